Source: an optimization exercise on an open RTL-to-GDS flow (aim: small area). Production flows keep margins and buffers that such runs may drop. At most, simulation tests tie the RTL to the original design; equivalence was not proved. Order is by start time. A run may have started before the one above it ended, and the first run may already hold edits. Not every run is shown, and edits may drop behaviour that the tests do not exercise. Only the layout flow was run in run 3; the RTL was not checked for function there. The clock cells of runs 6 to 8 come from the design's own scripts or RTL, not from TritonCTS. The clock input has no modelled driver; a real chip could not lean on it and would need a root buffer or a full tree.

## flow/config.mk

```make
export PLATFORM = sky130hd
export DESIGN_NAME = TOP_PWM_RAINBOW
export DESIGN_NICKNAME = TOP_PWM_RAINBOW
export VERILOG_FILES = /design/flow/design.v
export SDC_FILE = /design/flow/constraint.sdc
export NUM_CORES = 4
export LEC_CHECK = 0
export CAP_MARGIN = 20
export CORE_MARGIN = 2
export CORE_UTILIZATION = 40
export SLEW_MARGIN = 20
```

## flow/constraint.sdc

```tcl
create_clock -name core_clock -period 8.0 [get_ports {clk}]
set_input_delay 1.6000 -clock core_clock [delete_from_list [all_inputs] [get_ports {clk}]]
set_output_delay 1.6000 -clock core_clock [all_outputs]
set_load 0.01 [all_outputs]
```

## flow/design.v

```verilog
`timescale 1ns / 1ps
module PWM_ENHANCED #(parameter R = 10)
(
input wire clk, 
input wire rst,
input wire[31:0] dvsr,
input wire[R:0] duty,
output wire pwm_out
);
reg[31:0] q_reg;
wire[31:0] q_next;
reg[R-1:0] d_reg;
wire[R-1:0] d_next;
wire[R:0] d_ext;
reg pwm_reg;
wire pwm_next;
wire tick;
always@(posedge clk or posedge rst) 
begin
    if(rst)
    begin
        q_reg <= 0;
        d_reg <= 0;
        pwm_reg <= 0;
    end
    else
    begin
        q_reg <= q_next;
        d_reg <= d_next;
        pwm_reg <= pwm_next;
    end
end
assign q_next = (q_reg == dvsr) ? 0 : (q_reg + 1'b1);
assign tick = (!q_reg) ? 1 : 0;
assign d_next = (tick) ? (d_reg + 1) : d_reg;
assign d_ext = {1'b0, d_reg};
assign pwm_next = (d_ext < duty) ? 1'b1 : 1'b0;
assign pwm_out = pwm_reg;
endmodule
`timescale 1ns / 1ps
module TOP_PWM_RAINBOW
(
input wire clk,
input wire rst,
output wire[2:0] rgb,
input wire [3:0] sw
);
localparam resolution = 8;
wire[31:0] dvsr = 4;  
wire pwm_out1, pwm_out2, pwm_out3;
reg clk_50hz;
integer counter;
reg[resolution : 0] duty_reg;
reg[resolution : 0] duty_reg2, duty_reg3;
wire[resolution: 0] duty, duty2, duty3;
integer main_count;
wire tick_50hz = !rst && !(counter < 1279) && !clk_50hz;
always@(posedge clk)
begin
    if(rst)
    begin
        counter <= 0;
        clk_50hz <= 0;
    end
    else
    begin
        if(counter < 1279)
        begin
            counter <= counter + 1;                       
        end       
        else
        begin
            counter <= 0;
            clk_50hz <= ~ clk_50hz;
        end
    end
end
always@(posedge clk)
begin
    if(rst)
        main_count <= 0;
    else if(tick_50hz)
    begin
        if(main_count <= 256)
            main_count<=main_count + 1;
        else
            main_count <= 0;
    end
end
always@(posedge clk)
begin
    if(rst)
    begin
        duty_reg <= 2**resolution;
        duty_reg2 <= 0;
        duty_reg3 <= 0;
    end
    else if(tick_50hz)
    begin
        if(main_count >= 0 && main_count <= 45)
        begin
            duty_reg2 <= duty_reg2 + 1;  
        end
        else if(main_count >45 && main_count <= 90)
        begin
            duty_reg <= duty_reg - 1;    
        end
        else if(main_count > 90 && main_count <= 135)
        begin
            duty_reg3 <= duty_reg3 + 1;
        end
        else if(main_count > 135 && main_count <= 180)
        begin
            duty_reg2 <= duty_reg2 -1;
        end
        else if(main_count > 180 && main_count <= 225)
        begin
            duty_reg <= duty_reg + 1;
        end
        else if(main_count > 225 && main_count <= 255)
        begin
            duty_reg3 <= duty_reg3 - 1;
        end
        else
        begin
            duty_reg <= 2**resolution;
            duty_reg2 <= 0;
            duty_reg3 <= 0;
        end
    end
end
PWM_ENHANCED #(.R(resolution)) R1(.clk(clk), .rst(rst), .dvsr(dvsr), .duty(duty), .pwm_out(pwm_out1));
PWM_ENHANCED #(.R(resolution)) R2(.clk(clk), .rst(rst), .dvsr(dvsr), .duty(duty2), .pwm_out(pwm_out2));
PWM_ENHANCED #(.R(resolution)) R3(.clk(clk), .rst(rst), .dvsr(dvsr), .duty(duty3), .pwm_out(pwm_out3));
assign rgb[0] = pwm_out1;
assign rgb[1] = pwm_out2;
assign rgb[2] = pwm_out3;
assign duty = duty_reg;
assign duty2 = duty_reg2;
assign duty3 = duty_reg3;
endmodule
```

## flow/run.sh

```bash
#!/bin/bash
# synth_recipe.tcl (not shown) runs the flow's synth.tcl, then flattens the netlist and writes it again
# the make line also repeats each setting of config.mk as NAME=value (left out here)
make -C /OpenROAD-flow-scripts/flow DESIGN_CONFIG=/design/flow/config.mk WORK_HOME=/design/flow/orfs CLKGATE_MAP_FILE= SYNTH_SCRIPT=/design/flow/synth_recipe.tcl finish
```

==> results of run 1 <==
## per-stage QoR
step	worst slack [ns]	hold slack [ns]	instances	area, um^2	util, %
floorplan	2.092	0.4302	1211	11040	-
global placement	3.826	0.4465	1525	11400	42.19
detailed placement	3.779	0.4676	1525	11400	42.19
CTS	4.331	0.4753	1571	12210	45.19
global route	4.075	0.4916	1571	12210	45.19
finish	4.321	0.4677	1571	12210	45.19
## cell type report
cell class | count | share of cell area [%]
Inverter | 49 | 1.547
Multi-Input combinational cell | 907 | 47.15
Clock buffer | 39 | 6.126
Sequential cell | 215 | 40.28
Timing Repair Buffer | 13 | 0.8810
Tap cell | 341 | 3.493
Clock inverter | 7 | 0.5224
## per-layer routing
metal,share of wire (%),routed length (um)
met4,2.3,488
met5,0,0
met1,49,10450
met2,46,9629
met3,2.8,583
## logic make-up after synthesis
kind of cell / count (synthesis) / synth area share [%]
muxes: 6 / 0.6117
xor gates and xnor gates: 158 / 12.53
adders and majority gates: 41 / 4.645
DFF: 215 / 44.55
AOI/OAI and AO/OA: 162 / 9.516
and+or+nand+nor: 540 / 24.75
buffers and inverters: 89 / 3.399
## synthesized netlist by cell type (5+ instances only)
cell type / n / area, um^2
sky130_fd_sc_hd__or3_1: 21 / 131.4
sky130_fd_sc_hd__or2_2: 7 / 43.79
sky130_fd_sc_hd__ha_1: 41 / 513.0
sky130_fd_sc_hd__o22ai_1: 14 / 87.58
sky130_fd_sc_hd__a21oi_1: 50 / 250.2
sky130_fd_sc_hd__nor2b_1: 8 / 50.05
sky130_fd_sc_hd__dfrtp_1: 123 / 3078
sky130_fd_sc_hd__nand2b_1: 7 / 43.79
sky130_fd_sc_hd__buf_2: 6 / 30.03
sky130_fd_sc_hd__nor3_1: 26 / 130.1
sky130_fd_sc_hd__and4_1: 9 / 78.83
sky130_fd_sc_hd__clkbuf_1: 28 / 105.1
sky130_fd_sc_hd__o31ai_1: 6 / 45.04
sky130_fd_sc_hd__nor4_1: 37 / 231.5
sky130_fd_sc_hd__nand3_1: 77 / 385.4
sky130_fd_sc_hd__o21ai_0: 31 / 155.2
sky130_fd_sc_hd__xnor2_1: 89 / 779.5
sky130_fd_sc_hd__dfxtp_1: 92 / 1842
sky130_fd_sc_hd__and2_1: 5 / 31.28
sky130_fd_sc_hd__xor2_1: 69 / 604.3
sky130_fd_sc_hd__mux2_2: 6 / 67.56
sky130_fd_sc_hd__inv_1: 48 / 180.2
sky130_fd_sc_hd__nand2_1: 96 / 360.4
sky130_fd_sc_hd__a211oi_1: 15 / 112.6
sky130_fd_sc_hd__nand4_1: 45 / 281.5
sky130_fd_sc_hd__nor2_1: 140 / 525.5
sky130_fd_sc_hd__and3_1: 40 / 250.2
sky130_fd_sc_hd__a221oi_1: 10 / 87.58
## critical path, stage by stage
cell and delay, ns:
sky130_fd_sc_hd__clkdlybuf4s50_1 0.39, sky130_fd_sc_hd__buf_4 0.26, sky130_fd_sc_hd__or3_1 0.44, sky130_fd_sc_hd__nor2_1 0.32, sky130_fd_sc_hd__nand3_1 0.43, sky130_fd_sc_hd__or4_1 0.59, sky130_fd_sc_hd__o21ai_0 0.08
## worst min path at each step
stage                  from           end  depth (start not counted)
5_1_grt         R1.d_reg[7]   R1.d_reg[7]                          1
4_1_cts        R1.q_reg[31]  R1.q_reg[31]                          1
3_5_place_dp   R1.q_reg[31]  R1.q_reg[31]                          1
3_3_place_gp     counter[0]    counter[0]                          1
6_report       R1.q_reg[31]  R1.q_reg[31]                          1
2_1_floorplan    counter[0]    counter[0]                          1
==> impl_metrics.yaml, run 1 <==
outcome:
  run_status: "complete, no violations"
final_layout:
  num-nets-final: 1258
  layout-drive-gt1-share_pct: 6.098
  layout.cells.most_common: "sky130_fd_sc_hd__nor2_1"
  area_growth_pct: 10.59
  mostFrequentLayoutCells: "sky130_fd_sc_hd__nor2_1, sky130_fd_sc_hd__dfrtp_1, sky130_fd_sc_hd__nand2_1"
  insertedDiodeCount: 0
  seq_area_mm2: 0.004920
  multi_input_area_mm2: 0.005759
  n_fill_cell: 2590
global_route:
  globalRouteMet1Util_pct: 20.43
  global_route_track_usage_on_met3_pct: 2.163
  global_route_wire_length_before_repair_mm: 37.85
  number_of_global_route_vias_before_repair: 8199
  number_of_antenna_violations_at_the_first_check_in_global_routing: 0
  grtUsageMet2_pct: 25.38
  grt_usage_pct: 15.15
  grt_max_degree: 71
  gr-max-usage-layer: "met2"
  grt_remaining_overflow: 0
timing:
  rsz0062_at_grt: "no"
  slew_headroom_pct: 32.51
  timing.final.hold_violations: 0
  final_max_slew_viol_count: 0
  fin_setup_tns_ns: 0
  fin_worst_skew_ns: 0.01124
  finalCriticalPeriod_ns: 3.679
  clock.fmax_mhz: 271.8
  timing_worst_slew_pin_value_ns: 1.010
  setup-violations-final: 0
  final.period_utilization_pct: 45.98
yosys:
  synth_nets: 1258
  ys_async_sr_fraction_pct: 57.21
  synth-edff-count: 0
  ys_types: 65
  syn_area_mm2: 0.01104
  ys.warnings.count: 2
  sequential_cell_area_fraction_in_the_yosys_report_pct: 44.55
  postSynthCellCount: 1211
  synth-main-ff-cell: "sky130_fd_sc_hd__dfrtp_1"
  average_instance_area_after_synthesis_um2: 9.120
  yosys_register_bits: 215
clock_tree:
  cts.repair.resized: 0
  tritoncts: "done"
  cts-root-buf: "sky130_fd_sc_hd__clkbuf_16"
  htreeDepth: 1
  cts_buffers: 25
  cts-root-to-sink-buffers: 3
  cts.repair_timing.setup_buffer_count: 0
  path_clk_slew_ns: 0.06
  clkLatencyLatePin_ns: 0.52
  cts_hold_buf: 0
  cts.sink_count: 215
routing:
  post-route-drc-count: 0
  vias: 8388
  drtIter0Drc: 468
  antenna_violating_nets_left: 0
  detail_route.wirelength_mm: 21.16
  firstDrtPassIters: 5
  route.detailed.vias_per_inst: 5.339
  drt-wirelength-per-cell_um: 13.47
critical_path:
  worst_ep_required_time_ns: 8.45
  worstSetupPathType: "input pin to register"
  timing.critical_path.fanout_max: 30
  r2r_cells: 9
  timing.rr.end: "main_count[26]"
  setup.worst_path.end_class: "register"
  worstSetupEndpoint: "duty_reg3[8]"
  regToRegSetupSlack_ns: 5.04
  critical_path_launch_point: "rst"
  critPathArrivalTime_ns: 4.12
  rr_startpoint: "counter[0]"
  start_kind: "input pin"
die:
  die-height_um: 170.2
  die_ar_mm2: 0.02896
  initial_utilization_pct: 40.87
  row_count: 60
  die_width_um: 170.2
  i_o_pin_cnt: 9
  core_area_mm2: 0.02703
placement:
  dpl.hpwl_mm: 14.08
  io_buffers: 4
  routabilityCongestion: 0.8015
hold_path:
  worstHoldPathType: "register to register"
run:
  max-cap-violations: 0
Power of run 1 is not shown: the default activity estimate is doubtful for this run.
==> inputs of run 2 (changes only) <==
==> flow/design.v (replaced) <==
`timescale 1ns / 1ps
module PWM_ENHANCED #(parameter R = 10)
(
input wire clk,
input wire rst,
input wire[31:0] dvsr,
input wire[R:0] duty,
output wire pwm_out
);
reg[31:0] q_reg;
reg[R-1:0] d_reg;
reg pwm_reg;
wire tick = (q_reg == 0);
always@(posedge clk or posedge rst)
begin
    if(rst)
    begin
        q_reg <= 0;
        d_reg <= 0;
        pwm_reg <= 0;
    end
    else
    begin
        q_reg <= (q_reg == dvsr) ? 0 : (q_reg + 1'b1);
        d_reg <= tick ? (d_reg + 1) : d_reg;
        pwm_reg <= ({1'b0, d_reg} < duty);
    end
end
assign pwm_out = pwm_reg;
endmodule
`timescale 1ns / 1ps
module TOP_PWM_RAINBOW
(
input wire clk,
input wire rst,
output wire[2:0] rgb,
input wire [3:0] sw
);
reg [2:0] q;
reg [8:0] d;       
reg [2:0] seg;
reg [5:0] off;
reg       armed;
wire q_zero = !q[2] && !q[0];
wire q_four = q[2] && !q[1];
wire step   = q_four && (d[7:0] == 8'd0) && d[8];
reg       seg_end;
reg [5:0] off_start;
always @(*)
begin
    case (seg)
    3'd0:    seg_end = (off == 6'd45);
    3'd1:    seg_end = (off == 6'd44);
    3'd2:    seg_end = (off == 6'd44);
    3'd3:    seg_end = (off == 6'd61);
    3'd4:    seg_end = (off == 6'd62);
    3'd5:    seg_end = (off == 6'd48);
    default: seg_end = 1'b1;
    endcase
    case (seg)
    3'd2:    off_start = 6'd17;
    3'd3:    off_start = 6'd18;
    3'd4:    off_start = 6'd18;
    default: off_start = 6'd0;
    endcase
end
always @(posedge clk)
begin
    if (rst)
    begin
        q   <= 3'b100;
        d   <= 9'd0;
        seg <= 3'd0;
        off <= 6'd0;
    end
    else
    begin
        q <= {q[1:0], !q[2] && !q[1]};
        if (q_zero)
            d <= d + 9'd1;
        if (step)
        begin
            if (seg_end)
            begin
                seg <= (seg == 3'd6) ? 3'd0 : seg + 3'd1;
                off <= off_start;
            end
            else
                off <= off + 6'd1;
        end
    end
end
always @(posedge clk or posedge rst)
begin
    if (rst)
        armed <= 1'b0;
    else
        armed <= 1'b1;
end
wire       dn   = (seg == 3'd3) || (seg == 3'd4) || (seg == 3'd5);
wire       rr   = (seg == 3'd1) || (seg == 3'd4);
wire [5:0] ramp = dn ? ~off : off;
wire [7:0] x    = rr ? ~d[7:0] : d[7:0];
wire       ro   = (x < {2'b00, ramp}) ^ rr;
reg r, g, b;
always @(*)
begin
    case (seg)
    3'd0:    begin r = 1'b1;           g = ro;              b = 1'b0;          end
    3'd1:    begin r = ro;             g = (d[7:0] < 8'd46); b = 1'b0;          end
    3'd2:    begin r = (d[7:0] < 8'd211); g = (d[7:0] < 8'd46); b = ro;          end
    3'd3:    begin r = (d[7:0] < 8'd211); g = ro;              b = (d[7:0] < 8'd45); end
    3'd4:    begin r = ro;             g = (d[7:0] == 8'd0); b = (d[7:0] < 8'd45); end
    3'd5:    begin r = 1'b1;           g = (d[7:0] == 8'd0); b = ro;            end
    default: begin r = 1'b1;           g = 1'b0;            b = 1'b0;          end
    endcase
end
assign rgb = armed ? {b, g, r} : 3'b000;
endmodule
==> impl_metrics.yaml, run 2 <==
global_route:
  grt_remaining_overflow: 0
  number_of_global_route_vias_before_repair: 1412
  number_of_antenna_violations_at_the_first_check_in_global_routing: 0
  global_route_wire_length_before_repair_mm: 6.686
  grt_max_degree: 22
  grt_usage_pct: 16.34
yosys:
  average_instance_area_after_synthesis_um2: 7.962
  ys_types: 51
  synth_area_leaders: "sky130_fd_sc_hd__dfxtp_1, sky130_fd_sc_hd__ha_1, sky130_fd_sc_hd__xnor2_1, sky130_fd_sc_hd__xor2_1, sky130_fd_sc_hd__nor2_1"
  yosys_register_bits: 22
  sequential_cell_area_fraction_in_the_yosys_report_pct: 25.09
  synth-edff-count: 0
  synth-main-ff-cell: "sky130_fd_sc_hd__dfxtp_1"
  ys_async_sr_fraction_pct: 4.545
  syn_area_mm2: 0.001775
  netlist.top_cell.by_area: "sky130_fd_sc_hd__dfxtp_1"
  ys.warnings.count: 1
  synthMostInstantiatedCell: "sky130_fd_sc_hd__nor2_1"
  yosysTopAreaCellShare_pct: 23.68
  ys_top_cells_by_count: "sky130_fd_sc_hd__nor2_1, sky130_fd_sc_hd__dfxtp_1, sky130_fd_sc_hd__nand2_1"
  postSynthCellCount: 223
  synth_nets: 239
die:
  initial_utilization_pct: 41.06
  die_ar_mm2: 0.004988
  core_area_mm2: 0.004324
  die-height_um: 70.63
  i_o_pin_cnt: 9
  row_count: 24
  die_width_um: 70.63
clock_tree:
  path_clk_slew_ns: 0.09
  cts.repair_timing.setup_buffer_count: 0
  htreeDepth: 1
  tritoncts: "done"
  cts_hold_buf: 0
  cts-root-to-sink-buffers: 2
  cts.repair.resized: 0
  cts.sink_count: 22
  cts_buffers: 3
  clkLatencyLatePin_ns: 0.28
  cts-root-buf: "sky130_fd_sc_hd__clkbuf_8"
routing:
  detail_route.wirelength_mm: 3.849
  post-route-drc-count: 0
  route.detailed.vias_per_inst: 5.642
  drt-wirelength-per-cell_um: 14.52
  route.met3.wl_um: 86
  wirelength_met1_mm: 2.049
  drtIter0Drc: 54
  vias: 1495
  antenna_violating_nets_left: 0
  met2RoutedLength_mm: 1.647
  firstDrtPassIters: 4
  top_routing_layer_in_use: "met4"
timing:
  fin_worst_skew_ns: 0.005587
  fin_setup_tns_ns: 0
  finalCriticalPeriod_ns: 5.480
  rsz0062_at_grt: "no"
  setup-violations-final: 0
  clock.fmax_mhz: 182.5
  slew_headroom_pct: 45.46
  final.period_utilization_pct: 68.50
  timing.final.hold_violations: 0
  timing_worst_slew_pin_value_ns: 0.8156
  final_max_slew_viol_count: 0
final_layout:
  area_growth_pct: 5.004
  mostFrequentLayoutCells: "sky130_fd_sc_hd__nor2_1, sky130_fd_sc_hd__dfxtp_1, sky130_fd_sc_hd__nand2_1"
  num-nets-final: 230
  insertedDiodeCount: 0
  layout-drive-gt1-share_pct: 7.042
  layout.cells.most_common: "sky130_fd_sc_hd__nor2_1"
  largest_register_ffs: 9
critical_path:
  start_kind: "register"
  setup.worst_path.end_class: "output port"
  timing.critical_path.fanout_max: 21
  worst_ep_required_time_ns: 6.40
  critPathArrivalTime_ns: 3.88
  worstSetupPathType: "register to output port"
placement:
  dpl.hpwl_mm: 2.770
  io_buffers: 4
  routabilityCongestion: 0.7951
hold_path:
  worstHoldPathType: "register to register"
outcome:
  run_status: "complete, no violations"
run:
  max-cap-violations: 0
[run 2: metal layers]
metal | global-route usage [%] | up-vias
met3 | 1.709 | 5
li1 | - | 777
met2 | 25.05 | 16
met5 | 0 | -
met1 | 23.68 | 697
met4 | 6.289 | 0
[run 2: worst paths after layout]
| kind | endpoint | slack, ns | cells past startpoint | startpoint |
|---|---|---|---|---|
| worst max-delay path | rgb[1] | 2.52 | 13 | seg[0] |
| worst min-delay path | q[2] | 0.46 | 1 | q[1] |
| worst max register to register | off[4] | 5.20 | 8 | seg[0] |
| worst min register to register | q[2] | 0.46 | 1 | q[1] |
| max in group asynchronous | armed | 5.65 | 2 | rst |
| min in group asynchronous | armed | 2.14 | 2 | rst |
[run 2: cells by family after synthesis]
group           synth area share [%]
simple gates                   28.33
compound gates                 18.46
xor+xnor                       11.84
buf+inv                        6.201
flops                          25.09
fa+ha+maj                      7.047
mux                            2.819
other cells                   0.2112
[run 2: cell type report]
type | count | area (um^2)
Fill cell | 468 | 2460
Multi-Input combinational cell | 177 | 1220
Sequential cell | 22 | 445.4
Tap cell | 52 | 65.06
Clock buffer | 3 | 41.29
Timing Repair Buffer | 4 | 40.04
Clock inverter | 1 | 30.03
Inverter | 6 | 22.52
[run 2: worst max-delay path: stages (launching register included)]
cell,delay (ns)
sky130_fd_sc_hd__dfxtp_1,0.76
sky130_fd_sc_hd__xnor2_1,0.12
sky130_fd_sc_hd__nor2_1,0.54
sky130_fd_sc_hd__xor2_1,0.15
sky130_fd_sc_hd__ha_1,0.34
sky130_fd_sc_hd__a21oi_1,0.14
sky130_fd_sc_hd__nor2b_1,0.05
sky130_fd_sc_hd__o21ai_0,0.16
sky130_fd_sc_hd__o211ai_1,0.13
sky130_fd_sc_hd__ha_1,0.30
sky130_fd_sc_hd__o21ai_0,0.16
sky130_fd_sc_hd__a41oi_1,0.06
sky130_fd_sc_hd__nor2b_1,0.14
sky130_fd_sc_hd__clkdlybuf4s50_1,0.55
[run 2: stage by stage]
stage	util (%)	cell area (um^2)	hold slack (ns)	setup slack (ns)	instances
finish	43.11	1864	0.4642	2.520	265
global route	43.11	1864	0.4879	2.193	265
detailed placement	41.46	1793	0.4497	2.851	261
CTS	43.11	1864	0.4708	2.527	265
floorplan	-	1775	0.4313	3.626	223
global placement	41.46	1793	0.4503	2.843	261
Power of run 2 is not shown: the default activity estimate is doubtful for this run.
==> inputs of run 3 (changes only) <==
--- a/flow/design.v
+++ b/flow/design.v
@@ -99,7 +99,9 @@
 end
-wire       dn   = (seg == 3'd3) || (seg == 3'd4) || (seg == 3'd5);
-wire       rr   = (seg == 3'd1) || (seg == 3'd4);
-wire [5:0] ramp = dn ? ~off : off;
-wire [7:0] x    = rr ? ~d[7:0] : d[7:0];
-wire       ro   = (x < {2'b00, ramp}) ^ rr;
+wire [5:0] t    = d[5:0] ^ {6{seg[0]}};
+wire       up   = (seg == 3'd0) || (seg == 3'd1) || (seg == 3'd2);
+wire       lo   = (d[7:6] == 2'b00);
+wire       hi   = (d[7:6] != 2'b11);
+wire       cmp  = up ? (t < off) : (off < t);
+wire       ramp_gb = lo && cmp;
+wire       ramp_r  = hi || !cmp;
 reg r, g, b;
@@ -108,9 +110,9 @@
     case (seg)
-    3'd0:    begin r = 1'b1;           g = ro;              b = 1'b0;          end
-    3'd1:    begin r = ro;             g = (d[7:0] < 8'd46); b = 1'b0;          end
-    3'd2:    begin r = (d[7:0] < 8'd211); g = (d[7:0] < 8'd46); b = ro;          end
-    3'd3:    begin r = (d[7:0] < 8'd211); g = ro;              b = (d[7:0] < 8'd45); end
-    3'd4:    begin r = ro;             g = (d[7:0] == 8'd0); b = (d[7:0] < 8'd45); end
-    3'd5:    begin r = 1'b1;           g = (d[7:0] == 8'd0); b = ro;            end
-    default: begin r = 1'b1;           g = 1'b0;            b = 1'b0;          end
+    3'd0:    begin r = 1'b1;              g = ramp_gb;          b = 1'b0;             end
+    3'd1:    begin r = ramp_r;            g = (d[7:0] < 8'd46); b = 1'b0;             end
+    3'd2:    begin r = (d[7:0] < 8'd211); g = (d[7:0] < 8'd46); b = ramp_gb;          end
+    3'd3:    begin r = (d[7:0] < 8'd211); g = ramp_gb;          b = (d[7:0] < 8'd45); end
+    3'd4:    begin r = ramp_r;            g = (d[7:0] == 8'd0); b = (d[7:0] < 8'd45); end
+    3'd5:    begin r = 1'b1;              g = (d[7:0] == 8'd0); b = ramp_gb;          end
+    default: begin r = 1'b1;              g = 1'b0;             b = 1'b0;             end
     endcase
--- a/flow/config.mk
+++ b/flow/config.mk
@@ -7,2 +7,3 @@
 export LEC_CHECK = 0
+export ABC_AREA = 1
 export CAP_MARGIN = 20
==> impl_metrics.yaml, run 3 <==
outcome:
  run_status: "complete, no violations"
yosys:
  yosysTopAreaCellShare_pct: 26.31
  ys_top_cells_by_count: "sky130_fd_sc_hd__nand2_1, sky130_fd_sc_hd__inv_1, sky130_fd_sc_hd__nor2_1"
  synth-main-ff-cell: "sky130_fd_sc_hd__dfxtp_1"
  ys_async_sr_fraction_pct: 4.545
  sequential_cell_area_fraction_in_the_yosys_report_pct: 27.88
  synthMostInstantiatedCell: "sky130_fd_sc_hd__nand2_1"
  syn_area_mm2: 0.001598
  synth-edff-count: 0
  ys.warnings.count: 1
  yosys_register_bits: 22
  synth_nets: 253
  postSynthCellCount: 236
  synth_area_leaders: "sky130_fd_sc_hd__dfxtp_1, sky130_fd_sc_hd__nand2_1, sky130_fd_sc_hd__ha_1, sky130_fd_sc_hd__inv_1, sky130_fd_sc_hd__nor2_1"
  average_instance_area_after_synthesis_um2: 6.770
  ys_types: 33
  netlist.top_cell.by_area: "sky130_fd_sc_hd__dfxtp_1"
routing:
  firstDrtPassIters: 4
  wirelength_met1_mm: 1.666
  detail_route.wirelength_mm: 3.310
  route.met3.wl_um: 113
  route.detailed.vias_per_inst: 4.909
  drtIter0Drc: 49
  top_routing_layer_in_use: "met4"
  vias: 1399
  met2RoutedLength_mm: 1.515
  antenna_violating_nets_left: 0
  post-route-drc-count: 0
  drt-wirelength-per-cell_um: 11.61
timing:
  setup-violations-final: 0
  clock.fmax_mhz: 217.3
  rsz0062_at_grt: "no"
  fin_setup_tns_ns: 0
  fin_worst_skew_ns: 0.001153
  timing_worst_slew_pin_value_ns: 0.6137
  finalWorstSetupSlack_ns: 3.397
  final_max_slew_viol_count: 0
  final.period_utilization_pct: 57.54
  slew_headroom_pct: 59.03
  finalCriticalPeriod_ns: 4.603
  timing.final.hold_violations: 0
critical_path:
  timing.critical_path.fanout_max: 14
  rr_startpoint: "seg[0]"
  critPathArrivalTime_ns: 3.00
  worstSetupPathType: "register to output port"
  r2r_cells: 14
  start_kind: "register"
  regToRegSetupSlack_ns: 5.81
  timing.rr.end: "seg[2]"
  setup.worst_path.end_class: "output port"
  worst_ep_required_time_ns: 6.40
final_layout:
  num-nets-final: 255
  seq_area_um2: 445.4
  largest_register_ffs: 9
  n_fill_cell: 428
  layout-drive-gt1-share_pct: 10.97
  layout.cells.most_common: "sky130_fd_sc_hd__nand2_1"
  multi_input_area_um2: 985.9
  insertedDiodeCount: 0
  mostFrequentLayoutCells: "sky130_fd_sc_hd__nand2_1, sky130_fd_sc_hd__inv_1, sky130_fd_sc_hd__nor2_1"
  finalInstanceArea_mm2: 0.001730
  area_growth_pct: 8.301
hold_path:
  min_from: "q[0]"
  worstHoldPathType: "register to register"
  min_path_cells: 2
  sink_of_the_worst_hold_path: "q[1]"
clock_tree:
  cts-root-buf: "sky130_fd_sc_hd__clkbuf_8"
  cts.repair.resized: 0
  cts_hold_buf: 0
  tritoncts: "done"
  htreeDepth: 1
  clkLatencyLatePin_ns: 0.26
  cts_buffers: 3
  cts.repair_timing.setup_buffer_count: 0
  path_clk_slew_ns: 0.08
  cts-root-to-sink-buffers: 2
  cts.sink_count: 22
global_route:
  number_of_antenna_violations_at_the_first_check_in_global_routing: 0
  number_of_global_route_vias_before_repair: 1269
  grt_remaining_overflow: 0
  global_route_wire_length_before_repair_mm: 5.664
  grt_max_degree: 15
  grt_usage_pct: 16.40
die:
  core_area_mm2: 0.003744
  initial_utilization_pct: 42.68
  die_ar_mm2: 0.004516
  row_count: 22
  die-height_um: 67.20
  i_o_pin_cnt: 9
  die_width_um: 67.20
placement:
  routabilityCongestion: 0.8191
  dpl.hpwl_mm: 2.644
  io_buffers: 4
  post_dp_cell_area_mm2: 0.001659
  dpl_worst_slack_ns: 3.649
run:
  max-cap-violations: 0
-- run 3: cell count changes in the layout (fill, tap and decap cells not counted), sizes merged, moves of 7 or more --
| cell | change |
|---|---|
| inv | +28 |
| xor2 | -7 |
| nand2 | +31 |
| nor2 | +10 |
| a21oi | +12 |
| nor3b | -7 |
| nor2b | -9 |
| nand3 | +10 |
-- run 3: worst max path at each step --
| stage | start | endpoint |
|---|---|---|
| after floorplan | seg[0] | rgb[1] |
| after global placement | seg[0] | rgb[1] |
| after detailed placement | seg[0] | rgb[1] |
| after CTS | seg[0] | rgb[1] |
| after global routing | seg[0] | rgb[2] |
| final | seg[0] | rgb[1] |
-- run 3: metrics by stage --
step                hold WS [ns]  instances  utilization, %
floorplan                 0.4145        236               -
global placement          0.4286        281           44.32
detailed placement        0.4301        281           44.32
CTS                       0.4437        285           46.22
global route              0.4610        285           46.22
finish                    0.4389        285           46.22
-- run 3: area by class of cell --
| cell class | count | area share, % |
|---|---|---|
| multi-input combinational | 173 | 56.98 |
| timing repair buffer | 4 | 2.314 |
| tap | 48 | 3.471 |
| sequential | 22 | 25.74 |
| clock inverter | 1 | 1.735 |
| inverter | 34 | 7.375 |
| clock buffer | 3 | 2.386 |
-- run 3: critical path: stages (launching register included) --
cell and delay (ns):
sky130_fd_sc_hd__dfxtp_1 0.72, sky130_fd_sc_hd__xnor2_1 0.18, sky130_fd_sc_hd__ha_1 0.31, sky130_fd_sc_hd__nand2_1 0.07
sky130_fd_sc_hd__inv_1 0.04, sky130_fd_sc_hd__o21bai_1 0.12, sky130_fd_sc_hd__nand3_1 0.10, sky130_fd_sc_hd__o21ai_0 0.33
sky130_fd_sc_hd__nand3_1 0.12, sky130_fd_sc_hd__a21oi_1 0.19, sky130_fd_sc_hd__clkdlybuf4s50_1 0.56
-- run 3: cell families (layout without fill, tap and decap cells) --
kind of cell | count (synthesis) | in the layout | share of synthesized area, %
and+or+nand+nor | 110 | 110 | 32.18
buffers and inverters | 41 | 42 | 10.41
AOI/OAI and AO/OA | 39 | 39 | 14.10
DFF | 22 | 22 | 27.88
xor gates and xnor gates | 12 | 12 | 6.578
adders and majority gates | 11 | 11 | 8.614
other | 1 | 1 | 0.2347
-- run 3: layer usage --
layer / up-vias / GRT usage (%)
met4: 0 / 2.296
met2: 15 / 28.09
met3: 2 / 4.167
met1: 622 / 21.22
met5: - / 0
li1: 760 / -
Power of run 3 is not shown: the default activity estimate is doubtful for this run.
==> inputs of run 4 (changes only) <==
==> flow/design.v (replaced) <==
`timescale 1ns / 1ps
module PWM_ENHANCED #(parameter R = 10)
(
input wire clk,
input wire rst,
input wire[31:0] dvsr,
input wire[R:0] duty,
output wire pwm_out
);
reg[31:0] q_reg;
reg[R-1:0] d_reg;
reg pwm_reg;
wire tick = (q_reg == 0);
always@(posedge clk or posedge rst)
begin
    if(rst)
    begin
        q_reg <= 0;
        d_reg <= 0;
        pwm_reg <= 0;
    end
    else
    begin
        q_reg <= (q_reg == dvsr) ? 0 : (q_reg + 1'b1);
        d_reg <= tick ? (d_reg + 1) : d_reg;
        pwm_reg <= ({1'b0, d_reg} < duty);
    end
end
assign pwm_out = pwm_reg;
endmodule
`timescale 1ns / 1ps
module TOP_PWM_RAINBOW
(
input wire clk,
input wire rst,
output wire[2:0] rgb,
input wire [3:0] sw
);
reg [2:0] q;
reg [8:0] d;       
reg [2:0] seg;
reg [5:0] off;
wire q_zero = !q[2] && !q[0];
wire q_four = q[2] && !q[1];
wire step   = q_four && (d[7:0] == 8'd0) && d[8];
reg seg_end;
always @(*)
begin
    case (seg)
    3'd0:    seg_end = (off == 6'd45);
    3'd1:    seg_end = (off == 6'd44);
    3'd2:    seg_end = (off == 6'd45);
    3'd3:    seg_end = (off == 6'd62);
    3'd4:    seg_end = (off == 6'd63);
    3'd5:    seg_end = (off == 6'd49);
    default: seg_end = 1'b1;
    endcase
end
wire [5:0] off_start = (seg == 3'd2 || seg == 3'd3 || seg == 3'd4) ? 6'd19 : 6'd0;
always @(posedge clk)
begin
    if (rst)
    begin
        q   <= 3'b100;
        d   <= 9'd0;
        seg <= 3'd7;
        off <= 6'd0;
    end
    else
    begin
        q <= {q[1:0], !q[2] && !q[1]};
        if (q_zero)
            d <= d + 9'd1;
        if (step || seg == 3'd7)
        begin
            if (seg_end)
            begin
                seg <= (seg == 3'd6 || seg == 3'd7) ? 3'd0 : seg + 3'd1;
                off <= off_start;
            end
            else
                off <= off + 6'd1;
        end
    end
end
wire [6:0] sum = {1'b0, d[5:0]} + {1'b0, off};
wire lt  = (d[5:0] < off);    
wire cy  = sum[6];            
wire lo  = (d[7:6] == 2'b00);
wire hi  = (d[7:6] != 2'b11);
reg r, g, b;
always @(*)
begin
    case (seg)
    3'd0:    begin r = 1'b1;              g = lo && lt;         b = 1'b0;             end
    3'd1:    begin r = hi || !cy;         g = (d[7:0] < 8'd46); b = 1'b0;             end
    3'd2:    begin r = (d[7:0] < 8'd211); g = (d[7:0] < 8'd46); b = lo && lt;         end
    3'd3:    begin r = (d[7:0] < 8'd211); g = lo && !cy;        b = (d[7:0] < 8'd45); end
    3'd4:    begin r = hi || lt;          g = (d[7:0] == 8'd0); b = (d[7:0] < 8'd45); end
    3'd5:    begin r = 1'b1;              g = (d[7:0] == 8'd0); b = lo && !cy;        end
    3'd6:    begin r = 1'b1;              g = 1'b0;             b = 1'b0;             end
    default: begin r = 1'b0;              g = 1'b0;             b = 1'b0;             end
    endcase
end
assign rgb = {b, g, r};
endmodule
==> flow/flow/run.sh (new file) <==
#!/bin/bash
# Own layout flow: the standard flow (standard.sh) with three changes.
#  1. Synthesis runs the standard flow's synthesis script (synth_recipe.tcl, so the registers
#     and their names are the standard synthesis's) with the combinational logic
#     mapped by a stronger ABC script (flow/area.abc) and without the adder
#     extraction step.
#  2. Clock tree synthesis without dummy loads.
# Each tool's output goes to a log of its own in this folder.
set -euo pipefail
W=$(pwd)
F=$W/flow

cat > $W/own_synth.tcl <<EOT
proc abc {args} {
  set i [lsearch -exact \$args -script]
  if {\$i >= 0} { set args [lreplace \$args \$i [expr {\$i + 1}] -script $F/area.abc] }
  yosys abc {*}\$args
}
source $W/synth_recipe.tcl
EOT

bash standard.sh SYNTH_SCRIPT=$W/own_synth.tcl ADDER_MAP_FILE= synth > $W/synth.log 2>&1
bash standard.sh "CTS_ARGS=-sink_clustering_enable -sink_clustering_size 30 -sink_clustering_max_diameter 300 -repair_clock_nets -dont_use_dummy_load" "BUFFER_PORTS_ARGS=-buffer_cell sky130_fd_sc_hd__buf_1" finish > $W/layout.log 2>&1
==> flow/flow/area.abc (new file) <==
strash
ifraig
scorr
dc2
strash
&get -n
&deepsyn -T 20 -S 2
&put
dch -f
amap
topo
==> flow/standard.sh (new file) <==
#!/bin/bash
# synth_recipe.tcl (not shown) runs the flow's synth.tcl, then flattens the netlist and writes it again
# the make line also repeats each setting of config.mk as NAME=value (left out here)
make -C /OpenROAD-flow-scripts/flow DESIGN_CONFIG=/design/flow/config.mk WORK_HOME=/design/flow/orfs CLKGATE_MAP_FILE= SYNTH_SCRIPT=/design/flow/synth_recipe.tcl "${@:-finish}"
--- a/flow/config.mk
+++ b/flow/config.mk
@@ -9,4 +9,4 @@
 export CAP_MARGIN = 20
-export CORE_MARGIN = 2
-export CORE_UTILIZATION = 40
+export CORE_AREA = 3 3 67 67
+export DIE_AREA = 0 0 70 70
 export SLEW_MARGIN = 20
removed: flow/run.sh
==> impl_metrics.yaml, run 4 <==
final_layout:
  insertedDiodeCount: 0
  n_fill_cell: 430
  mostFrequentLayoutCells: "sky130_fd_sc_hd__nor2_1, sky130_fd_sc_hd__dfxtp_1, sky130_fd_sc_hd__clkinv_1"
  layout.cells.most_common: "sky130_fd_sc_hd__nor2_1"
  area_growth_pct: 8.700
  layout-drive-gt1-share_pct: 1.987
  num-nets-final: 159
  largest_register_ffs: 9
yosys:
  synth-simple-area-share_pct: 20.53
  syn_area_mm2: 0.001079
  synth-main-ff-cell: "sky130_fd_sc_hd__dfxtp_1"
  synthAdderAreaFrac_pct: 0
  synth-compound-area-share_pct: 31.44
  synth-edff-count: 0
  synth_mux_area_share_pct: 0
  combinational_family_with_the_most_area_after_synthesis: "compound AO/OA/AOI/OAI gates"
  netlist.top_cell.by_area: "sky130_fd_sc_hd__dfxtp_1"
  yosysTopAreaCellShare_pct: 38.98
  sequential_cell_area_fraction_in_the_yosys_report_pct: 38.98
  postSynthCellCount: 147
  ys.warnings.count: 1
  ys_types: 26
  synth_xor_area_share_pct: 0
  average_instance_area_after_synthesis_um2: 7.337
  synth_nets: 153
  ys_top_cells_by_count: "sky130_fd_sc_hd__nor2_1, sky130_fd_sc_hd__dfxtp_1, sky130_fd_sc_hd__clkinv_1"
  ys_async_sr_fraction_pct: 0
  synthMostInstantiatedCell: "sky130_fd_sc_hd__nor2_1"
  synth_area_leaders: "sky130_fd_sc_hd__dfxtp_1, sky130_fd_sc_hd__nor2_1, sky130_fd_sc_hd__o21ai_0, sky130_fd_sc_hd__clkinv_1, sky130_fd_sc_hd__nand2_1"
  yosys_register_bits: 21
die:
  die-height_um: 70
  core_area_mm2: 0.003799
  row_count: 22
  die_width_um: 70
  i_o_pin_cnt: 9
  initial_utilization_pct: 28.39
  die_ar_mm2: 0.004900
critical_path:
  worst_path_most_repeated_cell: "sky130_fd_sc_hd__o221ai_1"
  worstSetupPathType: "register to output port"
  worst_ep_required_time_ns: 6.40
  setup.worst_path.end_class: "output port"
  timing.critical_path.fanout_max: 6
  regToRegSetupSlack_ns: 4.90
  critical_path.cell_chain: "clkinv_1 -> o22ai_1 -> o221ai_1 -> a31oi_1 -> o221ai_1 -> o31ai_1 -> o21ai_0 -> o32ai_1 -> buf_1"
  max_stage_delay_ns: 0.43
  start_kind: "register"
  critPathArrivalTime_ns: 2.46
  critical-path-slowest-cell: "sky130_fd_sc_hd__dfxtp_1"
timing:
  timing_worst_slew_pin_value_ns: 0.5800
  rsz0062_at_grt: "no"
  slew_headroom_pct: 60.34
  finalCriticalPeriod_ns: 4.060
  fin_worst_skew_ns: 0.01312
  fin_setup_tns_ns: 0
  timing.final.hold_violations: 0
  final_max_slew_viol_count: 0
  setup-violations-final: 0
  final.period_utilization_pct: 50.75
  clock.fmax_mhz: 246.3
routing:
  post-route-drc-count: 0
  detail_route.wirelength_mm: 2.402
  route.detailed.vias_per_inst: 5.236
  drtIter0Drc: 44
  drt-wirelength-per-cell_um: 12.07
  firstDrtPassIters: 4
  antenna_violating_nets_left: 0
  vias: 1042
clock_tree:
  cts-root-to-sink-buffers: 2
  cts.sink_count: 21
  path_clk_slew_ns: 0.08
  cts.repair.resized: 0
  tritoncts: "done"
  clkLatencyLatePin_ns: 0.26
  cts_buffers: 3
  cts_hold_buf: 0
  htreeDepth: 1
  cts-root-buf: "sky130_fd_sc_hd__clkbuf_8"
  cts.repair_timing.setup_buffer_count: 0
global_route:
  global_route_wire_length_before_repair_mm: 4.057
  grt_usage_pct: 9.848
  grt_max_degree: 13
  gr-max-usage-layer: "met2"
  globalRouteMet1Util_pct: 13.62
  grt_remaining_overflow: 0
  number_of_antenna_violations_at_the_first_check_in_global_routing: 0
  grtUsageMet2_pct: 14.80
  global_route_track_usage_on_met3_pct: 3.597
  number_of_global_route_vias_before_repair: 918
placement:
  routabilityCongestion: 0.8104
  io_buffers: 4
  dpl.hpwl_mm: 1.880
outcome:
  run_status: "complete, no violations"
run:
  max-cap-violations: 0
hold_path:
  worstHoldPathType: "register to register"
-- run 4: cell type report --
cell class / instances / area, um^2 / share of cell area, %
flip-flops and latches: 21 / 420.4 / 35.86
clock buffers: 3 / 41.29 / 3.522
repair buffers: 4 / 15.01 / 1.281
inverters: 20 / 75.07 / 6.403
well taps: 48 / 60.06 / 5.123
multi-input cells: 103 / 560.5 / 47.81
-- run 4: path summary, 6_finish.rpt --
kind / startpoint / endpoint / cells after the start
worst max register to register: d[4] / off[0] / 11
worst min register to register: q[2] / q[0] / 1
worst max-delay path: off[1] / rgb[1] / 9
worst min-delay path: q[2] / q[0] / 1
-- run 4: logic make-up (layout without fill, tap and decap cells) --
group                  count (synthesis)  count (layout)
flip-flops                            21              21
buffers and inverters                 23              27
AND/OR/NAND/NOR                       52              52
AO/OA/AOI/OAI                         51              51
-- run 4: critical path: cells and delay by family, from the launching register on --
family | cells | cell delay (ns)
compound gates | 7 | 1.43
flops | 1 | 0.43
buf+inv | 2 | 0.35
-- run 4: through the flow --
step	utilization [%]	worst slack [ns]	instance area, um^2	cells	hold slack (ns)
after floorplan	-	4.623	1079	147	0.4141
after global placement	29.78	4.249	1131	196	0.4359
after detailed placement	29.78	4.276	1131	196	0.4450
after CTS	30.86	3.993	1172	199	0.4587
after global routing	30.86	3.696	1172	199	0.4773
final	30.86	3.940	1172	199	0.4526
-- run 4: routing by layer --
metal	wire length (um)	share of wire (%)	up-vias
met5	0	0	-
met4	22	0.92	0
met3	75	3.1	4
met2	992	41	13
met1	1312	55	479
li1	-	-	546
Power of run 4 is not shown: the default activity estimate is doubtful for this run.
==> inputs of run 5 (changes only) <==
==> flow/flow/run.sh (replaced) <==
#!/bin/bash
# Own layout flow: the standard flow (standard.sh) with these changes.
#  1. Synthesis runs the standard flow's synthesis script (synth_recipe.tcl, so the registers
#     and their names are the standard synthesis's) with the combinational logic
#     mapped by a stronger ABC script (flow/area.abc) and without the adder
#     extraction step.
#  2. Instead of a clock tree, one clock buffer drives all registers
#     (flow/cts.tcl).
#  3. The ports are buffered with the smallest buffer.
# Each tool's output goes to a log of its own in this folder.
set -euo pipefail
W=$(pwd)
F=$W/flow

cat > $W/own_synth.tcl <<EOT
proc abc {args} {
  set i [lsearch -exact \$args -script]
  if {\$i >= 0} { set args [lreplace \$args \$i [expr {\$i + 1}] -script $F/area.abc] }
  yosys abc {*}\$args
}
source $W/synth_recipe.tcl
EOT

bash standard.sh SYNTH_SCRIPT=$W/own_synth.tcl ADDER_MAP_FILE= synth > $W/synth.log 2>&1
bash standard.sh "PRE_CTS_TCL=$F/cts.tcl" "ONE_CLOCK_BUFFER=sky130_fd_sc_hd__clkbuf_8" "BUFFER_PORTS_ARGS=-buffer_cell sky130_fd_sc_hd__buf_1" finish > $W/layout.log 2>&1
==> flow/flow/area.abc (replaced) <==
strash
ifraig
scorr
dc2
strash
&get -n
&deepsyn -I 1 -J 300 -S 2
&put
dch -f
amap
topo
==> flow/flow/cts.tcl (new file) <==
# Sourced by ORFS's cts.tcl before clock tree synthesis (PRE_CTS_TCL). The
# design has few registers, so instead of TritonCTS's tree one clock buffer,
# placed at the centre of the registers, drives all of them; the clock port
# then feeds only that buffer.
proc clock_tree_synthesis {args} {
  set block [ord::get_db_block]
  set dbu [$block getDbUnitsPerMicron]
  set net [$block findNet clk]
  set xs 0
  set ys 0
  set n 0
  foreach it [$net getITerms] {
    set bb [[$it getInst] getBBox]
    incr xs [expr {([$bb xMin] + [$bb xMax]) / 2}]
    incr ys [expr {([$bb yMin] + [$bb yMax]) / 2}]
    incr n
  }
  set x [expr {double($xs) / $n / $dbu}]
  set y [expr {double($ys) / $n / $dbu}]
  puts "one clock buffer for $n clock pins at ($x, $y)"
  insert_buffer -buffer_cell $::env(ONE_CLOCK_BUFFER) -net clk -location [list $x $y] \
    -buffer_name clkbuf_0_clk -net_name clknet_0_clk
  [$block findNet clknet_0_clk] setSigType CLOCK
  set_propagated_clock [all_clocks]
}
==> impl_metrics.yaml, run 5 <==
outcome:
  run_status: "aborted with a tool error"
  stop_stage: "clock tree synthesis (4_1_cts)"
  error: "Error: cts.tcl, 36 invalid command name \"NULL\""
yosys:
  average_instance_area_after_synthesis_um2: 7.224
  ys_top_cells_by_count: "sky130_fd_sc_hd__nor2_1, sky130_fd_sc_hd__dfxtp_1, sky130_fd_sc_hd__clkinv_1"
  ys_types: 28
  yosysTopAreaCellShare_pct: 38.80
  yosys_register_bits: 21
  sequential_cell_area_fraction_in_the_yosys_report_pct: 38.80
  netlist.top_cell.by_area: "sky130_fd_sc_hd__dfxtp_1"
  postSynthCellCount: 150
  synth-main-ff-cell: "sky130_fd_sc_hd__dfxtp_1"
  synth_nets: 156
  ys_async_sr_fraction_pct: 0
  synth_area_leaders: "sky130_fd_sc_hd__dfxtp_1, sky130_fd_sc_hd__nor2_1, sky130_fd_sc_hd__o21ai_0, sky130_fd_sc_hd__clkinv_1, sky130_fd_sc_hd__a211oi_1"
  syn_area_mm2: 0.001084
  synth-edff-count: 0
  synthMostInstantiatedCell: "sky130_fd_sc_hd__nor2_1"
  ys.warnings.count: 1
die:
  die_width_um: 70
  die-height_um: 70
  initial_utilization_pct: 28.52
  row_count: 22
  i_o_pin_cnt: 9
placement:
  routabilityCongestion: 0.8197
  dpl.hpwl_mm: 1.827
  io_buffers: 4
-- run 5: worst max path at each step --
stage / to / slack (ns)
after detailed placement: rgb[1] / 4.50
after floorplan: rgb[1] / 4.73
after global placement: rgb[1] / 4.47
-- run 5: cells by family after synthesis --
family	synth area share [%]
and+or+nand+nor	22.17
buffers and inverters	8.661
AOI/OAI and AO/OA	30.37
DFF	38.80
-- run 5: stage by stage --
step | area [um^2] | util (%) | instances | worst slack [ns]
floorplan | 1084 | - | 150 | 4.728
global placement | 1136 | 29.91 | 199 | 4.474
detailed placement | 1136 | 29.91 | 199 | 4.498
==> inputs of run 6 (changes only) <==
--- a/flow/flow/run.sh
+++ b/flow/flow/run.sh
@@ -6,3 +6,3 @@
 #     extraction step.
-#  2. Instead of a clock tree, one clock buffer drives all registers
+#  2. Instead of a clock tree, a few clock buffers drive all registers
 #     (flow/cts.tcl).
@@ -24,2 +24,2 @@
 bash standard.sh SYNTH_SCRIPT=$W/own_synth.tcl ADDER_MAP_FILE= synth > $W/synth.log 2>&1
-bash standard.sh "PRE_CTS_TCL=$F/cts.tcl" "ONE_CLOCK_BUFFER=sky130_fd_sc_hd__clkbuf_8" "BUFFER_PORTS_ARGS=-buffer_cell sky130_fd_sc_hd__buf_1" finish > $W/layout.log 2>&1
+bash standard.sh "PRE_CTS_TCL=$F/cts.tcl" "CLOCK_BUFFER=sky130_fd_sc_hd__clkbuf_4" "CLOCK_BUFFERS=3" "BUFFER_PORTS_ARGS=-buffer_cell sky130_fd_sc_hd__buf_1" finish > $W/layout.log 2>&1
==> flow/flow/cts.tcl (replaced) <==
# Sourced by ORFS's cts.tcl before clock tree synthesis (PRE_CTS_TCL). The
# design has few registers, so instead of TritonCTS's tree, CLOCK_BUFFERS
# buffers of type CLOCK_BUFFER, each at the centre of its share of the
# registers (split along the longer side of their spread), drive them all; the
# clock port feeds only these buffers.
proc clock_tree_synthesis {args} {
  set block [ord::get_db_block]
  set master [[ord::get_db] findMaster $::env(CLOCK_BUFFER)]
  set nbuf $::env(CLOCK_BUFFERS)
  set clk [$block findNet clk]
  set sinks {}
  foreach it [$clk getITerms] {
    set bb [[$it getInst] getBBox]
    lappend sinks [list [expr {([$bb xMin] + [$bb xMax]) / 2}] [expr {([$bb yMin] + [$bb yMax]) / 2}] $it]
  }
  set xs [lsort -integer [lmap s $sinks {lindex $s 0}]]
  set ys [lsort -integer [lmap s $sinks {lindex $s 1}]]
  set axis [expr {([lindex $xs end] - [lindex $xs 0]) >= ([lindex $ys end] - [lindex $ys 0]) ? 0 : 1}]
  set sinks [lsort -integer -index $axis $sinks]
  set n [llength $sinks]
  for {set k 0} {$k < $nbuf} {incr k} {
    set part [lrange $sinks [expr {$k * $n / $nbuf}] [expr {($k + 1) * $n / $nbuf - 1}]]
    set inst [odb::dbInst_create $block $master clkbuf_${k}_clk]
    set net [odb::dbNet_create $block clknet_${k}_clk]
    $net setSigType CLOCK
    set sx 0
    set sy 0
    foreach s $part {
      incr sx [lindex $s 0]
      incr sy [lindex $s 1]
      set it [lindex $s 2]
      $it disconnect
      $it connect $net
    }
    [$inst findITerm A] connect $clk
    [$inst findITerm X] connect $net
    $inst setLocation [expr {$sx / [llength $part]}] [expr {$sy / [llength $part]}]
    $inst setPlacementStatus PLACED
    puts "clock buffer $k: [llength $part] registers"
  }
  global_connect
  set_propagated_clock [all_clocks]
}
--- a/flow/config.mk
+++ b/flow/config.mk
@@ -11,2 +11,3 @@
 export DIE_AREA = 0 0 70 70
+export PLACE_DENSITY = 0.8
 export SLEW_MARGIN = 20
==> impl_metrics.yaml, run 6 <==
clock_tree:
  path_clk_slew_ns: 0.08
  cts_hold_buf: 0
  cts.repair_timing.setup_buffer_count: 0
  cts.repair.resized: 0
  clkLatencyLatePin_ns: 0.15
outcome:
  run_status: "complete, no violations"
die:
  core_area_mm2: 0.003799
  i_o_pin_cnt: 9
  die-height_um: 70
  row_count: 22
  die_width_um: 70
  initial_utilization_pct: 28.52
  die_ar_mm2: 0.004900
critical_path:
  critical-path-slowest-cell: "sky130_fd_sc_hd__dfxtp_1"
  timing.critical_path.fanout_max: 5
  worstSetupPathType: "register to output port"
  start_kind: "register"
  worst_path_most_repeated_cell: "sky130_fd_sc_hd__o221ai_1"
  path_delay_family: "compound AO/OA/AOI/OAI gates"
  critical_path.cell_chain: "clkinv_1 -> o22ai_1 -> o221ai_1 -> o221ai_1 -> o221ai_1 -> a31oi_1 -> nand2_1 -> nand2_1 -> o21ai_0 -> o21ai_0 -> buf_1"
  max_stage_delay_ns: 0.39
  path_buf_inv: 2
  regToRegSetupSlack_ns: 5.33
  critPathArrivalTime_ns: 2.12
  setup.worst_path.end_class: "output port"
  worst_ep_required_time_ns: 6.40
routing:
  vias: 1023
  route.detailed.vias_per_inst: 5.064
  drtIter0Drc: 78
  detail_route.wirelength_mm: 2.207
  post-route-drc-count: 0
  drt-wirelength-per-cell_um: 10.93
  firstDrtPassIters: 4
  antenna_violating_nets_left: 0
yosys:
  yosys_register_bits: 21
  netlist.top_cell.by_area: "sky130_fd_sc_hd__dfxtp_1"
  syn_area_mm2: 0.001084
  ys.warnings.count: 1
  ys_top_cells_by_count: "sky130_fd_sc_hd__nor2_1, sky130_fd_sc_hd__dfxtp_1, sky130_fd_sc_hd__clkinv_1"
  synth-main-ff-cell: "sky130_fd_sc_hd__dfxtp_1"
  average_instance_area_after_synthesis_um2: 7.224
  ys_async_sr_fraction_pct: 0
  postSynthCellCount: 150
  synthMostInstantiatedCell: "sky130_fd_sc_hd__nor2_1"
  yosysTopAreaCellShare_pct: 38.80
  synth-edff-count: 0
  synth_area_leaders: "sky130_fd_sc_hd__dfxtp_1, sky130_fd_sc_hd__nor2_1, sky130_fd_sc_hd__o21ai_0, sky130_fd_sc_hd__clkinv_1, sky130_fd_sc_hd__a211oi_1"
  synth_nets: 156
  ys_types: 28
  sequential_cell_area_fraction_in_the_yosys_report_pct: 38.80
final_layout:
  finalInstanceArea_mm2: 0.001159
  layout-drive-gt1-share_pct: 1.948
  largest_register_ffs: 9
  insertedDiodeCount: 0
  n_fill_cell: 409
  layout.cells.most_common: "sky130_fd_sc_hd__nor2_1"
  num-nets-final: 162
  mostFrequentLayoutCells: "sky130_fd_sc_hd__nor2_1, sky130_fd_sc_hd__dfxtp_1, sky130_fd_sc_hd__clkinv_1"
  area_growth_pct: 6.928
  seq_area_um2: 420.4
  multi_input_area_um2: 569.3
global_route:
  grt_usage_pct: 8.371
  grt_max_degree: 11
  number_of_global_route_vias_before_repair: 801
  number_of_antenna_violations_at_the_first_check_in_global_routing: 0
  grt_remaining_overflow: 0
  global_route_wire_length_before_repair_mm: 3.622
placement:
  io_buffers: 4
  post_dp_cell_area_mm2: 0.001136
  dpl_worst_slack_ns: 4.465
  routabilityCongestion: 0.9326
  dpl.hpwl_mm: 1.733
timing:
  finalWorstSetupSlack_ns: 4.280
  timing.final.hold_violations: 0
  slew_headroom_pct: 66.90
  timing_worst_slew_pin_value_ns: 0.4840
  setup-violations-final: 0
  finalCriticalPeriod_ns: 3.720
  clock.fmax_mhz: 268.8
  fin_setup_tns_ns: 0
  fin_worst_skew_ns: 0.007928
  final.period_utilization_pct: 46.50
  final.hold.worst_slack_ns: 0.4640
  final_max_slew_viol_count: 0
  rsz0062_at_grt: "no"
hold_path:
  worstHoldPathType: "register to register"
run:
  max-cap-violations: 0
[run 6: cell counts after synthesis]
No cell type changed its count.
[run 6: kinds of logic after synthesis]
kind of cell	synth area share (%)
AOI/OAI and AO/OA	30.37
DFF	38.80
buffers and inverters	8.661
and+or+nand+nor	22.17
[run 6: cell type report]
class / instances / share of cell area (%)
repair buffers: 4 / 1.296
multi-input cells: 107 / 49.14
flip-flops and latches: 21 / 36.29
plain buffers: 3 / 1.944
inverters: 19 / 6.156
well taps: 48 / 5.184
[run 6: path summary, 6_finish.rpt]
check,start,to,cells past startpoint
setup / recovery,off[1],rgb[1],11
hold / removal,q[0],q[1],1
setup reg to reg,d[4],off[0],13
hold reg to reg,q[0],q[1],1
[run 6: worst register-to-register path, delay by kind of cell, from the launching register on]
| family | cells | cell delay (ns) |
|---|---|---|
| flops | 1 | 0.38 |
| compound gates | 3 | 0.35 |
| buf+inv | 2 | 0.26 |
| simple gates | 8 | 1.62 |
[run 6: layer usage]
layer,track usage (%),share of wire [%],routed length [um],vias to the layer above
li1,-,-,-,557
met1,13.40,54,1187,442
met2,12.17,40,878,22
met3,0.8633,5.3,117,2
met4,1.064,1.0,23,0
met5,0,0,0,-
[run 6: per-stage QoR]
step / std cells / utilization (%)
2_1_floorplan: 150 / -
3_3_place_gp: 199 / 29.91
3_5_place_dp: 199 / 29.91
4_1_cts: 202 / 30.50
5_1_grt: 202 / 30.50
6_report: 202 / 30.50
Power of run 6 is not shown: the default activity estimate is doubtful for this run.
==> inputs of run 7 (changes only) <==
--- a/flow/flow/run.sh
+++ b/flow/flow/run.sh
@@ -24,2 +24,2 @@
 bash standard.sh SYNTH_SCRIPT=$W/own_synth.tcl ADDER_MAP_FILE= synth > $W/synth.log 2>&1
-bash standard.sh "PRE_CTS_TCL=$F/cts.tcl" "CLOCK_BUFFER=sky130_fd_sc_hd__clkbuf_4" "CLOCK_BUFFERS=3" "BUFFER_PORTS_ARGS=-buffer_cell sky130_fd_sc_hd__buf_1" finish > $W/layout.log 2>&1
+bash standard.sh "PRE_CTS_TCL=$F/cts.tcl" "CLOCK_BUFFER=sky130_fd_sc_hd__clkbuf_4" "CLOCK_BUFFERS=2" "BUFFER_PORTS_ARGS=-buffer_cell sky130_fd_sc_hd__buf_1" finish > $W/layout.log 2>&1
==> impl_metrics.yaml, run 7 <==
yosys:
  synth_xor_area_share_pct: 0
  average_instance_area_after_synthesis_um2: 7.224
  synthAdderAreaFrac_pct: 0
  ys_top_cells_by_count: "sky130_fd_sc_hd__nor2_1, sky130_fd_sc_hd__dfxtp_1, sky130_fd_sc_hd__clkinv_1"
  postSynthCellCount: 150
  synth-main-ff-cell: "sky130_fd_sc_hd__dfxtp_1"
  netlist.top_cell.by_area: "sky130_fd_sc_hd__dfxtp_1"
  ys_types: 28
  combinational_family_with_the_most_area_after_synthesis: "compound AO/OA/AOI/OAI gates"
  yosysTopAreaCellShare_pct: 38.80
  syn_area_mm2: 0.001084
  synth_mux_area_share_pct: 0
  ys.warnings.count: 1
  synthMostInstantiatedCell: "sky130_fd_sc_hd__nor2_1"
  synth-edff-count: 0
  sequential_cell_area_fraction_in_the_yosys_report_pct: 38.80
  synth-compound-area-share_pct: 30.37
  synth_nets: 156
  ys_async_sr_fraction_pct: 0
  yosys_register_bits: 21
  synth_area_leaders: "sky130_fd_sc_hd__dfxtp_1, sky130_fd_sc_hd__nor2_1, sky130_fd_sc_hd__o21ai_0, sky130_fd_sc_hd__clkinv_1, sky130_fd_sc_hd__a211oi_1"
  synth-simple-area-share_pct: 22.17
routing:
  route.detailed.vias_per_inst: 5.060
  wirelength_met1_mm: 1.186
  firstDrtPassIters: 4
  met2RoutedLength_um: 887
  top_routing_layer_in_use: "met4"
  drt-wirelength-per-cell_um: 10.89
  vias: 1017
  route.met3.wl_um: 97
  post-route-drc-count: 0
  drtIter0Drc: 99
  detail_route.wirelength_mm: 2.189
  antenna_violating_nets_left: 0
final_layout:
  num-nets-final: 161
  largest_register_ffs: 9
  n_fill_cell: 408
  insertedDiodeCount: 0
  layout-drive-gt1-share_pct: 1.307
  stdcell_count: 201
  layout.cells.most_common: "sky130_fd_sc_hd__nor2_1"
  final_core_utilization_pct: 30.30
  mostFrequentLayoutCells: "sky130_fd_sc_hd__nor2_1, sky130_fd_sc_hd__dfxtp_1, sky130_fd_sc_hd__clkinv_1"
  area_growth_pct: 6.235
hold_path:
  min_from: "q[0]"
  min_path_cells: 1
  worstHoldPathType: "register to register"
  sink_of_the_worst_hold_path: "q[1]"
clock_tree:
  cts_hold_buf: 0
  cts.repair_timing.setup_buffer_count: 0
  clkLatencyLatePin_ns: 0.17
  path_clk_slew_ns: 0.11
  cts.repair.resized: 0
die:
  core_area_mm2: 0.003799
  die_width_um: 70
  die-height_um: 70
  die_ar_mm2: 0.004900
  initial_utilization_pct: 28.52
  i_o_pin_cnt: 9
  row_count: 22
global_route:
  number_of_global_route_vias_before_repair: 786
  grt_remaining_overflow: 0
  global_route_wire_length_before_repair_mm: 3.560
  number_of_antenna_violations_at_the_first_check_in_global_routing: 0
  grt_max_degree: 12
  grt_usage_pct: 8.222
run:
  max-cap-violations: 0
critical_path:
  start_kind: "register"
  worstSetupPathType: "register to output port"
  r2r_cells: 13
  timing.rr.end: "off[0]"
  critical_path_launch_point: "off[1]"
  critPathArrivalTime_ns: 2.15
  worst_ep_required_time_ns: 6.40
  regToRegSetupSlack_ns: 5.30
  rr_startpoint: "d[4]"
  setup.worst_path.end_class: "output port"
  timing.critical_path.fanout_max: 5
timing:
  finalCriticalPeriod_ns: 3.749
  timing_worst_slew_pin_value_ns: 0.4777
  timing.final.hold_violations: 0
  final.period_utilization_pct: 46.87
  fin_worst_skew_ns: 0.001186
  clock.fmax_mhz: 266.7
  setup-violations-final: 0
  fin_setup_tns_ns: 0
  final_max_slew_viol_count: 0
  final.hold.worst_slack_ns: 0.4700
  rsz0062_at_grt: "no"
  slew_headroom_pct: 67.33
placement:
  io_buffers: 4
  routabilityCongestion: 0.9326
  dpl.hpwl_mm: 1.733
  dp.cells: 199
outcome:
  run_status: "complete, no violations"
## run 7: cell counts after synthesis
Identical to the previous run, type by type.
## run 7: layout make-up
class                           count  area (um^2)  share of cell area (%)
Multi-Input combinational cell    107        569.3                   49.46
Sequential cell                    21        420.4                   36.52
Inverter                           19        71.32                   6.196
Tap cell                           48        60.06                   5.217
Timing Repair Buffer                4        15.01                   1.304
Buffer                              2        15.01                   1.304
## run 7: worst max-delay path: stages, from the launching register on
cell and delay, ns:
sky130_fd_sc_hd__dfxtp_1 0.39, sky130_fd_sc_hd__clkinv_1 0.16, sky130_fd_sc_hd__o22ai_1 0.19, sky130_fd_sc_hd__o221ai_1 0.13, sky130_fd_sc_hd__o221ai_1 0.09, sky130_fd_sc_hd__o221ai_1 0.14, sky130_fd_sc_hd__a31oi_1 0.23, sky130_fd_sc_hd__nand2_1 0.08
sky130_fd_sc_hd__nand2_1 0.10, sky130_fd_sc_hd__o21ai_0 0.13, sky130_fd_sc_hd__o21ai_0 0.18, sky130_fd_sc_hd__buf_1 0.17
## run 7: metal layers
layer	vias to the layer above	GRT usage, %
met3	2	0.8633
met4	0	0.8511
met5	-	0
met1	451	13.14
met2	13	12.07
li1	551	-
## run 7: logic make-up (layout without fill, tap and decap cells)
kind of cell	after synthesis	in the layout
flops	21	21
buf+inv	22	25
simple gates	56	56
compound gates	51	51
## run 7: how the worst max path moves through the flow
stage | to | slack [ns] | cells past startpoint
global placement | rgb[1] | 4.52 | 11
detailed placement | rgb[1] | 4.46 | 11
floorplan | rgb[1] | 4.73 | 11
CTS | rgb[1] | 4.26 | 11
finish | rgb[1] | 4.25 | 11
global route | rgb[1] | 3.90 | 11
## run 7: per-stage QoR
stage,instance area (um^2),setup WS [ns]
floorplan,1084,4.728
global placement,1136,4.519
detailed placement,1136,4.465
CTS,1151,4.261
global route,1151,3.902
finish,1151,4.251
Power of run 7 is not shown: the default activity estimate is doubtful for this run.
==> inputs of run 8 (changes only) <==
==> flow/design.v (replaced) <==
`timescale 1ns / 1ps
module PWM_ENHANCED #(parameter R = 10)
(
input wire clk,
input wire rst,
input wire[31:0] dvsr,
input wire[R:0] duty,
output wire pwm_out
);
reg[31:0] q_reg;
reg[R-1:0] d_reg;
reg pwm_reg;
wire tick = (q_reg == 0);
always@(posedge clk or posedge rst)
begin
    if(rst)
    begin
        q_reg <= 0;
        d_reg <= 0;
        pwm_reg <= 0;
    end
    else
    begin
        q_reg <= (q_reg == dvsr) ? 0 : (q_reg + 1'b1);
        d_reg <= tick ? (d_reg + 1) : d_reg;
        pwm_reg <= ({1'b0, d_reg} < duty);
    end
end
assign pwm_out = pwm_reg;
endmodule
`timescale 1ns / 1ps
module TOP_PWM_RAINBOW
(
input wire clk,
input wire rst,
output wire[2:0] rgb,
input wire [3:0] sw
);
localparam [2:0] G_UP = 3'd0, R_DN = 3'd5, B_UP = 3'd2, G_DN = 3'd4, R_UP = 3'd1, B_DN = 3'd6, WHITE = 3'd3, RST = 3'd7;
reg [2:0] q;
reg [8:0] d;       
reg [2:0] seg;
reg [5:0] off;
wire q_zero = !q[2] && !q[0];
wire q_four = q[2] && !q[1];
wire step   = q_four && (d[7:0] == 8'd0) && d[8];
wire adv    = step || (seg == RST);
reg       seg_end;
reg [2:0] seg_next;
reg [5:0] off_start;
always @(*)
begin
    case (seg)
    G_UP:    begin seg_end = ((off & 6'd45) == 6'd45); seg_next = R_DN; off_start = 6'd0; end
    R_DN:    begin seg_end = ((off & 6'd44) == 6'd44); seg_next = B_UP; off_start = 6'd0; end
    B_UP:    begin seg_end = ((off & 6'd45) == 6'd45); seg_next = G_DN; off_start = 6'd19; end
    G_DN:    begin seg_end = ((off & 6'd62) == 6'd62); seg_next = R_UP; off_start = 6'd19; end
    R_UP:    begin seg_end = ((off & 6'd63) == 6'd63); seg_next = B_DN; off_start = 6'd19; end
    B_DN:    begin seg_end = ((off & 6'd49) == 6'd49); seg_next = WHITE; off_start = 6'd0; end
    default: begin seg_end = 1'b1; seg_next = G_UP; off_start = 6'd0; end
    endcase
end
always @(posedge clk)
begin
    if (rst)
    begin
        q   <= 3'b100;
        d   <= 9'd0;
        seg <= RST;
        off <= 6'd0;
    end
    else
    begin
        q <= {q[1:0], !q[2] && !q[1]};
        if (q_zero)
            d <= d + 9'd1;
        if (adv)
        begin
            if (seg_end)
            begin
                seg <= seg_next;
                off <= off_start;
            end
            else
                off <= off + 6'd1;
        end
    end
end
wire [6:0] sum = {1'b0, d[5:0]} + {1'b0, off};
wire lt  = (d[5:0] < off);    
wire cy  = sum[6];            
wire lo  = (d[7:6] == 2'b00);
wire hi  = (d[7:6] != 2'b11);
wire       dn   = seg[2];
wire [1:0] ch   = seg[1:0];
wire       ramp = dn ? !cy : lt;
wire r = (ch == 2'd1) ? (hi || ramp) :
         (ch == 2'd3) ? !dn :
         ((ch == 2'd0) ^ dn) ? 1'b1 : (d[7:0] < 8'd211);
wire g = (ch == 2'd0) ? (lo && ramp) :
         (ch == 2'd3) ? 1'b0 :
         ((ch == 2'd1) ^ dn) ? (d[7:0] == 8'd0) : (d[7:0] < 8'd46);
wire b = (ch == 2'd2) ? (lo && ramp) :
         (ch == 2'd3) ? 1'b0 :
         ((ch == 2'd0) ^ dn) ? 1'b0 : (d[7:0] < 8'd45);
assign rgb = {b, g, r};
endmodule
==> flow/flow/area.abc (replaced) <==
strash
ifraig
scorr
dc2
strash
&get -n
&deepsyn -I 1 -J 300 -S 26
&put
dch -f
amap
topo
==> impl_metrics.yaml, run 8 <==
final_layout:
  mostFrequentLayoutCells: "sky130_fd_sc_hd__nor2_1, sky130_fd_sc_hd__dfxtp_1, sky130_fd_sc_hd__clkinv_1"
  multi_input_area_um2: 546.8
  n_fill_cell: 417
  layout.cells.most_common: "sky130_fd_sc_hd__nor2_1"
  area_growth_pct: 6.346
  layout-drive-gt1-share_pct: 1.361
  finalInstanceArea_mm2: 0.001132
  insertedDiodeCount: 0
  seq_area_um2: 420.4
  final_core_utilization_pct: 29.81
  largest_register_ffs: 9
  num-nets-final: 155
critical_path:
  critical_path_launch_point: "off[2]"
  setup.worst_path.end_class: "output port"
  critPathArrivalTime_ns: 2.03
  worst_ep_required_time_ns: 6.40
  start_kind: "register"
  worstSetupPathType: "register to output port"
  timing.critical_path.fanout_max: 5
  rr_startpoint: "d[4]"
  regToRegSetupSlack_ns: 5.38
hold_path:
  worstHoldPathType: "register to register"
  min_from: "q[2]"
placement:
  routabilityCongestion: 0.8664
  io_buffers: 4
  dpl.hpwl_mm: 1.743
  post_dp_cell_area_mm2: 0.001117
timing:
  finalCriticalPeriod_ns: 3.633
  setup-violations-final: 0
  final_max_slew_viol_count: 0
  timing.final.hold_violations: 0
  final.period_utilization_pct: 45.42
  rsz0062_at_grt: "no"
  slew_headroom_pct: 52.60
  fin_setup_tns_ns: 0
  timing_worst_slew_pin_value_ns: 0.7018
  fin_worst_skew_ns: 0.002646
  clock.fmax_mhz: 275.2
routing:
  antenna_violating_nets_left: 0
  detail_route.wirelength_mm: 2.250
  vias: 1028
  route.detailed.vias_per_inst: 5.272
  drtIter0Drc: 118
  firstDrtPassIters: 4
  post-route-drc-count: 0
  drt-wirelength-per-cell_um: 11.54
clock_tree:
  cts.repair.resized: 0
  clkLatencyLatePin_ns: 0.17
  cts_hold_buf: 0
  cts.repair_timing.setup_buffer_count: 0
  path_clk_slew_ns: 0.11
die:
  row_count: 22
  die-height_um: 70
  core_area_mm2: 0.003799
  i_o_pin_cnt: 9
  initial_utilization_pct: 28.03
  die_width_um: 70
  die_ar_mm2: 0.004900
yosys:
  ys_top_cells_by_count: "sky130_fd_sc_hd__nor2_1, sky130_fd_sc_hd__dfxtp_1, sky130_fd_sc_hd__clkinv_1"
  synthAdderAreaFrac_pct: 0
  yosys_register_bits: 21
  netlist.top_cell.by_area: "sky130_fd_sc_hd__dfxtp_1"
  ys.warnings.count: 1
  sequential_cell_area_fraction_in_the_yosys_report_pct: 39.48
  synthMostInstantiatedCell: "sky130_fd_sc_hd__nor2_1"
  synth_nets: 150
  ys_async_sr_fraction_pct: 0
  combinational_family_with_the_most_area_after_synthesis: "compound AO/OA/AOI/OAI gates"
  postSynthCellCount: 144
  synth-main-ff-cell: "sky130_fd_sc_hd__dfxtp_1"
  synth_area_leaders: "sky130_fd_sc_hd__dfxtp_1, sky130_fd_sc_hd__nor2_1, sky130_fd_sc_hd__clkinv_1, sky130_fd_sc_hd__o21ai_0, sky130_fd_sc_hd__nand2_1"
  synth_xor_area_share_pct: 0
  yosysTopAreaCellShare_pct: 39.48
  syn_area_mm2: 0.001065
  ys_types: 29
  synth_mux_area_share_pct: 0
  synth-simple-area-share_pct: 19.15
  synth-compound-area-share_pct: 32.20
  average_instance_area_after_synthesis_um2: 7.394
  synth-edff-count: 0
global_route:
  global_route_wire_length_before_repair_mm: 3.850
  grt_usage_pct: 8.842
  number_of_global_route_vias_before_repair: 865
  number_of_antenna_violations_at_the_first_check_in_global_routing: 0
  grt_remaining_overflow: 0
  grt_max_degree: 13
outcome:
  run_status: "complete, no violations"
run:
  max-cap-violations: 0
## run 8: cell type report
| class | count | area share [%] |
|---|---|---|
| plain buffers | 2 | 1.326 |
| multi-input cells | 100 | 48.29 |
| repair buffers | 4 | 1.326 |
| inverters | 20 | 6.630 |
| well taps | 48 | 5.304 |
| flip-flops and latches | 21 | 37.13 |
## run 8: kinds of logic (layout without fill, tap and decap cells)
group,after synthesis,count (layout)
compound gates,51,51
buf+inv,23,26
flops,21,21
simple gates,49,49
## run 8: worst max-delay path, cell delays in order (launching register included)
cell and delay, ns:
sky130_fd_sc_hd__dfxtp_1 0.40, sky130_fd_sc_hd__clkinv_1 0.17, sky130_fd_sc_hd__o211ai_1 0.22, sky130_fd_sc_hd__o221ai_1 0.13, sky130_fd_sc_hd__o21ai_0 0.08, sky130_fd_sc_hd__o21ai_0 0.10
sky130_fd_sc_hd__a222oi_1 0.22, sky130_fd_sc_hd__a31oi_1 0.11, sky130_fd_sc_hd__o22ai_1 0.19, sky130_fd_sc_hd__a32oi_1 0.11, sky130_fd_sc_hd__buf_1 0.14
## run 8: routing by layer
| metal | GRT usage (%) | wire, um |
|---|---|---|
| met5 | 0 | 0 |
| met4 | 1.277 | 31 |
| met3 | 0.8633 | 163 |
| met2 | 14.27 | 976 |
| met1 | 12.95 | 1079 |
## run 8: stage by stage
stage | cells | hold WS (ns) | worst slack [ns]
4_1_cts | 195 | 0.4706 | 4.368
3_3_place_gp | 193 | 0.4439 | 4.595
6_report | 195 | 0.4752 | 4.367
5_1_grt | 195 | 0.4945 | 4.184
2_1_floorplan | 144 | 0.4175 | 4.781
3_5_place_dp | 193 | 0.4543 | 4.599
## run 8: final timing paths
check,to,cells past startpoint
max,rgb[0],10
min,q[0],1
max reg2reg,off[1],11
min reg2reg,q[0],1
Power of run 8 is not shown: the default activity estimate is doubtful for this run.

## what the ideal ports hide
The flow's constraints put no driver on any port. The routed layouts listed below were extracted and timed again, unchanged, in two steps.
Step 1 sets driving cells, clkbuf_16 on the clock port and buf_2 on the other inputs (assumed; they add their load-dependent delay and slew).
Step 2, shift: input delay + t, output delay - t, t = (earliest + latest rising clock arrival at the registers) / 2. This alone moves slack from input paths to output paths.
Three values: ideal ports, drivers, drivers and shift; two values: the first two.
run	shift t [ns]	slack for setup (ns)	cell pins on the clock port's net
run 1	0.558	4.321 / 4.340 / 3.781	1
run 2	0.298	2.520 / 2.494 / 2.793	1
run 3	0.286	3.397 / 3.371 / 3.658	1
run 4	0.278	3.940 / 3.916 / 4.195	1
run 6	0.178	4.280 / 4.246 / 4.424	3
run 7	0.197	4.251 / 4.222 / 4.419	2
run 8	0.199	4.367 / 4.336 / 4.535	2
After both steps setup and hold are still met in every run listed. The setup slack of run 1, which loses most, moves by +0.019 ns with the drivers and by -0.540 ns with both steps.
